This design comes from an exercise in tuning for a short achievable clock period and few clock cycles on the open sky130 flow, not from production work. Where RTL was checked, it was by simulation tests only, not by an equivalence proof against the original. Order is by start time. A run may have started before the one above it ended, and the first run may already hold edits. Some runs may be left out. An edit can pass the tests and still lose a function that they never use. Only the layout flow was run in run 1; the RTL was not checked for function there.

--- flow/constraint.sdc ---
create_clock -name core_clock -period 5.0 [get_ports {clock}]
set_input_delay 1.0000 -clock core_clock [delete_from_list [all_inputs] [get_ports {clock}]]
set_output_delay 1.0000 -clock core_clock [all_outputs]
set_load 0.01 [all_outputs]
--- flow/config.mk ---
export PLATFORM = sky130hd
export DESIGN_NAME = kustar
export DESIGN_NICKNAME = kustar
export VERILOG_FILES = /design/flow/design.v
export SDC_FILE = /design/flow/constraint.sdc
export NUM_CORES = 4
export LEC_CHECK = 0
export CAP_MARGIN = 20
export CORE_MARGIN = 2
export CORE_UTILIZATION = 40
export SLEW_MARGIN = 20
--- flow/run.sh ---
#!/bin/bash
# synth_recipe.tcl (not shown) runs the flow's synth.tcl, then flattens the netlist and writes it again
# the make line also repeats each setting of config.mk as NAME=value (left out here)
make -C /OpenROAD-flow-scripts/flow DESIGN_CONFIG=/design/flow/config.mk WORK_HOME=/design/flow/orfs CLKGATE_MAP_FILE= SYNTH_SCRIPT=/design/flow/synth_recipe.tcl finish
--- flow/design.v ---
module mux2to1(datain0,datain1, dataout, select);
input [31:0] datain0, datain1;
input select;
output [31:0] dataout; 
reg [31:0] dataout;
    always @(datain0 or datain1 or select)  
    begin 
    if (select == 0)  
       dataout = datain0;
    else  
       dataout = datain1;
    end 
endmodule
module mux2to1_5bit(datain0, datain1, dataout, select);
input [4:0] datain0, datain1;
input select;
output reg [4:0] dataout;
    always @(datain0 or datain1 or select)  
    begin 
    if (select == 0)  
       dataout = datain0;
    else  
       dataout = datain1;
    end 
endmodule
module ALU(inputA, inputB, ALUop, result, zero);
input [31:0] inputA, inputB;  
input [2:0] ALUop;  
output [31:0] result;  
reg [31:0] result;
output zero;  
reg zero;
always @(inputA or inputB or ALUop)  
begin 
	case(ALUop)  
		3'b000: result=inputA&inputB;   
		3'b100: result=inputA&inputB;
		3'b001: result=inputA|inputB;    
		3'b101: result=inputA|inputB;
		3'b010: result=inputA+inputB;   
		3'b110: result=inputA-inputB;   
		3'b011: if(inputA<inputB)result=1;  
			else result=0;
		3'b111: if(inputA<inputB)result=1;  
			else result=0;
		default: result=1'bx;  
	endcase
   if (inputA == inputB)  
       zero = 1;  
   else  
       zero = 0;  
end 
endmodule
module single_register(datain, dataout, clk, clr, WE);
    input [31:0] datain;  
    output [31:0] dataout;  
    input clk, clr, WE;  
    reg [31:0] register;
    always @(posedge clk or posedge clr)  
    begin
	if(clr) register<=0;  
	else if(WE) register<=datain;  
    end
    assign dataout=register;  
endmodule
module mux4to1(datain0, datain1, datain2, datain3, dataout, select);
    input [31:0] datain0, datain1, datain2, datain3;  
    input[1:0] select;  
    output [31:0] dataout;  
    reg [31:0] data;
    always @(datain0 or datain1 or datain2 or datain3 or select)  
    begin
    case(select)  
	2'b00: data=datain0;  
	2'b01: data=datain1;  
	2'b10: data=datain2;  
	2'b11: data=datain3;  
    endcase
    end
    assign dataout=data;
endmodule
module signextd(datain, dataout);
    input [15:0] datain;  
    output [31:0] dataout;  
    reg [31:0] dataout;
    always @(datain)  
    begin
	dataout={{16{datain[15]}},datain[15:0]};  
    end
endmodule
module shiftleft2(datain, dataout);
    input [31:0] datain;  
    output [31:0] dataout;  
    reg [31:0] dataout;
    always @(datain)  
    begin
	dataout=datain<<2;   
    end
endmodule
module concatenate4to28(datain, pcin, pcout);
    input [31:0] datain, pcin;  
    output [31:0] pcout;  
    reg [31:0] pcout;
    always @(datain or pcin)  
    begin
	pcout={pcin[31:28],datain[27:0]};  
    end
    endmodule
module registerfile(ADDA, DATAA, ADDB, DATAB, ADDC, DATAC, clk, clr, WE);
    input [4:0]  ADDA, ADDB, ADDC;  
    input [31:0] DATAC;  
    input clk, clr, WE;
    output [31:0] DATAA, DATAB;  
    reg [31:0] register [31:0];
    integer i;
    always @(posedge clk or posedge clr) 
    begin
    if (clr)
       for (i=0; i<32; i=i+1)
          register[i] <= 0;
    else
       if (WE == 1)
       begin
          register[ADDC] <= DATAC;
          register[0] <= 0;
       end
    end
    assign DATAA = register[ADDA];
    assign DATAB = register[ADDB];
endmodule
module mcu(clk, clr, OP, PCWriteCond, PCWrite, IorD, MemRead, MemWrite, MemtoReg, IRWrite, PCSource, ALUOp, ALUSrcB, ALUSrcA, RegWrite, RegDst);
input clk, clr;
input [5:0] OP;
output PCWriteCond, PCWrite, IorD, MemRead, MemWrite, MemtoReg, IRWrite, ALUSrcA, RegWrite, RegDst;
reg PCWriteCond, PCWrite, IorD, MemRead, MemWrite, MemtoReg, IRWrite, ALUSrcA, RegWrite, RegDst;
output [1:0] PCSource, ALUOp, ALUSrcB;
reg [1:0] PCSource, ALUOp, ALUSrcB;
integer current_state;
integer next_state;
always @(current_state)  
begin
   MemWrite=0;
   IorD=0;
   MemRead=0;
   IRWrite=0;
   ALUSrcA=0;
   ALUSrcB=2'b11;
   ALUOp=2'b00;
   PCSource=2'b00;
   PCWrite=0;
   PCWriteCond=0;
   RegWrite=0;
   MemtoReg=0;
   RegDst=0;
   case(current_state)
   0:  
   begin
     MemRead=1;
     IRWrite=1;
     ALUSrcB=2'b01;
     PCWrite=1;
   end
   1:  
   begin
   end
   2:  
   begin
     ALUSrcA=1;
     ALUSrcB=2'b10;
   end
   3:  
   begin
     ALUSrcA=1;
     ALUSrcB=2'b10;
     MemRead=1;
     IorD=1;
   end
   4:  
   begin
     ALUSrcA=1;
     ALUSrcB=2'b10;
     IorD=1;
     MemtoReg=1;
     RegWrite=1;
   end
   5:  
   begin
     ALUSrcA=1;
     ALUSrcB=2'b10;
     IorD=1;
     MemWrite=1;
   end
   6:  
   begin
     ALUSrcA=1;
     ALUSrcB=2'b00;
     ALUOp=2'b10;
   end
   7:  
   begin
     ALUSrcA=1;
     ALUSrcB=2'b00;
     ALUOp=2'b10;
     RegWrite=1;
     RegDst=1;
   end
   8:  
   begin
     ALUSrcA=1;
     ALUSrcB=2'b00;
     ALUOp=2'b01;
     PCSource=2'b01;
     PCWriteCond=1;
   end
   9:  
   begin
     PCWrite=1;
     PCSource=2'b10;
   end
   default:  
   begin
   end
   endcase
end
always @(posedge clk)  
begin
   if (clr == 1'b1)
      current_state <= -1;
   else
      current_state <= next_state;
end
always @(current_state or OP)  
begin
   next_state = -1;  
   case (current_state)
   -1:  
     next_state = 0;
   0:   
     next_state = 1;  
   1:  
   begin
     if(OP==35||OP==43) next_state=2;  
     else if(OP==0) next_state=6;  
     else if(OP==4) next_state=8;  
     else if(OP==2) next_state=9;  
     else next_state=-1;  
   end
   2:  
   begin
     if(OP==35) next_state=3;  
     else if(OP==43) next_state=5;  
     else next_state=-1;  
   end
   3:  
     next_state=4;  
   4:  
     next_state=0;  
   5:  
     next_state=0;  
   6:  
     next_state=7;  
   7:  
     next_state=0;  
   8:  
     next_state=0;  
   9:  
     next_state=0;  
   default:
      next_state = -1;
   endcase
end
endmodule
module acu(funct, ALUOp, ALUcontrol);
input [5:0] funct;
input [1:0] ALUOp;
output [2:0] ALUcontrol;
reg [2:0] ALUcontrol;
always @(funct or ALUOp)  
begin
  ALUcontrol = 3'b010;  
  case(ALUOp)
    2'b00: ALUcontrol = 3'b010;  
    2'b01: ALUcontrol = 3'b110;  
    2'b10: 
	case(funct[5:0])
	  6'b100000: ALUcontrol = 3'b010;  
	  6'b100010: ALUcontrol = 3'b110;  
	  6'b100100: ALUcontrol = 3'b000;  
	  6'b100101: ALUcontrol = 3'b001;  
	  6'b101010: ALUcontrol = 3'b111;  
	endcase
    2'b11: 
	case(funct[5:0])
	  6'b100000: ALUcontrol = 3'b010;  
	  6'b100010: ALUcontrol = 3'b110;  
	  6'b100100: ALUcontrol = 3'b000;  
	  6'b100101: ALUcontrol = 3'b001;  
	  6'b101010: ALUcontrol = 3'b111;  
	endcase
  endcase
end
endmodule
module kustar(clock, clear, mem_addr, mem_wdata, mem_rdata, mem_read, mem_write);
input clock, clear;
output [31:0] mem_addr, mem_wdata;
input [31:0] mem_rdata;
output mem_read, mem_write;
wire [5:0] Op ;
wire PCWriteCond, PCWrite, IorD, MemRead, MemWrite, MemtoReg, IRWrite,  ALUSrcA, RegWrite, RegDst;
wire [1:0] PCSource, ALUOp, ALUSrcB;
wire [2:0] ALUcontrol;
wire Zero;
wire [31:0] MuxtoPC, PCtoMux, MuxtoMem, MemtoInstReg, SigntoShift, ShifttoMux, MemdatatoMux, MuxtoWriteData;
wire [31:0] RegtoA, RegtoB, AtoMux, BtoMux, AMuxtoALU, BMuxtoALU, ALUtoALUOut, ALUOuttoMux , ShifttoConcat, ConcattoMux;
wire [4:0] Rs, Rt, MuxtoWriteReg;
wire [15:0] AddrorConst ;
single_register PC (MuxtoPC, PCtoMux, clock, clear, (Zero&PCWriteCond)|PCWrite);  
single_register IR (MemtoInstReg, {Op,Rs,Rt,AddrorConst}, clock, clear, IRWrite);  
single_register MDR (MemtoInstReg, MemdatatoMux, clock, clear, 1'b1);  
single_register RRA (RegtoA, AtoMux, clock, clear, 1'b1);  
single_register RRB (RegtoB, BtoMux, clock, clear, 1'b1);  
single_register ALUOut (ALUtoALUOut, ALUOuttoMux, clock, clear, 1'b1);  
mux2to1 mux0 (PCtoMux, ALUOuttoMux, MuxtoMem, IorD);  
mux2to1_5bit mux1 (Rt, AddrorConst[15:11], MuxtoWriteReg, RegDst);  
mux2to1 mux2 (ALUOuttoMux, MemdatatoMux, MuxtoWriteData, MemtoReg);  
mux2to1 mux3 (PCtoMux, AtoMux, AMuxtoALU, ALUSrcA);  
mux4to1 mux4 (BtoMux, 4, SigntoShift, ShifttoMux, BMuxtoALU, ALUSrcB);  
mux4to1 mux5 (ALUtoALUOut, ALUOuttoMux, ConcattoMux, 0, MuxtoPC, PCSource);  
signextd signextd (AddrorConst, SigntoShift);  
shiftleft2 shiftleft0 ({6'd0,Rs,Rt,AddrorConst}, ShifttoConcat); 
shiftleft2 shiftleft1 (SigntoShift, ShifttoMux); 
concatenate4to28 concatenate0(ShifttoConcat, PCtoMux, ConcattoMux); 
ALU ALU (AMuxtoALU, BMuxtoALU, ALUcontrol, ALUtoALUOut, Zero);  
mcu MainControlUnit (clock, clear, Op, PCWriteCond, PCWrite, IorD, MemRead, MemWrite, MemtoReg, IRWrite, PCSource, ALUOp, ALUSrcB, ALUSrcA, RegWrite, RegDst);  
acu ALUControlUnit (AddrorConst[5:0], ALUOp, ALUcontrol);  
registerfile RegisterFile(Rs, RegtoA, Rt, RegtoB, MuxtoWriteReg, MuxtoWriteData, clock, clear, RegWrite);  
assign mem_addr = MuxtoMem;
assign mem_wdata = BtoMux;
assign MemtoInstReg = mem_rdata;
assign mem_read = MemRead;
assign mem_write = MemWrite;
endmodule
==> results of run 1 <==
## flip-flops by register name, indices dropped and copies added, names as in the netlist, named ones only
| name | count |
|---|---|
| RRB.register | 32 |
| MDR.register | 32 |
| RRA.register | 32 |
| PC.register | 32 |
| IR.register | 32 |
| MainControlUnit.current_state | 5 |
| ALUOut.register | 32 |
| RegisterFile.register | 992 |
## how the worst max path moves through the flow
stage,slack (ns),cells after the start,endpoint,start
4_1_cts,0.50,15,PC.register[29],MainControlUnit.current_state[30]
5_1_grt,0.05,16,PC.register[27],MainControlUnit.current_state[30]
2_1_floorplan,-14.83,6,flop,clear
3_3_place_gp,0.52,15,PC.register[23],MainControlUnit.current_state[30]
3_5_place_dp,0.51,15,PC.register[29],MainControlUnit.current_state[30]
6_report,0.43,15,PC.register[29],MainControlUnit.current_state[30]
## cell families (layout without fill, tap and decap cells)
| family | Yosys count | in the layout | synth area share [%] |
|---|---|---|---|
| AOI/OAI and AO/OA | 2407 | 2407 | 26.54 |
| xor gates and xnor gates | 46 | 46 | 0.6779 |
| adders and majority gates | 101 | 101 | 2.151 |
| buffers and inverters | 686 | 669 | 4.412 |
| DFF | 1203 | 1203 | 50.49 |
| muxes | 134 | 134 | 2.442 |
| other | 0 | 21 | 0 |
| and+or+nand+nor | 1820 | 1820 | 13.29 |
## layout by cell type, fill, tap and decap left out, types with 19 or more instances in the layout
cell             netlist  final
a21oi_1              607    602
mux2i_2                0     27
a222oi_1              64     64
nand2b_1              22     20
nand4_1              102    102
clkbuf_8               0     22
a22o_1               150    150
nand3_1              170    168
nor3_1                41     39
or3_1                 25     25
clkdlybuf4s50_1        0     99
inv_1                110    109
a221oi_1             155    155
mux2i_1               46     19
dfrtp_1             1184   1184
buf_12                 0     37
clkbuf_1             529     22
clkbuf_16              0    134
buf_4                  2    181
diode_2                0     21
nand2_1              635    623
nor2_1               697    622
ha_1                  99     98
a22oi_1              623    622
mux2_2                88     88
xnor2_1               37     37
o21ai_0              591    591
nor2_4                 0     73
a21o_1                39     39
clkinv_2               0     20
or4_1                 52     52
## metrics by stage
step | hold WS, ns | setup WS, ns | util (%)
2_1_floorplan | 0.4637 | -14.83 | -
3_3_place_gp | 0.4863 | 0.5210 | 43.01
3_5_place_dp | 0.4972 | 0.5129 | 43.07
4_1_cts | 0.5107 | 0.4980 | 46.12
5_1_grt | 0.5254 | 0.05313 | 46.17
6_report | 0.5056 | 0.4300 | 46.20
## worst max-delay path: stages, from the launching register on
cell and delay (ns):
dfxtp_2 0.37, buf_4 0.31, inv_1 0.10, nand2_1 0.43, nand2_1 0.11, o21ai_0 0.14
ha_1 0.41, nor2b_2 0.11, nor3_1 0.45, a2111oi_2 0.17, o311ai_1 0.55, a31oi_1 0.30
a221oi_2 0.37, xnor2_1 0.15, o221ai_1 0.21, a22o_1 0.27
## final cells by class
cell class,instances,share of cell area (%)
antenna,21,0.07704
sequential,1203,43.99
multi-input combinational,4508,40.56
clock inverter,59,1.106
tap,1930,3.540
clock buffer,178,5.481
inverter,113,0.6273
timing repair buffer,319,4.611
## layer usage
layer	track usage (%)	wire length, um	vias to the layer above	part of all wire, %
li1	-	-	23244	-
met1	48.41	107100	28038	36
met2	54.14	120800	5074	40
met3	17.53	47640	1552	16
met4	24.06	23780	36	7.9
met5	1.308	488	-	0.16
==> flow_metrics.tcl, run 1 <==
set metrics [dict create \
    fp.dieW_um 389.5 \
    boundaryPins 100 \
    r2r-start "MainControlUnit.current_state[30]" \
    holdPathEnd "RegisterFile.register[29][10]" \
    ys.flop_type "dfrtp_1" \
    portBuffers 99 \
    clk_path_buf_depth 3 \
    placed_cell_area_mm2 0.06360 \
    fin_area_mm2 0.06822 \
    ys_seq_area_share_pct 50.49 \
    via_per_inst 6.955 \
    max_freq_mhz 218.8 \
    cp-start-kind "flop" \
    yosysTopAreaCell "dfrtp_1" \
    regToRegSetupSlack_ns 0.43 \
    tightest_slew_ns 1.341 \
    critPathCaptureType "flop" \
    seqCellArea_mm2 0.03001 \
    gp_congestion 0.9592 \
    place_hpwl_mm 172.2 \
    cts_tree "done" \
    synth_top_cell_area_share_pct 49.85 \
    outcome "complete, no violations" \
    critical_path_class "reg -> reg" \
    r2r_cells 15 \
    hold_class "reg -> reg" \
    layoutNonFillerInstCount 8331 \
    multi_input_area_mm2 0.02767 \
    reg2reg_to "PC.register[29]" \
    cap_viol_max_count 0 \
    min_path_cells 2 \
    die_h_um 389.5 \
    placedCellCount 8070 \
    grt_max_degree 163 \
    clk_latency_ns 0.83 \
    synth_commonest_cells "dfrtp_1, nor2_1, nand2_1, a22oi_1, a21oi_1" \
    area_growth_pct 14.77 \
    wl_per_cell_um 35.98 \
    clock-root-buffer "clkbuf_16" \
    yosys-top-cells-area "dfrtp_1, a22oi_1, a21oi_1" \
    avgSynthCellArea_um2 9.291 \
    fin_crit_sh_pct 91.40 \
    drt_iter0_drc 10531 \
    arrival_ns 5.27 \
    hold_start "RegisterFile.register[29][10]" \
    yosysMostFrequentCell "dfrtp_1" \
    clock-skew-final_ns 0.03662 \
    drc_errors 0 \
    grt_pass1_wl_mm 417.9 \
    finalHoldViolations 0 \
    clkTransAtPathRegs_ns 0.06 \
    wl_mm 299.7 \
    htree_levels 4 \
    num_vias 57944 \
    antenna_found_initial 28 \
    required_ns 5.70 \
    start_util_pct 40.25 \
    nFillCells 13900 \
    grtUsageTotal_pct 38.73 \
    drv_slew 0 \
    cts.sinks 1203 \
    tns_ns 0 \
    coreArea_mm2 0.1477 \
    cts_made_buffers 134 \
    ant_nets 0 \
    drive_gt1_share_pct 10.92 \
    ys.warnings.count 12 \
    yosysUniqueCellTypes 88 \
    syn-cell-area_mm2 0.05943 \
    grt_setup_unrepaired "no" \
    period_needed_ns 4.570 \
    synth_nets 6532 \
    synth-seq-cells 1203 \
    postCtsSetupRepairBufs 0 \
    nets 6414 \
    rows 141 \
    synth-async-reset-ratio_pct 98.42 \
    cp_max_fo 25 \
    grt_pass1_vias 54080 \
    synthCells 6397 \
    hold_buffers 0 \
    slew_headroom_pct 10.41 \
    dieArea_mm2 0.1517 \
    post_cts_resized 0 \
    synth_edf_count 0 \
    gr-total-overflow 0 \
    drtPass1Iterations 12 \
    finalSetupViolCount 0 \
]
Power of run 1 is not shown: the default activity estimate is doubtful for this run.
==> inputs of run 2 (changes only) <==
==> flow/design.v (replaced) <==
module kustar(clock, clear, mem_addr, mem_wdata, mem_rdata, mem_read, mem_write);
input clock, clear;
output [31:0] mem_addr, mem_wdata;
input [31:0] mem_rdata;
output mem_read, mem_write;
reg [31:0] addr_q;       
reg        mcyc;         
reg        wr_q, rd_q;
reg [31:0] wd_q;
reg [29:0] npc;          
reg        m_lw;         
reg [4:0]  m_rt;
reg        xv;
reg [29:0] ipc;
reg        x_r, x_lw, x_sw, x_beq, x_and, x_or, x_slt, x_sub;
reg [4:0]  x_rs, x_rt, x_rd;
reg [31:0] x_imm;
reg [29:0] x_bt;
reg [31:0] a_q, b_q;
reg        byp_a, byp_b;
reg [31:0] r_q;          
reg [4:0]  r_tag;
reg [31:0] rf [1:31];
wire [31:0] ins = mem_rdata;
wire [5:0]  f_op = ins[31:26];
wire [4:0]  f_rs = ins[25:21];
wire [4:0]  f_rt = ins[20:16];
wire [4:0]  f_rd = ins[15:11];
wire [5:0]  f_fn = ins[5:0];
wire [29:0] fpc  = addr_q[31:2];
wire [29:0] fpc1 = fpc + 30'd1;
wire [29:0] f_bt = fpc1 + {{14{ins[15]}}, ins[15:0]};
wire [29:0] f_jt = {fpc1[29:26], ins[25:0]};
wire        f_isr  = (f_op == 6'd0);
wire        f_islw = (f_op == 6'd35);
wire        f_issw = (f_op == 6'd43);
wire        f_isbeq = (f_op == 6'd4);
wire        f_isj  = (f_op == 6'd2);
wire        f_beqt = f_isbeq && (f_rs == f_rt);
wire [29:0] f_next = f_isj ? f_jt : (f_beqt ? f_bt : fpc1);
wire        xact = xv && !mcyc;
wire [31:0] aeff = byp_a ? r_q : a_q;
wire [31:0] beff = byp_b ? r_q : b_q;
wire        x_mem = x_lw | x_sw;
wire [31:0] opb  = x_mem ? x_imm : beff;
wire [31:0] opbx = x_sub ? ~opb : opb;
wire [32:0] sum  = {1'b0, aeff} + {1'b0, opbx} + {32'd0, x_sub};
wire        ltu  = ~sum[32];
wire [31:0] res  = x_and ? (aeff & beff) :
                   x_or  ? (aeff | beff) :
                   x_slt ? {31'd0, ltu} : sum[31:0];
wire        eq   = (aeff == beff);
wire        go_m = xact && x_mem;
wire        taken = xact && x_beq && eq;
wire        we_x = xact && x_r && (x_rd != 5'd0);
wire        we_m = mcyc && m_lw && (m_rt != 5'd0);
wire        we   = we_x || we_m;
wire [4:0]  wa   = mcyc ? m_rt : x_rd;
wire [31:0] wdat = mcyc ? mem_rdata : res;
wire        ld_ir = !mcyc;            
wire [4:0]  n_rs  = ld_ir ? f_rs : x_rs;
wire [4:0]  n_rt  = ld_ir ? f_rt : x_rt;
wire [4:0]  n_tag = we ? wa : r_tag;
wire        smc   = mcyc && wr_q && xv && (addr_q[31:2] == ipc);
integer i;
always @(posedge clock or posedge clear)
begin
  if (clear) begin
    addr_q <= 0; mcyc <= 0; wr_q <= 0; rd_q <= 1; wd_q <= 0; npc <= 0;
    m_lw <= 0; m_rt <= 0;
    xv <= 0; ipc <= 0; x_r <= 0; x_lw <= 0; x_sw <= 0; x_beq <= 0;
    x_and <= 0; x_or <= 0; x_slt <= 0; x_sub <= 0;
    x_rs <= 0; x_rt <= 0; x_rd <= 0; x_imm <= 0; x_bt <= 0;
    a_q <= 0; b_q <= 0; byp_a <= 0; byp_b <= 0; r_q <= 0; r_tag <= 0;
    for (i = 1; i < 32; i = i + 1) rf[i] <= 0;
  end else begin
    if (we) begin
      rf[wa] <= wdat;
      r_q <= wdat;
      r_tag <= wa;
    end
    byp_a <= (n_rs == n_tag) && (n_rs != 5'd0);
    byp_b <= (n_rt == n_tag) && (n_rt != 5'd0);
    if (mcyc) begin
      mcyc <= 0;
      wr_q <= 0;
      rd_q <= 1;
      if (smc) begin
        addr_q <= {ipc, 2'b00};
        xv <= 0;
      end else
        addr_q <= {npc, 2'b00};
    end else begin
      xv <= !taken;
      ipc <= fpc;
      x_r <= f_isr;
      x_lw <= f_islw;
      x_sw <= f_issw;
      x_beq <= f_isbeq && !f_beqt;
      x_and <= f_isr && (f_fn == 6'b100100);
      x_or  <= f_isr && (f_fn == 6'b100101);
      x_slt <= f_isr && (f_fn == 6'b101010);
      x_sub <= f_isr && ((f_fn == 6'b100010) || (f_fn == 6'b101010));
      x_rs <= f_rs;
      x_rt <= f_rt;
      x_rd <= f_rd;
      x_imm <= {{16{ins[15]}}, ins[15:0]};
      x_bt <= f_bt;
      a_q <= (f_rs == 5'd0) ? 32'd0 : rf[f_rs];
      b_q <= (f_rt == 5'd0) ? 32'd0 : rf[f_rt];
      if (go_m) begin
        mcyc <= 1;
        addr_q <= sum[31:0];
        npc <= f_next;
        wr_q <= x_sw;
        rd_q <= !x_sw;
        wd_q <= beff;
        m_lw <= x_lw;
        m_rt <= x_rt;
      end else if (taken) begin
        addr_q <= {x_bt, 2'b00};
      end else begin
        addr_q <= {f_next, 2'b00};
      end
    end
  end
end
assign mem_addr  = addr_q;
assign mem_wdata = wd_q;
assign mem_write = wr_q;
assign mem_read  = rd_q;
endmodule
==> run 2 against run 1 <==
Still clean on timing, DRC and antenna. Critical path depth increased by 1. Worst setup slack got worse by 0.32 ns. Utilization increased by 1.1 points. Register-to-register slack got worse by 0.32 ns. Worst hold slack got worse by 0.041 ns. Maximum frequency decreased by 6.5%. Global-route usage about the same. Clock skew decreased by 0.0024 ns. Synthesized cell count increased by 14%. Routed wire length increased by 12%. Area after synthesis increased by 12%. Highest routed layer unchanged.
==> flow_metrics.tcl, run 2 <==
set metrics [dict create \
    yosysMostFrequentCell "dfrtp_1" \
    finalHoldViolations 0 \
    period_needed_ns 4.887 \
    slew_headroom_pct 10.43 \
    dieArea_mm2 0.1700 \
    rows 149 \
    cp_slowest_cell "or4_1" \
    cp-start-kind "flop" \
    cp_max_fo 32 \
    syn-cell-area_mm2 0.06667 \
    critical_path_class "reg -> reg" \
    placed_cell_area_mm2 0.07307 \
    critPathCaptureType "flop" \
    postCtsSetupRepairBufs 0 \
    hold_buffers 0 \
    clock-skew-final_ns 0.03419 \
    clk_path_buf_depth 3 \
    synth-async-reset-ratio_pct 100.0 \
    area_growth_pct 17.24 \
    gp_congestion 1.022 \
    portBuffers 99 \
    synth_nets 7459 \
    regToRegSetupSlack_ns 0.11 \
    r2r-start "x_lw" \
    drc_errors 0 \
    gr-total-overflow 0 \
    cp_num_buf_inv 2 \
    fin_area_mm2 0.07817 \
    path_cells "or2_2 -> nor2_1 -> a21oi_1 -> xnor2_1 -> fa_1 -> a21oi_2 -> o22ai_1 -> or4_1 -> a31o_2 -> o41ai_4 -> o21bai_1 -> xnor2_2 -> buf_4 -> o21a_1 -> buf_12 -> a21oi_1" \
    tightest_slew_ns 1.340 \
    r2r_cells 16 \
    synthCells 7291 \
    cts.sinks 1293 \
    max_freq_mhz 204.6 \
    synth_commonest_cells "dfrtp_1, nand2_1, o21ai_0, clkbuf_1, nor2_1" \
    largest_register_ffs 992 \
    fin_crit_sh_pct 97.74 \
    grtUsageTotal_pct 38.77 \
    via_per_inst 6.761 \
    nets 7544 \
    finalSetupViolCount 0 \
    hold_start "npc[13]" \
    htree_levels 4 \
    arrival_ns 5.55 \
    drv_slew 0 \
    synth_top_cell_area_share_pct 48.49 \
    synth-seq-cells 1293 \
    yosysTopAreaCell "dfrtp_1" \
    multi_input_area_mm2 0.03212 \
    cts_tree "done" \
    min_path_cells 2 \
    largest-register "rf" \
    start_util_pct 40.37 \
    avgSynthCellArea_um2 9.145 \
    place_hpwl_mm 215.9 \
    yosysUniqueCellTypes 92 \
    antenna_found_initial 18 \
    layout_commonest_cell "dfrtp_1" \
    nFillCells 15660 \
    drive_gt1_share_pct 13.31 \
    clkTransAtPathRegs_ns 0.06 \
    cap_viol_max_count 0 \
    seqCellArea_mm2 0.03236 \
    final_cell_mix "dfrtp_1, nand2_1, o21ai_0" \
    cts_made_buffers 143 \
    hold_class "reg -> reg" \
    wl_per_cell_um 34.71 \
    ant_nets 0 \
    cp_top_family "compound AO/OA/AOI/OAI gates" \
    holdPathEnd "npc[13]" \
    post_cts_resized 1 \
    grt_pass1_vias 61472 \
    reg2reg_to "rf[11][28]" \
    synth_edf_count 0 \
    clk_latency_ns 0.83 \
    wl_mm 336.1 \
    grt_max_degree 115 \
    outcome "complete, no violations" \
    num_vias 65473 \
    drt_iter0_drc 11688 \
    crit_path_max_incr_delay_ns 0.56 \
    cpMostUsedCell "a21oi_1" \
    grt_pass1_wl_mm 469.2 \
    boundaryPins 100 \
    clock-root-buffer "clkbuf_16" \
    ys.flop_type "dfrtp_1" \
    ys.warnings.count 2 \
    ys_seq_area_share_pct 48.53 \
    yosys-top-cells-area "dfrtp_1, o21ai_0, nand2_1" \
    required_ns 5.67 \
    coreArea_mm2 0.1652 \
    fp.dieW_um 412.3 \
    drtPass1Iterations 9 \
    die_h_um 412.3 \
]
## run 2: cells by family after synthesis
| kind of cell | count (synthesis) | synth area share, % |
|---|---|---|
| AO/OA/AOI/OAI | 2647 | 25.86 |
| XOR/XNOR | 160 | 2.102 |
| adder cells (fa/ha/maj) | 134 | 2.537 |
| buffers and inverters | 754 | 4.466 |
| flip-flops | 1293 | 48.53 |
| multiplexers | 175 | 2.764 |
| AND/OR/NAND/NOR | 2128 | 13.74 |
## run 2: worst reg2reg max path: stages (launching register included)
cell and delay [ns]:
dfrtp_1 0.45, or2_2 0.49, nor2_1 0.16, a21oi_1 0.06
xnor2_1 0.18, fa_1 0.46, a21oi_2 0.18, o22ai_1 0.33
or4_1 0.57, a31o_2 0.27, o41ai_4 0.44, o21bai_1 0.20
xnor2_2 0.28, buf_4 0.16, o21a_1 0.21, buf_12 0.21
a21oi_1 0.12
## run 2: worst max path at each step
stage | from | endpoint | cells after the start | slack (ns)
detailed placement | byp_b | rf[24][28] | 16 | 0.03
global placement | byp_b | rf[8][28] | 16 | 0.06
global route | r_q[0] | rf[1][28] | 16 | -0.003
CTS | byp_b | rf[17][28] | 16 | 0.10
floorplan | clear | a_q[0] | 1 | -13.88
finish | x_lw | rf[11][28] | 16 | 0.11
## run 2: final cells by class
cell class | count | area share (%)
tap | 2189 | 3.504
multi-input combinational | 5244 | 41.09
clock inverter | 60 | 0.9892
inverter | 116 | 0.5618
antenna | 13 | 0.04162
clock buffer | 191 | 5.319
timing repair buffer | 578 | 7.096
sequential | 1293 | 41.40
## run 2: through the flow
| step | cells | hold WS, ns | TNS (ns) | utilization, % | setup WS [ns] |
|---|---|---|---|---|---|
| CTS | 9666 | 0.4653 | 0 | 47.22 | 0.1004 |
| floorplan | 7291 | 0.4331 | - | - | -13.88 |
| global placement | 9413 | 0.4502 | 0 | 44.21 | 0.05737 |
| detailed placement | 9415 | 0.4517 | 0 | 44.23 | 0.02555 |
| global route | 9673 | 0.4960 | -0.004768 | 47.31 | -0.002742 |
| finish | 9684 | 0.4642 | 0 | 47.32 | 0.1132 |
## run 2: metal layers
layer	global-route usage (%)	share of wire (%)	up-vias
met5	0.1131	0.036	-
li1	-	-	26862
met4	27.00	8.8	18
met3	15.30	14	1734
met2	55.72	41	5320
met1	47.50	36	31539
Testbench counts for the RTL of run 2, summed over its fixed seeds: cycles 30,712.
Power of run 2 is not shown: the default activity estimate is doubtful for this run.
==> inputs of run 3 (changes only) <==
--- a/flow/config.mk
+++ b/flow/config.mk
@@ -5,7 +5,9 @@
 export SDC_FILE = /design/flow/constraint.sdc
 export NUM_CORES = 4
 export LEC_CHECK = 0
+export ABC_CLOCK_PERIOD_IN_PS = 2000
 export CAP_MARGIN = 20
 export CORE_MARGIN = 2
 export CORE_UTILIZATION = 40
+export SETUP_SLACK_MARGIN = 2.5
 export SLEW_MARGIN = 20
==> run 3 against run 2 <==
Still clean on timing, DRC and antenna. Highest routed layer unchanged. Critical path depth grew 1. Die area unchanged. Cell count up 6.4%. Critical endpoint is now rf[18][26]. Routed wire length rose by 13%. First-iteration DRC count increased by 17%. Maximum frequency increased by 11%.
==> flow_metrics.tcl, run 3 <==
set metrics [dict create \
    placed_cell_area_mm2 0.07307 \
    required_ns 5.69 \
    area_growth_pct 37.57 \
    fin_crit_sh_pct 87.75 \
    yosysMostFrequentCell "dfrtp_1" \
    endpoint "rf[18][26]" \
    cap_viol_max_count 0 \
    cts_made_buffers 143 \
    num_vias 72300 \
    cp_slowest_cell "or4_4" \
    ant_nets 0 \
    largest_register_ffs 992 \
    largest-register "rf" \
    fp.dieW_um 412.3 \
    clkTransAtPathRegs_ns 0.06 \
    ys_seq_area_share_pct 48.53 \
    grtUsageTotal_pct 39.05 \
    multi_input_area_mm2 0.03793 \
    fin_area_mm2 0.09172 \
    cp-start-kind "flop" \
    drt_iter0_drc 13710 \
    finalHoldViolations 0 \
    reg2reg_to "rf[18][26]" \
    tightest_slew_ns 1.362 \
    ys.flop_type "dfrtp_1" \
    grt_pass1_wl_mm 472.2 \
    synth_commonest_cells "dfrtp_1, nand2_1, o21ai_0, clkbuf_1, nor2_1" \
    nFillCells 14264 \
    start_util_pct 40.37 \
    clk_latency_ns 0.84 \
    cp.depth 17 \
    max_freq_mhz 227.9 \
    antenna_found_initial 18 \
    r2r_cells 17 \
    slew_headroom_pct 9.077 \
    synth_edf_count 0 \
    boundaryPins 100 \
    grt_max_degree 115 \
    cp_top_family "compound AO/OA/AOI/OAI gates" \
    hold_start "npc[1]" \
    hold_slack_ns 0.4718 \
    synth_top_cell_area_share_pct 48.49 \
    grt_setup_unrepaired "yes" \
    critical_path_class "reg -> reg" \
    gp_congestion 1.022 \
    gr-total-overflow 0 \
    drtPass1Iterations 13 \
    cts_tree "done" \
    synth-seq-cells 1293 \
    cp_num_buf_inv 4 \
    regToRegSetupSlack_ns 0.61 \
    arrival_ns 5.07 \
    syn-cell-area_mm2 0.06667 \
    hold_buffers 0 \
    drc_errors 0 \
    portBuffers 99 \
    tns_ns 0 \
    ys.warnings.count 2 \
    yosysTopAreaCell "dfrtp_1" \
    htree_levels 4 \
    placedCellCount 9415 \
    finalSetupViolCount 0 \
    yosys-top-cells-area "dfrtp_1, o21ai_0, nand2_1" \
    yosysUniqueCellTypes 92 \
    wl_per_cell_um 36.69 \
    clock-skew-final_ns 0.03173 \
    r2r-start "byp_b" \
    crit_path_max_incr_delay_ns 0.46 \
    dieArea_mm2 0.1700 \
    wl_mm 378.2 \
    nets 8160 \
    rows 149 \
    synth-async-reset-ratio_pct 100.0 \
    outcome "complete, no violations" \
    synthCells 7291 \
    coreArea_mm2 0.1652 \
    place_hpwl_mm 215.9 \
    clk_path_buf_depth 3 \
    crit_path_start "byp_b" \
    grt_pass1_vias 61864 \
    avgSynthCellArea_um2 9.145 \
    drive_gt1_share_pct 31.19 \
    seqCellArea_mm2 0.03240 \
    path_cells "mux2i_4 -> inv_2 -> a211oi_4 -> nor2_2 -> fa_2 -> a21oi_4 -> o22ai_4 -> or4_4 -> a31o_4 -> buf_4 -> nor3_4 -> o31ai_2 -> xor2_1 -> a22oi_2 -> buf_6 -> clkbuf_16 -> a21oi_2" \
    layout_commonest_cell "dfrtp_1" \
    via_per_inst 7.014 \
    period_needed_ns 4.387 \
    layoutNonFillerInstCount 10308 \
    critPathCaptureType "flop" \
    clock-root-buffer "clkbuf_16" \
    cp_max_fo 8 \
    die_h_um 412.3 \
    hold_class "reg -> reg" \
    synth_nets 7459 \
    cts.sinks 1293 \
    drv_slew 0 \
    final_cell_mix "dfrtp_1, nand2_1, buf_4" \
]
==> run 3: changes by cell type in the layout (fill, tap and decap cells not counted), sizes merged <==
| cell | delta |
|---|---|
| clkbuf | +65 |
| or2 | +7 |
| nor2 | +6 |
| clkdlybuf4s50 | -84 |
| buf | +568 |
| dlymetal6s2s | +51 |
| a31o | +3 |
| diode | +8 |
==> run 3: repair_timing <==
| action | CTS | global route |
|---|---|---|
| gates resized for setup | 76 | 1915 |
| pin swaps | 18 | 570 |
| gates cloned | 7 | 84 |
| buffers inserted | 31 | 495 |
| setup endpoints to repair | 1310 | 1321 |
==> run 3: layout make-up <==
type,instances,area share [%]
multi-input combinational,5260,41.35
sequential,1293,35.32
timing repair buffer,1178,14.43
clock buffer,191,4.533
tap,2189,2.986
clock inverter,60,0.8430
inverter,116,0.4788
antenna,21,0.05729
==> run 3: through the flow <==
stage               util (%)  worst slack (ns)
CTS                    47.66            0.7894
floorplan                  -            -13.88
finish                 55.53            0.6126
detailed placement     44.23           0.02555
global route           55.50            0.5065
global placement       44.21           0.05737
==> run 3: cell families after synthesis <==
| kind of cell | synth area share (%) |
|---|---|
| flip-flops | 48.53 |
| multiplexers | 2.764 |
| AO/OA/AOI/OAI | 25.86 |
| buffers and inverters | 4.466 |
| XOR/XNOR | 2.102 |
| adder cells (fa/ha/maj) | 2.537 |
| AND/OR/NAND/NOR | 13.74 |
==> run 3: worst min-delay path by stage <==
stage / end / slack, ns / cells after the start
after global routing: x_sw / 0.47 / 2
after floorplan: m_rt[0] / 0.43 / 2
after CTS: npc[13] / 0.47 / 2
after global placement: npc[13] / 0.45 / 2
after detailed placement: npc[13] / 0.45 / 2
final: npc[1] / 0.47 / 2
==> run 3: routing by layer <==
metal  share of wire [%]  vias to the layer above  GRT usage [%]
met3                  16                     2430          15.50
met4                  10                       41          27.32
met5                0.37                        -         0.1131
met1                  34                    34910          47.62
met2                  39                     6715          56.25
li1                    -                    28204              -
==> run 3: tightest hold or removal path, stage by stage, from the launching register on <==
cell     delay (ns)
dfrtp_1        0.34
nand2_1        0.05
nand2_1        0.05
Power of run 3 is not shown: the default activity estimate is doubtful for this run.
==> inputs of run 4 (changes only) <==
==> flow/config.mk (replaced) <==
export PLATFORM = sky130hd
export DESIGN_NAME = kustar
export DESIGN_NICKNAME = kustar
export VERILOG_FILES = /design/flow/design.v
export SDC_FILE = /design/flow/constraint.sdc
export NUM_CORES = 4
export LEC_CHECK = 0
export ABC_CLOCK_PERIOD_IN_PS = 2500
export CAP_MARGIN = 20
export CORE_MARGIN = 2
export CORE_UTILIZATION = 50
export SETUP_SLACK_MARGIN = 2.0
export SLEW_MARGIN = 20
==> run 4 against run 3 <==
Worst setup slack gained 0.015 ns. Still clean. Final area rose by 1.6%. Clock-buffer cell count increased by 20. Critical endpoint is now rf[5][22]. Register-to-register slack improved by 0.02 ns.
==> flow_metrics.tcl, run 4 <==
set metrics [dict create \
    outcome "complete, no violations" \
    cp_slowest_cell "dfrtp_1" \
    fin_crit_sh_pct 87.44 \
    holdPathEnd "m_rt[3]" \
    critPathCaptureType "flop" \
    wl_per_cell_um 39.92 \
    clk_latency_ns 0.84 \
    ant_nets 0 \
    nets 8081 \
    drc_errors 0 \
    dieArea_mm2 0.1363 \
    yosys-top-cells-area "dfrtp_1, o21ai_0, nand2_1" \
    wl_mm 391.3 \
    syn-cell-area_mm2 0.06667 \
    tns_ns 0 \
    fp.dieW_um 369.2 \
    hold_class "reg -> reg" \
    synth-seq-cells 1293 \
    drtPass1Iterations 14 \
    synth_nets 7459 \
    arrival_ns 5.14 \
    synth_commonest_cells "dfrtp_1, nand2_1, o21ai_0, clkbuf_1, nor2_1" \
    grt_pass1_vias 66696 \
    clock-root-buffer "clkbuf_16" \
    grtUsageTotal_pct 53.01 \
    min_path_cells 2 \
    largest_register_ffs 992 \
    coreArea_mm2 0.1320 \
    path_cells "or2_4 -> nand2b_2 -> o21ai_0 -> xnor2_1 -> ha_2 -> a21oi_1 -> o21bai_1 -> a21oi_2 -> nor2_4 -> o41ai_4 -> buf_6 -> xor2_4 -> o221ai_2 -> o221ai_4 -> clkbuf_16 -> o21ai_2" \
    required_ns 5.77 \
    cts_tree "done" \
    portBuffers 99 \
    cts.sinks 1293 \
    max_freq_mhz 228.7 \
    cap_viol_max_count 0 \
    r2r-start "x_lw" \
    drive_gt1_share_pct 35.72 \
    cp-start-kind "flop" \
    regToRegSetupSlack_ns 0.63 \
    synth-async-reset-ratio_pct 100.0 \
    drt_iter0_drc 15076 \
    yosysUniqueCellTypes 92 \
    cts_made_buffers 145 \
    cp_max_fo 13 \
    start_util_pct 50.52 \
    avgSynthCellArea_um2 9.145 \
    hold_start "x_rt[3]" \
    place_hpwl_mm 215.2 \
    hold_buffers 0 \
    critical_path_class "reg -> reg" \
    layout_commonest_cell "dfrtp_1" \
    r2r_cells 16 \
    finalHoldViolations 0 \
    ys.flop_type "dfrtp_1" \
    via_per_inst 7.580 \
    synthCells 7291 \
    slew_headroom_pct 9.762 \
    drv_slew 0 \
    die_h_um 369.2 \
    period_needed_ns 4.372 \
    grt_max_degree 154 \
    rows 133 \
    grt_setup_unrepaired "yes" \
    seqCellArea_mm2 0.03239 \
    yosysTopAreaCell "dfrtp_1" \
    tightest_slew_ns 1.354 \
    ys.warnings.count 2 \
    hold_slack_ns 0.4694 \
    ys_seq_area_share_pct 48.53 \
    gp_congestion 1.018 \
    gr-total-overflow 0 \
    largest-register "rf" \
    crit_path_max_incr_delay_ns 0.42 \
    finalSetupViolCount 0 \
    clkTransAtPathRegs_ns 0.06 \
    num_vias 74304 \
    clock-skew-final_ns 0.04060 \
    multi_input_area_mm2 0.03967 \
    area_growth_pct 39.77 \
    clk_path_buf_depth 3 \
    antenna_found_initial 26 \
    htree_levels 4 \
    synth_top_cell_area_share_pct 48.49 \
    yosysMostFrequentCell "dfrtp_1" \
    nFillCells 9836 \
    boundaryPins 100 \
    synth_edf_count 0 \
    reg2reg_to "rf[5][22]" \
    final_cell_mix "dfrtp_1, nand2_1, o21ai_2" \
    grt_pass1_wl_mm 509.5 \
]
run 4: logic make-up (layout without fill, tap and decap cells):
logic type                 Yosys count  in the layout  share of synthesized area [%]
AOI/OAI and AO/OA                 2647           2648                          25.86
DFF                               1293           1293                          48.53
muxes                              175            175                          2.764
adders and majority gates          134            134                          2.537
other                                0             24                              0
buffers and inverters              754           1479                          4.466
and+or+nand+nor                   2128           2135                          13.74
xor gates and xnor gates           160            160                          2.102
run 4: area by class of cell:
| cell class | instances | share of cell area [%] |
|---|---|---|
| well taps | 1755 | 2.356 |
| flip-flops and latches | 1293 | 34.76 |
| diodes | 24 | 0.06445 |
| clock buffers | 211 | 4.605 |
| inverters | 116 | 0.4713 |
| clock inverters | 47 | 0.6847 |
| repair buffers | 1105 | 14.50 |
| multi-input cells | 5252 | 42.56 |
run 4: timing repair:
| action | 4_1_cts | 5_1_grt |
|---|---|---|
| setup endpoints to repair | 1185 | 1164 |
| setup buffers | 285 | 165 |
| pin swaps | 499 | 619 |
| endpoints found under the hold margin | 0 | 0 |
| cloned | 64 | 42 |
| resized for setup | 1262 | 1344 |
run 4: per-layer routing:
layer | part of all wire, % | wire length, um | vias to the layer above | global-route usage [%]
met2 | 37 | 146600 | 7455 | 70.61
met3 | 18 | 69990 | 2745 | 28.81
li1 | - | - | 28163 | -
met5 | 0.52 | 2029 | - | 4.701
met1 | 33 | 129600 | 35895 | 63.57
met4 | 11 | 43100 | 46 | 38.95
run 4: how the worst max path moves through the flow:
stage / from / endpoint / depth (start not counted)
3_3_place_gp: mem_rdata[2] / addr_q[19] / 11
4_1_cts: byp_b / rf[24][28] / 19
5_1_grt: byp_b / rf[19][22] / 18
3_5_place_dp: r_q[0] / rf[8][24] / 15
2_1_floorplan: clear / a_q[0] / 1
6_report: x_lw / rf[5][22] / 16
run 4: per-stage QoR:
step,util [%],worst slack [ns],instance area (um2),instances
6_report,70.62,0.6279,93190,9803
5_1_grt,70.58,0.5004,93140,9784
2_1_floorplan,-,-13.88,66680,7291
3_3_place_gp,54.94,0.2562,72500,8963
3_5_place_dp,54.97,0.2437,72540,8965
4_1_cts,65.24,0.7957,86100,9572
run 4: worst max-delay path: cells and delay by family, from the launching register on:
family | cells | cell delay [ns]
AND/OR/NAND/NOR | 3 | 0.78
flip-flops | 1 | 0.42
XOR/XNOR | 2 | 0.31
AO/OA/AOI/OAI | 8 | 1.88
buffers and inverters | 2 | 0.53
adder cells (fa/ha/maj) | 1 | 0.39
Power of run 4 is not shown: the default activity estimate is doubtful for this run.
==> inputs of run 5 (changes only) <==
==> flow/design.v (replaced) <==
module ks_add32(a, b, cin, s, cout);
input  [31:0] a, b;
input         cin;
output [31:0] s;
output        cout;
wire [31:0] p = a ^ b;
wire [31:0] g0 = a & b;
wire [31:0] g1, p1, g2, p2, g3, p3, g4, p4, g5, p5;
wire [31:0] gi = {g0[31:1], g0[0] | (p[0] & cin)};
genvar k;
generate
  for (k = 0; k < 32; k = k + 1) begin : lv
    if (k >= 1) begin
      assign g1[k] = gi[k] | (p[k] & gi[k-1]);
      assign p1[k] = p[k] & p[k-1];
    end else begin
      assign g1[k] = gi[k];
      assign p1[k] = p[k];
    end
    if (k >= 2) begin
      assign g2[k] = g1[k] | (p1[k] & g1[k-2]);
      assign p2[k] = p1[k] & p1[k-2];
    end else begin
      assign g2[k] = g1[k];
      assign p2[k] = p1[k];
    end
    if (k >= 4) begin
      assign g3[k] = g2[k] | (p2[k] & g2[k-4]);
      assign p3[k] = p2[k] & p2[k-4];
    end else begin
      assign g3[k] = g2[k];
      assign p3[k] = p2[k];
    end
    if (k >= 8) begin
      assign g4[k] = g3[k] | (p3[k] & g3[k-8]);
      assign p4[k] = p3[k] & p3[k-8];
    end else begin
      assign g4[k] = g3[k];
      assign p4[k] = p3[k];
    end
    if (k >= 16) begin
      assign g5[k] = g4[k] | (p4[k] & g4[k-16]);
      assign p5[k] = p4[k] & p4[k-16];
    end else begin
      assign g5[k] = g4[k];
      assign p5[k] = p4[k];
    end
  end
endgenerate
assign s = p ^ {g5[30:0], cin};
assign cout = g5[31];
endmodule
module kustar(clock, clear, mem_addr, mem_wdata, mem_rdata, mem_read, mem_write);
input clock, clear;
output [31:0] mem_addr, mem_wdata;
input [31:0] mem_rdata;
output mem_read, mem_write;
reg [31:0] addr_q;       
reg        mcyc;         
reg        wr_q, rd_q;
reg [31:0] wd_q;
reg [29:0] npc;          
reg        m_lw;         
reg [4:0]  m_rt;
reg        xv;
reg [29:0] ipc;
reg        x_r, x_lw, x_sw, x_beq, x_and, x_or, x_slt, x_sub;
reg [4:0]  x_rs, x_rt, x_rd;
reg [31:0] x_imm;
reg [29:0] x_bt;
reg [31:0] a_q, b_q;
reg [31:0] bx_q;         
reg        cin_q, x_add;
reg [31:0] rf [1:31];
reg        w_en;
reg [4:0]  w_tag;
reg [31:0] w_q;
wire [31:0] ins = mem_rdata;
wire [5:0]  f_op = ins[31:26];
wire [4:0]  f_rs = ins[25:21];
wire [4:0]  f_rt = ins[20:16];
wire [4:0]  f_rd = ins[15:11];
wire [5:0]  f_fn = ins[5:0];
wire [29:0] fpc  = addr_q[31:2];
wire [29:0] fpc1 = fpc + 30'd1;
wire [31:0] f_bt_s;
wire        f_bt_c;
ks_add32 btadd({2'b00, fpc}, {2'b00, {14{ins[15]}}, ins[15:0]}, 1'b1, f_bt_s, f_bt_c);
wire [29:0] f_bt = f_bt_s[29:0];
wire [29:0] f_jt = {fpc1[29:26], ins[25:0]};
wire        f_isr  = (f_op == 6'd0);
wire        f_islw = (f_op == 6'd35);
wire        f_issw = (f_op == 6'd43);
wire        f_isbeq = (f_op == 6'd4);
wire        f_isj  = (f_op == 6'd2);
wire        f_beqt = f_isbeq && (f_rs == f_rt);
wire [29:0] f_next = f_isj ? f_jt : (f_beqt ? f_bt : fpc1);
wire        xact = xv && !mcyc;
wire        x_mem = x_lw | x_sw;
wire [31:0] sum;
wire        cout;
ks_add32 adder(a_q, bx_q, cin_q, sum, cout);
wire        ltu  = ~cout;
wire [31:0] res  = ({32{x_and}} & (a_q & b_q)) | ({32{x_or}} & (a_q | b_q)) |
                   ({32{x_add}} & sum) | {31'd0, x_slt & ltu};
wire        eq   = (a_q == b_q);
wire        go_m = xact && x_mem;
wire        taken = xact && x_beq && eq;
wire        we_x = xact && x_r && (x_rd != 5'd0);
wire        we_m = mcyc && m_lw && (m_rt != 5'd0);
wire        we   = we_x || we_m;
wire [4:0]  wa   = mcyc ? m_rt : x_rd;
wire [31:0] wdat = mcyc ? mem_rdata : res;
wire        ld_ir = !mcyc;            
wire [4:0]  o_rs  = ld_ir ? f_rs : x_rs;
wire [4:0]  o_rt  = ld_ir ? f_rt : x_rt;
wire [31:0] rf_a  = (f_rs == 5'd0) ? 32'd0 : (w_en && w_tag == f_rs) ? w_q : rf[f_rs];
wire [31:0] rf_b  = (f_rt == 5'd0) ? 32'd0 : (w_en && w_tag == f_rt) ? w_q : rf[f_rt];
wire [31:0] base_a = ld_ir ? rf_a : a_q;
wire [31:0] base_b = ld_ir ? rf_b : b_q;
wire [31:0] n_a = (we && wa == o_rs) ? wdat : base_a;
wire [31:0] n_b = (we && wa == o_rt) ? wdat : base_b;
wire        f_and = f_isr && (f_fn == 6'b100100);
wire        f_or  = f_isr && (f_fn == 6'b100101);
wire        f_slt = f_isr && (f_fn == 6'b101010);
wire        f_sub = f_isr && ((f_fn == 6'b100010) || (f_fn == 6'b101010));
wire        o_mem = ld_ir ? (f_islw | f_issw) : x_mem;
wire        o_sub = ld_ir ? f_sub : x_sub;
wire [31:0] o_imm = ld_ir ? {{16{ins[15]}}, ins[15:0]} : x_imm;
wire [31:0] n_bx  = o_mem ? o_imm : (o_sub ? ~n_b : n_b);
wire        smc   = mcyc && wr_q && xv && (addr_q[31:2] == ipc);
integer i;
always @(posedge clock or posedge clear)
begin
  if (clear) begin
    addr_q <= 0; mcyc <= 0; wr_q <= 0; rd_q <= 1; wd_q <= 0; npc <= 0;
    m_lw <= 0; m_rt <= 0;
    xv <= 0; ipc <= 0; x_r <= 0; x_lw <= 0; x_sw <= 0; x_beq <= 0;
    x_and <= 0; x_or <= 0; x_slt <= 0; x_sub <= 0;
    x_rs <= 0; x_rt <= 0; x_rd <= 0; x_imm <= 0; x_bt <= 0;
    a_q <= 0; b_q <= 0; bx_q <= 0; cin_q <= 0; x_add <= 0;
    for (i = 1; i < 32; i = i + 1) rf[i] <= 0;
    w_en <= 0; w_tag <= 0; w_q <= 0;
  end else begin
    if (w_en) rf[w_tag] <= w_q;
    w_en <= we;
    w_tag <= wa;
    w_q <= wdat;
    a_q <= n_a;
    b_q <= n_b;
    bx_q <= n_bx;
    cin_q <= o_sub && !o_mem;
    if (mcyc) begin
      mcyc <= 0;
      wr_q <= 0;
      rd_q <= 1;
      if (smc) begin
        addr_q <= {ipc, 2'b00};
        xv <= 0;
      end else
        addr_q <= {npc, 2'b00};
    end else begin
      xv <= !taken;
      ipc <= fpc;
      x_r <= f_isr;
      x_lw <= f_islw;
      x_sw <= f_issw;
      x_beq <= f_isbeq && !f_beqt;
      x_and <= f_and;
      x_or  <= f_or;
      x_slt <= f_slt;
      x_sub <= f_sub;
      x_add <= !(f_and || f_or || f_slt);
      x_rs <= f_rs;
      x_rt <= f_rt;
      x_rd <= f_rd;
      x_imm <= {{16{ins[15]}}, ins[15:0]};
      x_bt <= f_bt;
      if (go_m) begin
        mcyc <= 1;
        addr_q <= sum;
        npc <= f_next;
        wr_q <= x_sw;
        rd_q <= !x_sw;
        wd_q <= b_q;
        m_lw <= x_lw;
        m_rt <= x_rt;
      end else if (taken) begin
        addr_q <= {x_bt, 2'b00};
      end else begin
        addr_q <= {f_next, 2'b00};
      end
    end
  end
end
assign mem_addr  = addr_q;
assign mem_wdata = wd_q;
assign mem_write = wr_q;
assign mem_read  = rd_q;
endmodule
==> flow/config.mk (replaced) <==
export PLATFORM = sky130hd
export DESIGN_NAME = kustar
export DESIGN_NICKNAME = kustar
export VERILOG_FILES = /design/flow/design.v
export SDC_FILE = /design/flow/constraint.sdc
export NUM_CORES = 4
export LEC_CHECK = 0
export CAP_MARGIN = 20
export CORE_MARGIN = 2
export CORE_UTILIZATION = 45
export SETUP_SLACK_MARGIN = 2.2
export SLEW_MARGIN = 20
==> run 5 against run 4 <==
Routed wire length fell by 1.9%. Maximum frequency rose by 28%. Cell count fell by 4.3%. Synthesized cell count fell by 10%.
==> flow_metrics.tcl, run 5 <==
set metrics [dict create \
    clock-skew-final_ns 0.03381 \
    cts.sinks 1347 \
    hold_buffers 0 \
    layout_commonest_cell "dfrtp_1" \
    slew_headroom_pct 14.23 \
    drv_slew 0 \
    wl_met1_mm 136.8 \
    regToRegSetupSlack_ns 1.60 \
    via_per_inst 7.131 \
    synth_nets 6712 \
    hold_start "x_rt[0]" \
    routed-wl-met2_mm 161.6 \
    outcome "complete, no violations" \
    hold_class "reg -> reg" \
    fin_crit_sh_pct 68.09 \
    clkTransAtPathRegs_ns 0.06 \
    gr-total-overflow 0 \
    synth-compound-area-share_pct 16.90 \
    r2r-start "bx_q[0]" \
    final_cell_mix "dfrtp_1, mux2_2, a22oi_1" \
    clk_latency_ns 0.83 \
    boundaryPins 100 \
    synth-seq-cells 1347 \
    htree_levels 4 \
    synth-simple-area-share_pct 10.34 \
    grtUsageTotal_pct 46.00 \
    synthMuxAreaShare_pct 17.45 \
    nFillCells 13190 \
    grt_pass1_wl_mm 520.6 \
    dieArea_mm2 0.1612 \
    antenna_found_initial 24 \
    drc_errors 0 \
    cp_max_fo 4 \
    yosysUniqueCellTypes 100 \
    synth_edf_count 0 \
    gp_congestion 1.016 \
    grt_max_degree 154 \
    cp-start-kind "flop" \
    wl_per_cell_um 40.90 \
    coreArea_mm2 0.1566 \
    cts_tree "done" \
    rows 145 \
    largest_register_ffs 992 \
    yosysTopAreaCell "dfrtp_1" \
    ant_nets 0 \
    drt_iter0_drc 10547 \
    period_needed_ns 3.404 \
    synth_top_cell_area_share_pct 47.36 \
    ys_seq_area_share_pct 47.39 \
    syn-cell-area_mm2 0.07112 \
    max_freq_mhz 293.7 \
    largest-register "rf" \
    arrival_ns 4.10 \
    holdPathEnd "m_rt[0]" \
    drtPass1Iterations 10 \
    synth-xor-area-share_pct 1.601 \
    wl_mm 383.8 \
    nets 7342 \
    critical_path_class "reg -> reg" \
    synth-async-reset-ratio_pct 100.0 \
    yosys-top-cells-area "dfrtp_1, mux2_2, a22oi_1" \
    fp.dieW_um 401.6 \
    reg2reg_to "bx_q[29]" \
    place_hpwl_mm 236.9 \
    num_vias 66911 \
    required_ns 5.69 \
    synth_top_family_by_area "multiplexers" \
    min_path_cells 2 \
    cts_made_buffers 154 \
    yosysMostFrequentCell "dfrtp_1" \
    finalHoldViolations 0 \
    drive_gt1_share_pct 39.82 \
    ys.flop_type "dfrtp_1" \
    critPathCaptureType "flop" \
    seqCellArea_mm2 0.03377 \
    portBuffers 99 \
    area_growth_pct 28.40 \
    clock-root-buffer "clkbuf_16" \
    top_layer "met5" \
    synth_commonest_cells "dfrtp_1, mux2_2, a22oi_1, nand2_1, clkbuf_1" \
    grt_pass1_vias 64603 \
    route.met3.wl_mm 47.15 \
    die_h_um 401.6 \
    grt_setup_unrepaired "yes" \
    r2r_cells 12 \
    ys.warnings.count 2 \
    clk_path_buf_depth 3 \
    synth_fa_ha_area_share_pct 2.283 \
    avgSynthCellArea_um2 10.86 \
    tightest_slew_ns 1.287 \
    finalSetupViolCount 0 \
    multi_input_area_mm2 0.03840 \
    synthCells 6550 \
    start_util_pct 45.43 \
    cap_viol_max_count 0 \
    tns_ns 0 \
]
==> run 5: cell types whose count changed in the layout (fill, tap and decap cells not counted), sizes merged, moves of 56 or more <==
cell	change
a21oi	-260
a221oi	-186
a22o	-213
a22oi	+385
and3	+125
clkdlybuf4s50	-61
mux2	+990
mux2i	-56
nand2	-635
nand3	+62
nor2	-226
o21ai	-832
==> run 5: cells by family (layout without fill, tap and decap cells) <==
group	Yosys count	in the layout
buffers and inverters	692	1445
other	0	17
AOI/OAI and AO/OA	1665	1665
DFF	1347	1347
muxes	1109	1109
and+or+nand+nor	1479	1484
adders and majority gates	128	128
xor gates and xnor gates	130	130
==> run 5: cell type report <==
cell class,count,area share (%)
tap,2058,2.820
multi-input combinational,4516,42.05
inverter,122,0.5165
clock buffer,229,5.030
antenna,17,0.04658
sequential,1347,36.98
clock inverter,55,0.8604
timing repair buffer,1039,11.69
==> run 5: worst max path at each step <==
| stage | depth (start not counted) | to | startpoint | slack, ns |
|---|---|---|---|---|
| after detailed placement | 13 | bx_q[13] | mem_rdata[19] | -0.39 |
| after CTS | 12 | bx_q[24] | bx_q[0] | 1.64 |
| after global routing | 13 | bx_q[15] | bx_q[0] | 1.59 |
| after floorplan | 1 | a_q[0] | clear | -14.63 |
| final | 12 | bx_q[29] | bx_q[0] | 1.60 |
| after global placement | 12 | bx_q[20] | mem_rdata[19] | -0.25 |
==> run 5: per-stage QoR <==
step	instance area [um2]	hold slack (ns)	instances	utilization, %	setup slack [ns]
6_report	91320	0.4677	9383	58.33	1.596
5_1_grt	91290	0.4924	9370	58.31	1.591
3_3_place_gp	76870	0.4448	8581	49.09	-0.2550
2_1_floorplan	71130	0.4331	6550	-	-14.63
4_1_cts	88550	0.4670	9226	56.56	1.635
3_5_place_dp	76940	0.4580	8584	49.14	-0.3908
==> run 5: critical path, stage by stage, from the launching register on <==
cell	delay, ns
dfrtp_1	0.39
fa_2	0.42
buf_6	0.13
buf_6	0.12
a211oi_4	0.24
o21ai_2	0.13
a2111o_1	0.53
and3_4	0.25
o21ba_4	0.22
or4_4	0.43
nand3_4	0.14
mux2i_1	0.21
nor3_1	0.07
==> run 5: metal layers <==
metal | vias up | global-route usage, %
li1 | 26022 | -
met1 | 33675 | 54.87
met2 | 5319 | 66.80
met3 | 1871 | 16.74
met4 | 24 | 36.80
met5 | - | 0.3568
==> run 5: what timing repair did <==
item                                    CTS  global route
pin swaps                               240           179
gates resized for setup                 769           308
buffers inserted                        341           130
endpoints found under the setup margin  351           215
cloned                                   17             9
Testbench counts for the RTL of run 5, summed over its fixed seeds: cycles 30,712.
Power of run 5 is not shown: the default activity estimate is doubtful for this run.
==> inputs of run 6 (changes only) <==
--- a/flow/design.v
+++ b/flow/design.v
@@ -45,6 +45,52 @@
       assign g5[k] = g4[k];
       assign p5[k] = p4[k];
     end
+  end
+endgenerate
+assign s = p ^ {g5[30:0], cin};
+assign cout = g5[31];
+endmodule
+module pfx_add32(g, p, cin, s, cout);
+input  [31:0] g, p;
+input         cin;
+output [31:0] s;
+output        cout;
+wire [31:0] g1, p1, g2, p2, g3, p3, g4, p4, g5;
+genvar k;
+generate
+  for (k = 0; k < 32; k = k + 1) begin : lv
+    if (k >= 1) begin
+      assign g1[k] = g[k] | (p[k] & g[k-1]);
+      assign p1[k] = p[k] & p[k-1];
+    end else begin
+      assign g1[k] = g[k];
+      assign p1[k] = p[k];
+    end
+    if (k >= 2) begin
+      assign g2[k] = g1[k] | (p1[k] & g1[k-2]);
+      assign p2[k] = p1[k] & p1[k-2];
+    end else begin
+      assign g2[k] = g1[k];
+      assign p2[k] = p1[k];
+    end
+    if (k >= 4) begin
+      assign g3[k] = g2[k] | (p2[k] & g2[k-4]);
+      assign p3[k] = p2[k] & p2[k-4];
+    end else begin
+      assign g3[k] = g2[k];
+      assign p3[k] = p2[k];
+    end
+    if (k >= 8) begin
+      assign g4[k] = g3[k] | (p3[k] & g3[k-8]);
+      assign p4[k] = p3[k] & p3[k-8];
+    end else begin
+      assign g4[k] = g3[k];
+      assign p4[k] = p3[k];
+    end
+    if (k >= 16)
+      assign g5[k] = g4[k] | (p4[k] & g4[k-16]);
+    else
+      assign g5[k] = g4[k];
   end
 endgenerate
 assign s = p ^ {g5[30:0], cin};
@@ -69,7 +115,7 @@
 reg [31:0] x_imm;
 reg [29:0] x_bt;
 reg [31:0] a_q, b_q;
-reg [31:0] bx_q;         
+reg [31:0] p_q, g_q;     
 reg        cin_q, x_add;
 reg [31:0] rf [1:31];
 reg        w_en;
@@ -85,8 +131,12 @@
 wire [29:0] fpc1 = fpc + 30'd1;
 wire [31:0] f_bt_s;
 wire        f_bt_c;
-ks_add32 btadd({2'b00, fpc}, {2'b00, {14{ins[15]}}, ins[15:0]}, 1'b1, f_bt_s, f_bt_c);
-wire [29:0] f_bt = f_bt_s[29:0];
+ks_add32 btadd({16'd0, fpc[15:0]}, {16'd0, ins[15:0]}, 1'b1, f_bt_s, f_bt_c);
+wire [13:0] fhi_p = fpc[29:16] + 14'd1;
+wire [13:0] fhi_m = fpc[29:16] - 14'd1;
+wire [13:0] f_bt_hi = (f_bt_s[16] && !ins[15]) ? fhi_p :
+                      (!f_bt_s[16] && ins[15]) ? fhi_m : fpc[29:16];
+wire [29:0] f_bt = {f_bt_hi, f_bt_s[15:0]};
 wire [29:0] f_jt = {fpc1[29:26], ins[25:0]};
 wire        f_isr  = (f_op == 6'd0);
 wire        f_islw = (f_op == 6'd35);
@@ -99,11 +149,11 @@
 wire        x_mem = x_lw | x_sw;
 wire [31:0] sum;
 wire        cout;
-ks_add32 adder(a_q, bx_q, cin_q, sum, cout);
+pfx_add32 adder(g_q, p_q, cin_q, sum, cout);
 wire        ltu  = ~cout;
-wire [31:0] res  = ({32{x_and}} & (a_q & b_q)) | ({32{x_or}} & (a_q | b_q)) |
+wire [31:0] res  = ({32{x_and}} & g_q) | ({32{x_or}} & (g_q | p_q)) |
                    ({32{x_add}} & sum) | {31'd0, x_slt & ltu};
-wire        eq   = (a_q == b_q);
+wire        eq   = ~|p_q;
 wire        go_m = xact && x_mem;
 wire        taken = xact && x_beq && eq;
 wire        we_x = xact && x_r && (x_rd != 5'd0);
@@ -116,10 +166,11 @@
 wire [4:0]  o_rt  = ld_ir ? f_rt : x_rt;
 wire [31:0] rf_a  = (f_rs == 5'd0) ? 32'd0 : (w_en && w_tag == f_rs) ? w_q : rf[f_rs];
 wire [31:0] rf_b  = (f_rt == 5'd0) ? 32'd0 : (w_en && w_tag == f_rt) ? w_q : rf[f_rt];
-wire [31:0] base_a = ld_ir ? rf_a : a_q;
-wire [31:0] base_b = ld_ir ? rf_b : b_q;
-wire [31:0] n_a = (we && wa == o_rs) ? wdat : base_a;
-wire [31:0] n_b = (we && wa == o_rt) ? wdat : base_b;
+wire        haz_new = we_x && ((x_rd == f_rs) || (x_rd == f_rt));
+wire [31:0] held_a = (w_en && w_tag == x_rs) ? w_q : a_q;
+wire [31:0] held_b = (w_en && w_tag == x_rt) ? w_q : b_q;
+wire [31:0] n_a = ld_ir ? rf_a : (we_m && m_rt == x_rs) ? mem_rdata : held_a;
+wire [31:0] n_b = ld_ir ? rf_b : (we_m && m_rt == x_rt) ? mem_rdata : held_b;
 wire        f_and = f_isr && (f_fn == 6'b100100);
 wire        f_or  = f_isr && (f_fn == 6'b100101);
 wire        f_slt = f_isr && (f_fn == 6'b101010);
@@ -128,6 +179,9 @@
 wire        o_sub = ld_ir ? f_sub : x_sub;
 wire [31:0] o_imm = ld_ir ? {{16{ins[15]}}, ins[15:0]} : x_imm;
 wire [31:0] n_bx  = o_mem ? o_imm : (o_sub ? ~n_b : n_b);
+wire        n_cin = o_sub && !o_mem;
+wire [31:0] n_p   = n_a ^ n_bx;
+wire [31:0] n_g   = {n_a[31:1] & n_bx[31:1], (n_a[0] & n_bx[0]) | (n_p[0] & n_cin)};
 wire        smc   = mcyc && wr_q && xv && (addr_q[31:2] == ipc);
 integer i;
 always @(posedge clock or posedge clear)
@@ -138,7 +192,7 @@
     xv <= 0; ipc <= 0; x_r <= 0; x_lw <= 0; x_sw <= 0; x_beq <= 0;
     x_and <= 0; x_or <= 0; x_slt <= 0; x_sub <= 0;
     x_rs <= 0; x_rt <= 0; x_rd <= 0; x_imm <= 0; x_bt <= 0;
-    a_q <= 0; b_q <= 0; bx_q <= 0; cin_q <= 0; x_add <= 0;
+    a_q <= 0; b_q <= 0; p_q <= 0; g_q <= 0; cin_q <= 0; x_add <= 0;
     for (i = 1; i < 32; i = i + 1) rf[i] <= 0;
     w_en <= 0; w_tag <= 0; w_q <= 0;
   end else begin
@@ -148,8 +202,9 @@
     w_q <= wdat;
     a_q <= n_a;
     b_q <= n_b;
-    bx_q <= n_bx;
-    cin_q <= o_sub && !o_mem;
+    p_q <= n_p;
+    g_q <= n_g;
+    cin_q <= n_cin;
     if (mcyc) begin
       mcyc <= 0;
       wr_q <= 0;
@@ -176,7 +231,14 @@
       x_rd <= f_rd;
       x_imm <= {{16{ins[15]}}, ins[15:0]};
       x_bt <= f_bt;
-      if (go_m) begin
+      if (haz_new) begin
+        mcyc <= 1;
+        addr_q <= {f_next, 2'b00};
+        npc <= f_next;
+        wr_q <= 0;
+        rd_q <= 1;
+        m_lw <= 0;
+      end else if (go_m) begin
         mcyc <= 1;
         addr_q <= sum;
         npc <= f_next;
--- a/flow/config.mk
+++ b/flow/config.mk
@@ -8,5 +8,5 @@
 export CAP_MARGIN = 20
 export CORE_MARGIN = 2
 export CORE_UTILIZATION = 45
-export SETUP_SLACK_MARGIN = 2.2
+export SETUP_SLACK_MARGIN = 2.3
 export SLEW_MARGIN = 20
==> run 6 against run 5 <==
Cell count increased by 4.7%. Critical path depth increased by 3. Worst hold slack got worse by 0.00068 ns. Die area increased by 2.9%. Global-route usage decreased by 2.2 points. Utilization increased by 0.57 points. Area after synthesis increased by 3.0%. Register-to-register slack improved by 0.34 ns. Non-clock buffer count increased by 24. Worst setup slack improved by 0.11 ns. Critical endpoint is now p_q[19].
==> flow_metrics.tcl, run 6 <==
set metrics [dict create \
    drt_iter0_drc 12522 \
    hold_slack_ns 0.4670 \
    clkTransAtPathRegs_ns 0.06 \
    cap_viol_max_count 0 \
    antenna_found_initial 17 \
    wl_mm 382.2 \
    ys.flop_type "dfrtp_1" \
    synthCells 7027 \
    synth-compound-area-share_pct 12.86 \
    critPathCaptureType "flop" \
    yosysTopAreaCell "dfrtp_1" \
    tightest_slew_ns 1.204 \
    cts_made_buffers 157 \
    cpMostUsedCell "buf_12" \
    grt_max_degree 129 \
    synth-seq-cells 1379 \
    path_cells "buf_12 -> buf_12 -> buf_6 -> nor3b_4 -> buf_6 -> buf_12 -> buf_4 -> nand3_1 -> nand4_1 -> nor4_1 -> a211oi_2 -> a211o_1 -> mux2i_1 -> a31oi_1 -> ha_1" \
    cts_tree "done" \
    nets 7600 \
    grt_pass1_vias 67541 \
    via_per_inst 7.191 \
    rows 148 \
    grt_setup_unrepaired "yes" \
    yosysUniqueCellTypes 95 \
    fin_crit_sh_pct 65.86 \
    grt_pass1_wl_mm 522.8 \
    synth_top_family_by_area "multiplexers" \
    utilization_pct 58.89 \
    slew_headroom_pct 19.74 \
    portBuffers 99 \
    finalHoldViolations 0 \
    start_util_pct 45.14 \
    htree_levels 4 \
    drtPass1Iterations 9 \
    synth_commonest_cells "dfrtp_1, mux2_2, nand3_1, clkbuf_1, nand2_1" \
    seqCellArea_mm2 0.03460 \
    finalSetupViolCount 0 \
    yosys-top-cells-area "dfrtp_1, mux2_2, nand3_1" \
    max_freq_mhz 303.7 \
    gp_congestion 0.9836 \
    clk_latency_ns 0.86 \
    area_growth_pct 30.46 \
    clock-root-buffer "clkbuf_16" \
    largest-register "rf" \
    yosysMostFrequentCell "dfrtp_1" \
    layout_commonest_cell "dfrtp_1" \
    cp-start-kind "input port" \
    synth_fa_ha_area_share_pct 0.9158 \
    fp.dieW_um 407.4 \
    hold_class "reg -> reg" \
    critical_path_class "in -> reg" \
    grtUsageTotal_pct 43.77 \
    synth_edf_count 0 \
    synth_nets 7114 \
    setup_ws_ns 1.707 \
    drv_slew 0 \
    drc_errors 0 \
    wl_per_cell_um 38.89 \
    die_h_um 407.4 \
    cp_slowest_cell "a211oi_2" \
    drive_gt1_share_pct 38.33 \
    gr-total-overflow 0 \
    outcome "complete, no violations" \
    clock-skew-final_ns 0.03321 \
    synth-async-reset-ratio_pct 100.0 \
    avgSynthCellArea_um2 10.42 \
    ys.warnings.count 2 \
    place_hpwl_mm 225.3 \
    ys_seq_area_share_pct 47.12 \
    synthMuxAreaShare_pct 17.88 \
    nFillCells 13550 \
    final_cell_mix "dfrtp_1, mux2_2, nand3_1" \
    synth-simple-area-share_pct 14.97 \
    boundaryPins 100 \
    cts.sinks 1379 \
    dieArea_mm2 0.1660 \
    coreArea_mm2 0.1622 \
    arrival_ns 4.01 \
    synth-xor-area-share_pct 1.866 \
    synth_top_cell_area_share_pct 47.09 \
    required_ns 5.72 \
    largest_register_ffs 992 \
    ant_nets 0 \
    period_needed_ns 3.293 \
    num_vias 70676 \
    syn-cell-area_mm2 0.07323 \
    multi_input_area_mm2 0.03941 \
    dpl_worst_slack_ns 0.009452 \
    cp_max_fo 6 \
    clk_path_buf_depth 3 \
    crit_path_max_incr_delay_ns 0.71 \
]
run 6: changes by cell type in the layout (fill, tap and decap cells not counted), moves of 36 or more:
cell     before  now
nand3_1     157  851
a22oi_1     733  341
nand4_1     138  270
buf_4       651  547
and3_1      127   40
ha_1         90   15
mux2i_1      54  129
inv_1       101   40
buf_12      130  183
nor2_4       80   33
buf_16       11   55
nand2_1     429  393
run 6: path summary, 6_finish.rpt:
path                                 end  depth (start not counted)          start  slack (ns)
worst max register to register   p_q[24]                         13       w_tag[4]        1.94
min in group asynchronous        wd_q[3]                          2          clear        0.73
worst min-delay path            wd_q[21]                          2        b_q[21]        0.47
worst max-delay path             p_q[19]                         15  mem_rdata[20]        1.71
max in group asynchronous        w_q[29]                          4          clear        2.90
worst min register to register  wd_q[21]                          2        b_q[21]        0.47
run 6: logic make-up (layout without fill, tap and decap cells):
logic type,Yosys count,in the layout
and+or+nand+nor,2154,2157
DFF,1379,1379
AOI/OAI and AO/OA,1319,1319
muxes,1178,1178
buffers and inverters,788,1400
xor gates and xnor gates,156,156
adders and majority gates,53,53
other,0,11
run 6: through the flow:
| step | instances | TNS (ns) | area (um2) |
|---|---|---|---|
| floorplan | 7027 | - | 73230 |
| global placement | 9032 | -0.06340 | 79190 |
| detailed placement | 9033 | 0 | 79220 |
| CTS | 9660 | 0 | 91680 |
| global route | 9820 | 0 | 95510 |
| finish | 9828 | 0 | 95530 |
run 6: critical path: cells and delay by family:
kind	cells	cell delay, ns
simple gates	4	0.60
mux	1	0.20
fa+ha+maj	1	0.29
compound gates	3	1.00
buf+inv	6	0.89
run 6: final cells by class:
| type | instances | area share, % |
|---|---|---|
| Antenna cell | 11 | 0.02881 |
| Clock buffer | 208 | 4.554 |
| Clock inverter | 80 | 1.328 |
| Inverter | 49 | 0.2043 |
| Multi-Input combinational cell | 4863 | 41.25 |
| Sequential cell | 1379 | 36.21 |
| Tap cell | 2175 | 2.849 |
| Timing Repair Buffer | 1063 | 13.58 |
run 6: layer usage:
layer	routed length [um]	global-route usage, %	part of all wire (%)
met4	37020	32.68	9.7
met5	335	0.8908	0.088
met2	157900	63.08	41
met1	135400	54.04	35
met3	51600	15.14	14
run 6: repair_timing:
action | CTS | global route
gates cloned | 51 | 26
setup buffers | 288 | 131
resized for setup | 825 | 406
endpoints found under the setup margin | 1095 | 421
hold buffers | 0 | 0
pin swaps | 222 | 234
Testbench counts for the RTL of run 6, summed over its fixed seeds: cycles 31,194.
Power of run 6 is not shown: the default activity estimate is doubtful for this run.
==> inputs of run 7 (changes only) <==
--- a/flow/design.v
+++ b/flow/design.v
@@ -101,11 +101,11 @@
 output [31:0] mem_addr, mem_wdata;
 input [31:0] mem_rdata;
 output mem_read, mem_write;
-reg [31:0] addr_q;       
+reg [29:0] pc_q;         
+reg [31:0] ea_q;         
 reg        mcyc;         
 reg        wr_q, rd_q;
 reg [31:0] wd_q;
-reg [29:0] npc;          
 reg        m_lw;         
 reg [4:0]  m_rt;
 reg        xv;
@@ -115,19 +115,21 @@
 reg [31:0] x_imm;
 reg [29:0] x_bt;
 reg [31:0] a_q, b_q;
-reg [31:0] p_q, g_q;     
+reg [31:0] bx_q;         
 reg        cin_q, x_add;
 reg [31:0] rf [1:31];
 reg        w_en;
 reg [4:0]  w_tag;
-reg [31:0] w_q;
+reg [31:0] w_q;          
+reg [31:0] l_q;          
+reg        w_isl;        
 wire [31:0] ins = mem_rdata;
 wire [5:0]  f_op = ins[31:26];
 wire [4:0]  f_rs = ins[25:21];
 wire [4:0]  f_rt = ins[20:16];
 wire [4:0]  f_rd = ins[15:11];
 wire [5:0]  f_fn = ins[5:0];
-wire [29:0] fpc  = addr_q[31:2];
+wire [29:0] fpc  = pc_q;
 wire [29:0] fpc1 = fpc + 30'd1;
 wire [31:0] f_bt_s;
 wire        f_bt_c;
@@ -149,26 +151,30 @@
 wire        x_mem = x_lw | x_sw;
 wire [31:0] sum;
 wire        cout;
-pfx_add32 adder(g_q, p_q, cin_q, sum, cout);
+wire [31:0] p_x = a_q ^ bx_q;
+wire [31:0] g_x = {a_q[31:1] & bx_q[31:1], (a_q[0] & bx_q[0]) | (p_x[0] & cin_q)};
+pfx_add32 adder(g_x, p_x, cin_q, sum, cout);
 wire        ltu  = ~cout;
-wire [31:0] res  = ({32{x_and}} & g_q) | ({32{x_or}} & (g_q | p_q)) |
+wire [31:0] res  = ({32{x_and}} & (a_q & b_q)) | ({32{x_or}} & (a_q | b_q)) |
                    ({32{x_add}} & sum) | {31'd0, x_slt & ltu};
-wire        eq   = ~|p_q;
+wire        eq   = (a_q == b_q);
 wire        go_m = xact && x_mem;
 wire        taken = xact && x_beq && eq;
 wire        we_x = xact && x_r && (x_rd != 5'd0);
 wire        we_m = mcyc && m_lw && (m_rt != 5'd0);
 wire        we   = we_x || we_m;
 wire [4:0]  wa   = mcyc ? m_rt : x_rd;
-wire [31:0] wdat = mcyc ? mem_rdata : res;
+wire [31:0] wv   = w_isl ? l_q : w_q;    
 wire        ld_ir = !mcyc;            
 wire [4:0]  o_rs  = ld_ir ? f_rs : x_rs;
 wire [4:0]  o_rt  = ld_ir ? f_rt : x_rt;
-wire [31:0] rf_a  = (f_rs == 5'd0) ? 32'd0 : (w_en && w_tag == f_rs) ? w_q : rf[f_rs];
-wire [31:0] rf_b  = (f_rt == 5'd0) ? 32'd0 : (w_en && w_tag == f_rt) ? w_q : rf[f_rt];
-wire        haz_new = we_x && ((x_rd == f_rs) || (x_rd == f_rt));
-wire [31:0] held_a = (w_en && w_tag == x_rs) ? w_q : a_q;
-wire [31:0] held_b = (w_en && w_tag == x_rt) ? w_q : b_q;
+wire [31:0] rf_a  = (f_rs == 5'd0) ? 32'd0 : (w_en && w_tag == f_rs) ? wv : rf[f_rs];
+wire [31:0] rf_b  = (f_rt == 5'd0) ? 32'd0 : (w_en && w_tag == f_rt) ? wv : rf[f_rt];
+wire        f_users = f_isr | f_islw | f_issw | (f_isbeq & !f_beqt);
+wire        f_usert = f_isr | f_issw | (f_isbeq & !f_beqt);
+wire        haz_new = we_x && ((f_users && x_rd == f_rs) || (f_usert && x_rd == f_rt));
+wire [31:0] held_a = (w_en && w_tag == x_rs) ? wv : a_q;
+wire [31:0] held_b = (w_en && w_tag == x_rt) ? wv : b_q;
 wire [31:0] n_a = ld_ir ? rf_a : (we_m && m_rt == x_rs) ? mem_rdata : held_a;
 wire [31:0] n_b = ld_ir ? rf_b : (we_m && m_rt == x_rt) ? mem_rdata : held_b;
 wire        f_and = f_isr && (f_fn == 6'b100100);
@@ -180,43 +186,30 @@
 wire [31:0] o_imm = ld_ir ? {{16{ins[15]}}, ins[15:0]} : x_imm;
 wire [31:0] n_bx  = o_mem ? o_imm : (o_sub ? ~n_b : n_b);
 wire        n_cin = o_sub && !o_mem;
-wire [31:0] n_p   = n_a ^ n_bx;
-wire [31:0] n_g   = {n_a[31:1] & n_bx[31:1], (n_a[0] & n_bx[0]) | (n_p[0] & n_cin)};
-wire        smc   = mcyc && wr_q && xv && (addr_q[31:2] == ipc);
+wire        smc   = mcyc && wr_q && xv && (ea_q[31:2] == ipc);
 integer i;
 always @(posedge clock or posedge clear)
 begin
   if (clear) begin
-    addr_q <= 0; mcyc <= 0; wr_q <= 0; rd_q <= 1; wd_q <= 0; npc <= 0;
-    m_lw <= 0; m_rt <= 0;
-    xv <= 0; ipc <= 0; x_r <= 0; x_lw <= 0; x_sw <= 0; x_beq <= 0;
-    x_and <= 0; x_or <= 0; x_slt <= 0; x_sub <= 0;
-    x_rs <= 0; x_rt <= 0; x_rd <= 0; x_imm <= 0; x_bt <= 0;
-    a_q <= 0; b_q <= 0; p_q <= 0; g_q <= 0; cin_q <= 0; x_add <= 0;
+    pc_q <= 0; mcyc <= 0; wr_q <= 0; rd_q <= 1;
+    m_lw <= 0;
+    xv <= 0; x_r <= 0; x_lw <= 0; x_sw <= 0; x_beq <= 0;
+    x_and <= 0; x_or <= 0; x_slt <= 0; x_sub <= 0; x_add <= 0;
     for (i = 1; i < 32; i = i + 1) rf[i] <= 0;
-    w_en <= 0; w_tag <= 0; w_q <= 0;
+    w_en <= 0;
   end else begin
-    if (w_en) rf[w_tag] <= w_q;
+    if (w_en) rf[w_tag] <= wv;
     w_en <= we;
-    w_tag <= wa;
-    w_q <= wdat;
-    a_q <= n_a;
-    b_q <= n_b;
-    p_q <= n_p;
-    g_q <= n_g;
-    cin_q <= n_cin;
     if (mcyc) begin
       mcyc <= 0;
       wr_q <= 0;
       rd_q <= 1;
       if (smc) begin
-        addr_q <= {ipc, 2'b00};
+        pc_q <= ipc;
         xv <= 0;
-      end else
-        addr_q <= {npc, 2'b00};
+      end
     end else begin
       xv <= !taken;
-      ipc <= fpc;
       x_r <= f_isr;
       x_lw <= f_islw;
       x_sw <= f_issw;
@@ -226,36 +219,51 @@
       x_slt <= f_slt;
       x_sub <= f_sub;
       x_add <= !(f_and || f_or || f_slt);
-      x_rs <= f_rs;
-      x_rt <= f_rt;
-      x_rd <= f_rd;
-      x_imm <= {{16{ins[15]}}, ins[15:0]};
-      x_bt <= f_bt;
       if (haz_new) begin
         mcyc <= 1;
-        addr_q <= {f_next, 2'b00};
-        npc <= f_next;
+        pc_q <= f_next;
         wr_q <= 0;
         rd_q <= 1;
         m_lw <= 0;
       end else if (go_m) begin
         mcyc <= 1;
-        addr_q <= sum;
-        npc <= f_next;
+        pc_q <= f_next;
         wr_q <= x_sw;
         rd_q <= !x_sw;
-        wd_q <= b_q;
         m_lw <= x_lw;
-        m_rt <= x_rt;
       end else if (taken) begin
-        addr_q <= {x_bt, 2'b00};
+        pc_q <= x_bt;
       end else begin
-        addr_q <= {f_next, 2'b00};
+        pc_q <= f_next;
       end
     end
   end
 end
-assign mem_addr  = addr_q;
+always @(posedge clock)
+begin
+  w_tag <= wa;
+  w_q <= res;
+  ea_q <= sum;
+  l_q <= mem_rdata;
+  w_isl <= mcyc;
+  a_q <= n_a;
+  b_q <= n_b;
+  bx_q <= n_bx;
+  cin_q <= n_cin;
+  if (!mcyc) begin
+    ipc <= fpc;
+    x_rs <= f_rs;
+    x_rt <= f_rt;
+    x_rd <= f_rd;
+    x_imm <= {{16{ins[15]}}, ins[15:0]};
+    x_bt <= f_bt;
+    if (!haz_new && go_m) begin
+      wd_q <= b_q;
+      m_rt <= x_rt;
+    end
+  end
+end
+assign mem_addr  = mcyc ? ea_q : {pc_q, 2'b00};
 assign mem_wdata = wd_q;
 assign mem_write = wr_q;
 assign mem_read  = rd_q;
--- a/flow/config.mk
+++ b/flow/config.mk
@@ -8,5 +8,5 @@
 export CAP_MARGIN = 20
 export CORE_MARGIN = 2
 export CORE_UTILIZATION = 45
-export SETUP_SLACK_MARGIN = 2.3
+export SETUP_SLACK_MARGIN = 2.5
 export SLEW_MARGIN = 20
==> run 7 against run 6 <==
Still clean on timing, DRC and antenna. Register-to-register slack got worse by 0.18 ns. Sequential share of layout area increased by 0.84 points. Synthesized cell count increased by 3.5%. Flip-flop and latch count grew 1. Global-route usage grew 6.0 points. Via count is 0.66% higher. Worst setup slack better by 0.011 ns. Clock skew shrank 0.0035 ns. Final area is 3.1% lower. Critical path type is now reg -> out. Largest cell class unchanged.
==> flow_metrics.tcl, run 7 <==
set metrics [dict create \
    crit_path_max_incr_delay_ns 0.60 \
    synth-seq-cells 1380 \
    drtPass1Iterations 12 \
    yosysMostFrequentCell "dfrtp_1" \
    start_util_pct 45.46 \
    grt_pass1_vias 65006 \
    synth_top_cell_area_share_pct 38.48 \
    largest_register_ffs 992 \
    slew_headroom_pct 27.64 \
    syn-cell-area_mm2 0.06737 \
    hold_slack_ns 0.3296 \
    synthCells 7270 \
    hold_class "in -> reg" \
    outcome "complete, no violations" \
    synth_commonest_cells "dfrtp_1, a22oi_1, nor2_1, nand2_1, a21oi_1" \
    grtUsageTotal_pct 49.72 \
    place_hpwl_mm 231.0 \
    wl_per_cell_um 39.52 \
    htree_levels 4 \
    ant_nets 0 \
    cts_tree "done" \
    yosys-top-cells-area "dfrtp_1, a22oi_1, edfxtp_1" \
    dieArea_mm2 0.1528 \
    ys_seq_area_share_pct 50.85 \
    num_vias 71144 \
    clk_latency_ns 0.85 \
    antenna_found_initial 15 \
    clkTransAtPathRegs_ns 0.06 \
    drv_slew 0 \
    cp_max_fo 6 \
    cts.sinks 1380 \
    ys.flop_type "dfrtp_1" \
    placedCellCount 9100 \
    boundaryPins 100 \
    yosysUniqueCellTypes 80 \
    regToRegSetupSlack_ns 1.76 \
    synth-async-reset-ratio_pct 75.14 \
    tns_ns 0 \
    max_freq_mhz 304.7 \
    arrival_ns 2.28 \
    required_ns 4.00 \
    coreArea_mm2 0.1482 \
    via_per_inst 7.033 \
    cap_viol_max_count 0 \
    portBuffers 99 \
    clk_path_buf_depth 3 \
    placed_cell_area_mm2 0.07349 \
    layout_commonest_cell "dfrtp_1" \
    period_needed_ns 3.282 \
    avgSynthCellArea_um2 9.267 \
    finalSetupViolCount 0 \
    grt_max_degree 120 \
    drc_errors 0 \
    critPathCaptureType "output pin" \
    yosysTopAreaCell "dfrtp_1" \
    nets 8198 \
    path_cells "buf_16 -> buf_8 -> mux2_4 -> buf_6" \
    grt_pass1_wl_mm 527.5 \
    finalHoldViolations 0 \
    fin_crit_sh_pct 65.64 \
    synth_edf_count 144 \
    fp.dieW_um 390.9 \
    largest-register "rf" \
    gp_congestion 1.009 \
    die_h_um 390.9 \
    area_growth_pct 37.38 \
    cts_made_buffers 155 \
    wl_mm 399.8 \
    ys.warnings.count 2 \
    rows 141 \
    fin_area_mm2 0.09255 \
    critical_path_class "reg -> out" \
    r2r_cells 13 \
    clock-skew-final_ns 0.02966 \
    clock-root-buffer "clkbuf_16" \
    drt_iter0_drc 12691 \
    cp-start-kind "flop" \
    cp_slowest_cell "dfrtp_4" \
    tightest_slew_ns 1.063 \
    nFillCells 12182 \
    drive_gt1_share_pct 29.23 \
    final_cell_mix "dfrtp_1, nand2_1, a21oi_1" \
    layoutNonFillerInstCount 10116 \
    gr-total-overflow 0 \
    min_path_cells 1 \
    grt_setup_unrepaired "yes" \
    synth_nets 7421 \
]
## run 7: worst max-delay path: cells and delay by family, from the launching register on
family	cells	cell delay, ns
muxes	1	0.33
DFF	1	0.60
buffers and inverters	3	0.50
## run 7: cells by family (layout without fill, tap and decap cells)
group | Yosys count | in the layout | share of synthesized area, %
simple gates | 2114 | 2129 | 13.46
compound gates | 2535 | 2535 | 23.63
other cells | 0 | 10 | 0
flops | 1380 | 1380 | 50.85
mux | 187 | 187 | 3.014
fa+ha+maj | 117 | 117 | 2.206
xor+xnor | 182 | 182 | 2.366
buf+inv | 755 | 1646 | 4.468
## run 7: per-layer routing
layer,track usage [%],part of all wire (%),vias to the layer above
li1,-,-,28003
met5,0.1276,0.073,-
met4,38.57,10,18
met2,70.19,40,6495
met3,20.10,15,2149
met1,60.22,35,34479
## run 7: cell type report
class,count,area [um2],area share [%]
Clock inverter,61,611.8,0.6611
Clock buffer,225,4624,4.997
Sequential cell,1380,34290,37.05
Inverter,115,450.4,0.4867
Antenna cell,10,25.02,0.02704
Timing Repair inverter,1,8.758,0.009463
Tap cell,1930,2415,2.609
Multi-Input combinational cell,5150,35620,38.48
Timing Repair Buffer,1244,14510,15.67
## run 7: through the flow
| step | util, % | setup slack (ns) |
|---|---|---|
| after floorplan | - | -10.30 |
| after global placement | 49.56 | -0.1027 |
| after detailed placement | 49.59 | -0.08438 |
| after CTS | 58.86 | 1.714 |
| after global routing | 62.44 | 1.683 |
| final | 62.45 | 1.718 |
## run 7: worst paths after layout
kind | startpoint | to
worst max-delay path | mcyc | mem_addr[9]
worst min-delay path | mem_rdata[31] | l_q[31]
worst max register to register | a_q[0] | w_q[20]
worst min register to register | x_imm[26] | x_imm[26]
max in group asynchronous | clear | rf[26][8]
min in group asynchronous | clear | mcyc
## run 7: timing repair
item | 4_1_cts | 5_1_grt
hold buffers | 0 | 0
setup buffers | 418 | 239
setup endpoints to repair | 1069 | 480
gates resized for setup | 1125 | 668
cloned | 44 | 18
pin swaps | 357 | 386
Testbench counts for the RTL of run 7, summed over its fixed seeds: cycles 31,117.
Power of run 7 is not shown: the default activity estimate is doubtful for this run.
==> inputs of run 8 (changes only) <==
--- a/flow/design.v
+++ b/flow/design.v
@@ -103,6 +103,7 @@
 output mem_read, mem_write;
 reg [29:0] pc_q;         
 reg [31:0] ea_q;         
+reg        asel_q;       
 reg        mcyc;         
 reg        wr_q, rd_q;
 reg [31:0] wd_q;
@@ -120,7 +121,10 @@
 reg [31:0] rf [1:31];
 reg        w_en;
 reg [4:0]  w_tag;
-reg [31:0] w_q;          
+reg [31:0] lg_q;         
+reg        slt_q;        
+reg        w_lg, w_slt;  
+reg        smc_q;        
 reg [31:0] l_q;          
 reg        w_isl;        
 wire [31:0] ins = mem_rdata;
@@ -147,7 +151,7 @@
 wire        f_isj  = (f_op == 6'd2);
 wire        f_beqt = f_isbeq && (f_rs == f_rt);
 wire [29:0] f_next = f_isj ? f_jt : (f_beqt ? f_bt : fpc1);
-wire        xact = xv && !mcyc;
+wire        xact = xv && !mcyc && !smc_q;
 wire        x_mem = x_lw | x_sw;
 wire [31:0] sum;
 wire        cout;
@@ -155,8 +159,6 @@
 wire [31:0] g_x = {a_q[31:1] & bx_q[31:1], (a_q[0] & bx_q[0]) | (p_x[0] & cin_q)};
 pfx_add32 adder(g_x, p_x, cin_q, sum, cout);
 wire        ltu  = ~cout;
-wire [31:0] res  = ({32{x_and}} & (a_q & b_q)) | ({32{x_or}} & (a_q | b_q)) |
-                   ({32{x_add}} & sum) | {31'd0, x_slt & ltu};
 wire        eq   = (a_q == b_q);
 wire        go_m = xact && x_mem;
 wire        taken = xact && x_beq && eq;
@@ -164,7 +166,7 @@
 wire        we_m = mcyc && m_lw && (m_rt != 5'd0);
 wire        we   = we_x || we_m;
 wire [4:0]  wa   = mcyc ? m_rt : x_rd;
-wire [31:0] wv   = w_isl ? l_q : w_q;    
+wire [31:0] wv   = w_isl ? l_q : w_slt ? {31'd0, slt_q} : w_lg ? lg_q : ea_q;
 wire        ld_ir = !mcyc;            
 wire [4:0]  o_rs  = ld_ir ? f_rs : x_rs;
 wire [4:0]  o_rt  = ld_ir ? f_rt : x_rt;
@@ -191,7 +193,7 @@
 always @(posedge clock or posedge clear)
 begin
   if (clear) begin
-    pc_q <= 0; mcyc <= 0; wr_q <= 0; rd_q <= 1;
+    pc_q <= 0; mcyc <= 0; asel_q <= 0; smc_q <= 0; wr_q <= 0; rd_q <= 1;
     m_lw <= 0;
     xv <= 0; x_r <= 0; x_lw <= 0; x_sw <= 0; x_beq <= 0;
     x_and <= 0; x_or <= 0; x_slt <= 0; x_sub <= 0; x_add <= 0;
@@ -200,14 +202,12 @@
   end else begin
     if (w_en) rf[w_tag] <= wv;
     w_en <= we;
+    asel_q <= 0;
+    smc_q <= smc;
     if (mcyc) begin
       mcyc <= 0;
       wr_q <= 0;
       rd_q <= 1;
-      if (smc) begin
-        pc_q <= ipc;
-        xv <= 0;
-      end
     end else begin
       xv <= !taken;
       x_r <= f_isr;
@@ -219,7 +219,10 @@
       x_slt <= f_slt;
       x_sub <= f_sub;
       x_add <= !(f_and || f_or || f_slt);
-      if (haz_new) begin
+      if (smc_q) begin
+        xv <= 0;
+        pc_q <= ipc;
+      end else if (haz_new) begin
         mcyc <= 1;
         pc_q <= f_next;
         wr_q <= 0;
@@ -227,6 +230,7 @@
         m_lw <= 0;
       end else if (go_m) begin
         mcyc <= 1;
+        asel_q <= 1;
         pc_q <= f_next;
         wr_q <= x_sw;
         rd_q <= !x_sw;
@@ -242,7 +246,10 @@
 always @(posedge clock)
 begin
   w_tag <= wa;
-  w_q <= res;
+  lg_q <= x_and ? (a_q & b_q) : (a_q | b_q);
+  slt_q <= ltu;
+  w_lg <= x_and | x_or;
+  w_slt <= x_slt;
   ea_q <= sum;
   l_q <= mem_rdata;
   w_isl <= mcyc;
@@ -263,7 +270,7 @@
     end
   end
 end
-assign mem_addr  = mcyc ? ea_q : {pc_q, 2'b00};
+assign mem_addr  = asel_q ? ea_q : {pc_q, 2'b00};
 assign mem_wdata = wd_q;
 assign mem_write = wr_q;
 assign mem_read  = rd_q;
--- a/flow/config.mk
+++ b/flow/config.mk
@@ -7,6 +7,6 @@
 export LEC_CHECK = 0
 export CAP_MARGIN = 20
 export CORE_MARGIN = 2
-export CORE_UTILIZATION = 45
+export CORE_UTILIZATION = 40
 export SETUP_SLACK_MARGIN = 2.5
 export SLEW_MARGIN = 20
==> run 8 against run 7 <==
Worst hold slack gained 0.020 ns. Clock-buffer cell count fell by 1. Maximum frequency rose by 6.7%. Routed wire length grew 1.2%. Area after synthesis increased by 0.87%. Via count grew 1.8%. Die area is 13% higher. Still clean on timing, DRC and antenna. Global-route usage is 6.1 points lower.
==> flow_metrics.tcl, run 8 <==
set metrics [dict create \
    synth_commonest_cells "dfrtp_1, a22oi_1, nor2_1, nand2_1, a21oi_1" \
    yosysUniqueCellTypes 83 \
    wl_mm 404.7 \
    die_h_um 416.2 \
    clkTransAtPathRegs_ns 0.06 \
    critPathCaptureType "output pin" \
    nFillCells 14269 \
    start_util_pct 40.19 \
    dieArea_mm2 0.1732 \
    drc_errors 0 \
    synth-seq-cells 1384 \
    grt_pass1_vias 65202 \
    boundaryPins 100 \
    final_cell_mix "dfrtp_1, nor2_1, nand2_1" \
    antenna_found_initial 32 \
    max_freq_mhz 325.0 \
    grt_busiest_layer "met2" \
    yosys-top-cells-area "dfrtp_1, a22oi_1, edfxtp_1" \
    cap_viol_max_count 0 \
    clk_path_buf_depth 3 \
    cts_made_buffers 157 \
    via_per_inst 6.949 \
    tns_ns 0 \
    synth_top_cell_area_share_pct 38.19 \
    synth_nets 7485 \
    hold_buffers 0 \
    htree_levels 4 \
    syn-cell-area_mm2 0.06795 \
    place_hpwl_mm 226.3 \
    required_ns 4.00 \
    area_growth_pct 37.45 \
    drtPass1Iterations 13 \
    nets 8193 \
    grt_setup_unrepaired "yes" \
    clock-skew-final_ns 0.03541 \
    synth_edf_count 144 \
    gp_congestion 1.005 \
    drt_iter0_drc 13173 \
    drive_gt1_share_pct 28.93 \
    cts_tree "done" \
    rows 151 \
    grt_pass1_wl_mm 529.7 \
    period_needed_ns 3.077 \
    hold_slack_ns 0.3493 \
    fin_crit_sh_pct 61.54 \
    avgSynthCellArea_um2 9.266 \
    ys.flop_type "dfrtp_1" \
    synth-async-reset-ratio_pct 75.00 \
    clk_latency_ns 0.84 \
    yosysTopAreaCell "dfrtp_1" \
    outcome "complete, no violations" \
    finalSetupViolCount 0 \
    fp.dieW_um 416.2 \
    cts.sinks 1384 \
    gr-total-overflow 0 \
    largest_register_ffs 992 \
    wl_per_cell_um 38.82 \
    num_vias 72434 \
    gr-usage-met1_pct 51.38 \
    drv_slew 0 \
    use_met2_pct 61.72 \
    yosysMostFrequentCell "dfrtp_1" \
    slew_headroom_pct 30.67 \
    ant_nets 0 \
    grtUsageTotal_pct 43.60 \
    largest-register "rf" \
    cp_max_fo 8 \
    cp-start-kind "flop" \
    grt.met3_usage_pct 19.14 \
    grt_max_degree 117 \
    ys.warnings.count 2 \
    finalHoldViolations 0 \
    arrival_ns 2.08 \
    coreArea_mm2 0.1691 \
    synthCells 7334 \
    hold_class "in -> reg" \
    portBuffers 99 \
    critical_path_class "reg -> out" \
    layout_commonest_cell "dfrtp_1" \
    tightest_slew_ns 1.029 \
    clock-root-buffer "clkbuf_16" \
    ys_seq_area_share_pct 50.54 \
]
==> run 8: changes by cell type after synthesis, moves of 32 or more <==
| cell | change |
|---|---|
| nor2_1 | -35 |
| a22oi_1 | -32 |
| a211oi_1 | +37 |
| and3_1 | +135 |
| a2111oi_0 | +39 |
| nand2_1 | -60 |
| xor2_1 | -47 |
| a221o_1 | -43 |
| buf_2 | +43 |
| nand4_1 | +37 |
| xnor2_1 | +44 |
| nor3_1 | -53 |
| a21oi_1 | -59 |
| mux2i_1 | -39 |
==> run 8: layer usage <==
layer	up-vias	part of all wire, %
met5	-	0.23
met3	2402	15
met1	35157	34
met2	6594	40
met4	42	11
li1	28239	-
==> run 8: logic make-up after synthesis <==
family | count (synthesis) | synth area share [%]
multiplexers | 126 | 2.044
adder cells (fa/ha/maj) | 117 | 2.187
XOR/XNOR | 179 | 2.307
AND/OR/NAND/NOR | 2227 | 14.86
flip-flops | 1384 | 50.54
buffers and inverters | 773 | 4.599
AO/OA/AOI/OAI | 2528 | 23.47
==> run 8: timing repair <==
action | in CTS | in global routing
buffers inserted | 400 | 243
setup endpoints to repair | 1007 | 620
pin swaps | 407 | 406
gates cloned | 47 | 19
gates resized for setup | 1302 | 499
==> run 8: worst max-delay path: stages, from the launching register on <==
cell and delay, ns:
dfrtp_4 0.52, buf_12 0.17, buf_12 0.13, mux2_2 0.30
buf_6 0.13
==> run 8: worst paths after layout <==
check                      slack (ns)           end  cells after the start          start
hold / removal                   0.35       l_q[31]                      1  mem_rdata[31]
max in group asynchronous        3.01    rf[18][19]                      4          clear
setup reg to reg                 1.92         slt_q                     13         a_q[0]
hold reg to reg                  0.37         w_slt                      0          x_slt
min in group asynchronous        1.12     rf[1][10]                      3          clear
setup / recovery                 1.92  mem_addr[24]                      4         asel_q
==> run 8: cell type report <==
class	count	area [um2]	share of cell area [%]
timing repair buffer	1192	14040	15.04
sequential	1384	34410	36.84
clock inverter	67	848.3	0.9083
clock buffer	224	4608	4.934
antenna	32	80.08	0.08573
multi-input combinational	5194	36190	38.75
inverter	113	446.7	0.4782
tap	2218	2775	2.971
==> run 8: stage by stage <==
step                setup WS [ns]  util (%)  area [um2]  std cells
detailed placement        0.04669     43.70       73900       9392
global route                1.895     55.19       93330      10396
CTS                         1.892     52.26       88380      10130
floorplan                  -10.31         -       68260       7334
global placement           0.1211     43.64       73790       9387
finish                      1.923     55.24       93400      10424
Testbench counts for the RTL of run 8, summed over its fixed seeds: cycles 31,117.
Power of run 8 is not shown: the default activity estimate is doubtful for this run.
==> inputs of run 9 (changes only) <==
--- a/flow/config.mk
+++ b/flow/config.mk
@@ -7,6 +7,6 @@
 export LEC_CHECK = 0
 export CAP_MARGIN = 20
 export CORE_MARGIN = 2
-export CORE_UTILIZATION = 40
+export CORE_UTILIZATION = 35
 export SETUP_SLACK_MARGIN = 2.5
 export SLEW_MARGIN = 20
==> run 9 against run 8 <==
Worst hold slack improved by 0.051 ns. Largest cell class unchanged. Sequential share of layout area about the same. Still clean on timing, DRC and antenna. Die area increased by 14%. Via count decreased by 0.95%. Register-to-register slack got worse by 0.04 ns. Global-route usage decreased by 5.5 points. Clock skew increased by 0.0098 ns.
==> flow_metrics.tcl, run 9 <==
set metrics [dict create \
    layoutNonFillerInstCount 10705 \
    tns_ns 0 \
    path_cells "buf_12 -> buf_6 -> mux2_2 -> buf_6" \
    dieArea_mm2 0.1977 \
    grt_setup_unrepaired "yes" \
    cp_num_buf_inv 3 \
    cp-start-kind "flop" \
    wl_mm 397.0 \
    synth_nets 7485 \
    cts.sinks 1384 \
    yosysUniqueCellTypes 83 \
    cap_viol_max_count 0 \
    finalHoldViolations 0 \
    yosysMostFrequentCell "dfrtp_1" \
    avgSynthCellArea_um2 9.266 \
    largest-register "rf" \
    place_hpwl_mm 226.5 \
    rows 161 \
    cp_slowest_cell "dfrtp_4" \
    grt_pass1_wl_mm 531.4 \
    wl_per_cell_um 37.08 \
    arrival_ns 2.20 \
    nets 8180 \
    placedCellCount 9706 \
    area_growth_pct 37.70 \
    portBuffers 99 \
    start_util_pct 35.25 \
    cp_max_fo 7 \
    outcome "complete, no violations" \
    max_freq_mhz 312.3 \
    largest_register_ffs 992 \
    grtUsageTotal_pct 38.06 \
    boundaryPins 100 \
    cts_made_buffers 157 \
    yosys-top-cells-area "dfrtp_1, a22oi_1, edfxtp_1" \
    period_needed_ns 3.202 \
    synth-seq-cells 1384 \
    drtPass1Iterations 15 \
    layout_commonest_cell "dfrtp_1" \
    crit_path_max_incr_delay_ns 0.58 \
    critPathCaptureType "output pin" \
    coreArea_mm2 0.1928 \
    fp.dieW_um 444.6 \
    critical_path_class "reg -> out" \
    ys_seq_area_share_pct 50.54 \
    ant_nets 0 \
    grt_pass1_vias 66768 \
    gr-usage-met1_pct 44.98 \
    antenna_found_initial 31 \
    ys.flop_type "dfrtp_1" \
    clock-skew-final_ns 0.04525 \
    synth_top_cell_area_share_pct 38.19 \
    clk_path_buf_depth 3 \
    clkTransAtPathRegs_ns 0.06 \
    drv_slew 0 \
    drive_gt1_share_pct 28.93 \
    slew_headroom_pct 19.51 \
    yosysTopAreaCell "dfrtp_1" \
    cp_top_family "flip-flops" \
    placed_cell_area_mm2 0.07402 \
    grt.met3_usage_pct 16.70 \
    hold_buffers 0 \
    use_met2_pct 53.72 \
    final_cell_mix "dfrtp_1, nor2_1, nand2_1" \
    htree_levels 4 \
    via_per_inst 6.702 \
    fin_area_mm2 0.09357 \
    grt_max_degree 145 \
    finalSetupViolCount 0 \
    drc_errors 0 \
    required_ns 4.00 \
    tightest_slew_ns 1.207 \
    gp_congestion 1.008 \
    gr-total-overflow 0 \
    nFillCells 17240 \
    synth-async-reset-ratio_pct 75.00 \
    clock-root-buffer "clkbuf_16" \
    clk_latency_ns 0.86 \
    synthCells 7334 \
    ys.warnings.count 2 \
    hold_class "reg -> reg" \
    grt_busiest_layer "met2" \
    synth_edf_count 144 \
    cpMostUsedCell "buf_6" \
    fin_crit_sh_pct 64.03 \
    hold_slack_ns 0.4003 \
    drt_iter0_drc 12422 \
    num_vias 71744 \
    cts_tree "done" \
    synth_commonest_cells "dfrtp_1, a22oi_1, nor2_1, nand2_1, a21oi_1" \
    syn-cell-area_mm2 0.06795 \
    die_h_um 444.6 \
]
## run 9: metal layers
metal  wire length, um  vias up
met5               855        -
met4             41350       39
met3             58980     2374
met2            159100     6548
met1            136700    34579
li1                  -    28204
## run 9: cell type report
cell class	count	area [um2]	area share (%)
multi-input combinational	5190	36430	38.94
clock inverter	59	593.1	0.6338
tap	2526	3161	3.378
antenna	25	62.56	0.06686
timing repair buffer	1181	13900	14.85
sequential	1384	34440	36.80
inverter	113	456.7	0.4881
clock buffer	225	4509	4.819
timing repair inverter	2	20.02	0.02139
## run 9: worst paths after layout
path	from	to	slack [ns]	depth (start not counted)
setup / recovery	asel_q	mem_addr[21]	1.80	4
hold / removal	x_slt	w_slt	0.40	0
setup reg to reg	a_q[0]	slt_q	1.88	13
hold reg to reg	x_slt	w_slt	0.40	0
max in group asynchronous	clear	asel_q	3.15	4
min in group asynchronous	clear	rf[29][8]	0.87	3
## run 9: kinds of logic after synthesis
kind of cell / Yosys count / share of synthesized area, %
xor gates and xnor gates: 179 / 2.307
buffers and inverters: 773 / 4.599
adders and majority gates: 117 / 2.187
and+or+nand+nor: 2227 / 14.86
muxes: 126 / 2.044
DFF: 1384 / 50.54
AOI/OAI and AO/OA: 2528 / 23.47
## run 9: worst register-to-register path, cell delays in order, from the launching register on
cell      delay (ns)
edfxtp_1        0.39
inv_2           0.09
fa_2            0.22
inv_2           0.04
fa_2            0.37
a21oi_4         0.21
o211ai_1        0.15
a211o_1         0.34
nand2_4         0.13
a31oi_4         0.14
nand4_1         0.17
nand2_1         0.12
a221o_1         0.38
a21oi_4         0.26
## run 9: through the flow
stage | util [%] | setup WS [ns]
2_1_floorplan | - | -10.31
3_3_place_gp | 38.38 | 0.004851
3_5_place_dp | 38.39 | 0.09552
4_1_cts | 46.39 | 1.804
5_1_grt | 48.51 | 1.799
6_report | 48.54 | 1.798
## run 9: what timing repair did
| item | 4_1_cts | 5_1_grt |
|---|---|---|
| resized for setup | 1422 | 488 |
| hold endpoints to repair | 0 | 0 |
| pin swaps | 446 | 393 |
| endpoints found under the setup margin | 1149 | 408 |
| buffers inserted | 476 | 153 |
| cloned | 44 | 17 |
Power of run 9 is not shown: the default activity estimate is doubtful for this run.
==> inputs of run 10 (changes only) <==
--- a/flow/config.mk
+++ b/flow/config.mk
@@ -7,6 +7,6 @@
 export LEC_CHECK = 0
 export CAP_MARGIN = 20
 export CORE_MARGIN = 2
-export CORE_UTILIZATION = 35
-export SETUP_SLACK_MARGIN = 2.5
+export CORE_UTILIZATION = 40
+export SETUP_SLACK_MARGIN = 2.7
 export SLEW_MARGIN = 20
==> run 10 against run 9 <==
Still clean on timing, DRC and antenna. Die area shrank 12%. Flip-flop and latch count is the same. Via count increased by 1.7%. Final area up 0.27%. Critical path type unchanged.
==> flow_metrics.tcl, run 10 <==
set metrics [dict create \
    outcome "complete, no violations" \
    cp_slowest_cell "dfrtp_4" \
    synthMuxAreaShare_pct 2.044 \
    avgSynthCellArea_um2 9.266 \
    finalHoldViolations 0 \
    period_needed_ns 3.088 \
    max_freq_mhz 323.8 \
    cp.depth 4 \
    portBuffers 99 \
    required_ns 4.00 \
    rows 151 \
    regToRegSetupSlack_ns 1.92 \
    seqCellArea_mm2 0.03442 \
    drc_errors 0 \
    synth-simple-area-share_pct 14.86 \
    htree_levels 4 \
    layout_commonest_cell "dfrtp_1" \
    synth-async-reset-ratio_pct 75.00 \
    cp-start-kind "flop" \
    clkTransAtPathRegs_ns 0.06 \
    tns_ns 0 \
    yosysTopAreaCell "dfrtp_1" \
    fin_crit_sh_pct 61.77 \
    tightest_slew_ns 0.9952 \
    ys.flop_type "dfrtp_1" \
    clk_latency_ns 0.89 \
    boundaryPins 100 \
    clk_path_buf_depth 3 \
    crit_path_max_incr_delay_ns 0.53 \
    drt_iter0_drc 13639 \
    synth_fa_ha_area_share_pct 2.187 \
    synth_top_cell_area_share_pct 38.19 \
    nFillCells 14298 \
    cts_made_buffers 157 \
    r2r_cells 13 \
    hold_buffers 0 \
    cts_tree "done" \
    slew_headroom_pct 32.95 \
    yosysMostFrequentCell "dfrtp_1" \
    fp.dieW_um 416.2 \
    grt_max_degree 117 \
    clock-skew-final_ns 0.07341 \
    grt_pass1_vias 65985 \
    via_per_inst 7.008 \
    ys.warnings.count 2 \
    grtUsageTotal_pct 44.45 \
    largest_register_ffs 992 \
    drv_slew 0 \
    holdPathEnd "l_q[30]" \
    wl_per_cell_um 39.72 \
    critPathCaptureType "output pin" \
    final_cell_mix "dfrtp_1, nor2_1, nand2_1" \
    synth_edf_count 144 \
    yosysUniqueCellTypes 83 \
    cp_num_buf_inv 3 \
    finalSetupViolCount 0 \
    synth_nets 7485 \
    clock-root-buffer "clkbuf_16" \
    syn-cell-area_mm2 0.06795 \
    wl_mm 413.4 \
    cp_max_fo 8 \
    min_path_cells 1 \
    synthCells 7334 \
    critical_path_class "reg -> out" \
    cts.sinks 1384 \
    grt_pass1_wl_mm 538.9 \
    coreArea_mm2 0.1691 \
    area_growth_pct 38.07 \
    place_hpwl_mm 226.3 \
    synth_commonest_cells "dfrtp_1, a22oi_1, nor2_1, nand2_1, a21oi_1" \
    reg2reg_to "slt_q" \
    nets 8176 \
    ant_nets 0 \
    cp_top_family "flip-flops" \
    multi_input_area_mm2 0.03639 \
    path_cells "buf_12 -> buf_12 -> mux2_2 -> buf_6" \
    largest-register "rf" \
    synth_top_family_by_area "compound AO/OA/AOI/OAI gates" \
    gp_congestion 1.005 \
    antenna_found_initial 33 \
    r2r-start "a_q[0]" \
    drtPass1Iterations 13 \
    synth-seq-cells 1384 \
    gr-total-overflow 0 \
    synth-xor-area-share_pct 2.307 \
    arrival_ns 2.09 \
    cap_viol_max_count 0 \
    cpMostUsedCell "buf_12" \
    start_util_pct 40.19 \
    hold_class "in -> reg" \
    yosys-top-cells-area "dfrtp_1, a22oi_1, edfxtp_1" \
    hold_start "mem_rdata[30]" \
    drive_gt1_share_pct 29.18 \
    ys_seq_area_share_pct 50.54 \
    num_vias 72933 \
    synth-compound-area-share_pct 23.47 \
    grt_setup_unrepaired "yes" \
    dieArea_mm2 0.1732 \
    die_h_um 416.2 \
]
run 10: what timing repair did:
item,CTS,global route
cloned,60,29
resized for setup,1421,487
buffers inserted,439,164
endpoints found under the setup margin,1303,790
pin swaps,446,361
run 10: cell type report:
class	instances	area share (%)
tap	2218	2.958
clock buffer	224	4.911
clock inverter	67	0.9041
antenna	32	0.08535
inverter	113	0.4734
timing repair buffer	1165	15.20
multi-input combinational	5204	38.78
sequential	1384	36.68
run 10: worst max path at each step:
stage	to	slack [ns]	startpoint
floorplan	asel_q	-10.31	clear
CTS	mem_addr[24]	1.89	asel_q
global route	slt_q	1.86	a_q[0]
global placement	bx_q[5]	0.12	mem_rdata[20]
finish	mem_addr[24]	1.91	asel_q
detailed placement	bx_q[0]	0.05	mem_rdata[20]
run 10: logic make-up (layout without fill, tap and decap cells):
| logic type | Yosys count | after routing |
|---|---|---|
| adder cells (fa/ha/maj) | 117 | 117 |
| flip-flops | 1384 | 1384 |
| AO/OA/AOI/OAI | 2528 | 2528 |
| multiplexers | 126 | 126 |
| buffers and inverters | 773 | 1569 |
| XOR/XNOR | 179 | 179 |
| other | 0 | 32 |
| AND/OR/NAND/NOR | 2227 | 2254 |
run 10: metrics by stage:
stage	cell area [um2]	utilization [%]	instances	hold WS, ns	setup slack [ns]
floorplan	68260	-	7334	0.3454	-10.31
global placement	73790	43.64	9387	0.3670	0.1211
detailed placement	73900	43.70	9392	0.3540	0.04669
CTS	89280	52.80	10182	0.2751	1.892
global route	93760	55.45	10381	0.3033	1.859
finish	93830	55.49	10407	0.3273	1.912
run 10: routing by layer:
metal / GRT usage [%] / routed length [um] / up-vias
li1: - / - / 28253
met1: 51.73 / 139500 / 35283
met2: 62.58 / 163200 / 6824
met3: 20.12 / 63420 / 2527
met4: 36.08 / 46510 / 46
met5: 2.056 / 691 / -
Power of run 10 is not shown: the default activity estimate is doubtful for this run.

==> what the ideal ports hide <==
How much do the figures lean on ideal ports? The routed layouts below were timed once more, with nothing changed but the port constraints.
Step 1 sets driving cells, clkbuf_16 on the clock port and buf_2 on the other inputs (assumed; they add their load-dependent delay and slew).
Step 2, shift: input delay + t, output delay - t, t = (earliest + latest rising clock arrival at the registers) / 2. This alone moves slack from input paths to output paths.
Slacks: ideal / step 1 / step 2; pairs: ideal / step 1.
| run | t, ns | setup WS [ns] | cell pins on the clock port's net |
|---|---|---|---|
| run 1 | 0.895 | 0.430 / 0.430 / 0.430 | 1 |
| run 2 | 0.903 | 0.113 / 0.113 / 0.021 | 1 |
| run 3 | 0.907 | 0.613 / 0.613 / 0.563 | 1 |
| run 4 | 0.902 | 0.628 / 0.628 / 0.628 | 1 |
| run 5 | 0.899 | 1.596 / 1.596 / 0.792 | 1 |
| run 6 | 0.924 | 1.707 / 1.740 / 0.815 | 1 |
| run 7 | 0.919 | 1.718 / 1.635 / 0.944 | 1 |
| run 8 | 0.906 | 1.923 / 1.838 / 1.062 | 1 |
| run 9 | 0.936 | 1.798 / 1.701 / 0.920 | 1 |
| run 10 | 0.933 | 1.912 / 1.827 / 1.042 | 1 |
After both steps setup and hold are still met in every run listed. The setup slack of run 6, which loses most, moves by +0.033 ns with the drivers and by -0.892 ns with both steps.
